This design comes from an exercise in tuning for a short achievable clock period and few clock cycles on the open sky130 flow, not from production work.
The RTL was checked by simulation tests, not by an equivalence proof against the original design.
Order is by start time. A run may have started before the one above it ended, and the first run may already hold edits.
The series may have gaps, and a smaller design here may also do less where the tests do not look.

==> design/flow/design.v <==
module CPU(clk, rst, memoryData, memoryAddress, dataOut, readSignal, writeSignal, AC);
input clk;
input rst;  
input [15:0] memoryData;
reg [3:0] state;
reg [5:0] PC;
reg [10:0] MAR;
reg signed [15:0] MBR;
reg [3:0] opcode;
reg M;
reg [15:0] IR;
reg zeroFlag, overflowFlag, carryFlag, negativeFlag;
output reg readSignal;
output reg writeSignal;
output reg signed [15:0] AC;
output reg [15:0] dataOut; 
output reg [10:0] memoryAddress;
reg signed [15:0] result;
parameter Load = 4'd1, Store = 4'd2, Add = 4'd3, Sub = 4'd4, Mul = 4'd5, Div = 4'd6 , Branch = 4'd7, BRZ = 4'd8;
always @ (posedge clk) begin
	if (rst) begin
	PC <= 0;
	state = 0;
	AC <= 0;
	dataOut <= 0;
	memoryAddress <= 0;
	zeroFlag = 0;
	overflowFlag = 0;
	carryFlag = 0;
	negativeFlag = 0;
	readSignal = 1;
	writeSignal = 0;
	end
	else
	case (state)
		0: begin  
			MAR <= PC;
			state = 1;
		end
		1: begin  
			writeSignal = 0;
			readSignal = 1;
			memoryAddress <= MAR;
			PC <= PC + 1;
			state = 2;
		end
		2:state = 3;  
		3: begin
			MBR <= memoryData;
			state = 4;
		end
		4: begin
			IR <= MBR;
			state = 5;
		end
		5: begin  
			opcode <= IR[15:12];
			M <= IR[11];
			MAR <= IR[10:0];
			state = 6;
		end
		6: begin
				if (opcode == Branch) begin  
					PC <= MAR; 
					state = 0;
				end
				else if (opcode == BRZ) begin  
					if(zeroFlag == 1 && M == 1) begin
						PC <= MAR;
						state = 0;
					end
					else begin
						state = 0;
					end
				end
				else begin
					state = 7;
				end
		end
		7: begin
			if (opcode == Store) begin
				memoryAddress <= MAR;
			end
			state = 8;
		end
		8: begin
			if (opcode == Store) begin  
				writeSignal = 1;
				readSignal = 0;
				dataOut <= AC;
				state = 0;
			end
			else begin
				state = 9;
			end
		end
		9: begin
			writeSignal = 0;
			readSignal = 1;
			if(M == 1) begin
				memoryAddress <= MAR;
			end
			state = 10;
			end
		10: begin
			state = 11;
		end
		11: begin
			if (M == 1) begin
				MBR <= memoryData;
			end
			else if (M == 0) begin
				MBR <= $signed(IR[10:0]);
			end
			state = 12;
		end
		12: begin  
			if (opcode == Load) begin  
				AC <= MBR;
				state = 0;
			end
			else if (opcode != Add && opcode != Sub && opcode != Mul && opcode != Div) begin  
				state = 0;
			end
			else begin
				case(opcode)
				Add :  
					begin
					{carryFlag, result} = AC + MBR;
					zeroFlag = (result==0)? 1:0;
					if(AC[15]==MBR[15]) begin
					  if(MBR[15]==result[15])begin
					  overflowFlag = 0;
					  end
					  else begin
					  overflowFlag = 1;
					  end
					end
					else begin
					overflowFlag = 0;
					end						
					negativeFlag =(result[15]==1)? 1:0;	
					end
				Sub :  
					begin
					{carryFlag, result} = AC - MBR;
					zeroFlag = (result==0)? 1:0;
					if(AC[15]==MBR[15]) begin
					  if(MBR[15]==result[15])begin
					  overflowFlag = 0;
					  end
					  else begin
					  overflowFlag = 1;
					  end
					end
					else begin
					overflowFlag = 0;
					end
					negativeFlag =(result[15]==1)? 1:0;
					end
				Mul :  
					begin
					result = AC * MBR;
					zeroFlag = (result==0)? 1:0;
					if(result > 16'h0FFF || result < 16'hF000) begin
					overflowFlag = 1;
					end
					else begin
						overflowFlag = 0;
					end
					negativeFlag =(result[15]==1)? 1:0;
					end	
				Div :  
					begin
					if (MBR == 0) result = 0;  
					else result = AC / MBR;
					zeroFlag = (result==0)? 1:0;
					negativeFlag =(result[15]==1)? 1:0;
					end						
			endcase  
			AC <= result;
			state = 0;
			end
		end
	endcase
end
endmodule
==> design/flow/run.sh <==
#!/bin/bash
# synth_recipe.tcl (not shown) runs the flow's synth.tcl, then flattens the netlist and writes it again
# the make line also repeats each setting of config.mk as NAME=value (left out here)
make -C /OpenROAD-flow-scripts/flow DESIGN_CONFIG=/design/flow/config.mk WORK_HOME=/design/flow/orfs CLKGATE_MAP_FILE= SYNTH_SCRIPT=/design/flow/synth_recipe.tcl finish
==> design/flow/config.mk <==
export PLATFORM = sky130hd
export DESIGN_NAME = CPU
export DESIGN_NICKNAME = CPU
export VERILOG_FILES = /design/flow/design.v
export SDC_FILE = /design/flow/constraint.sdc
export NUM_CORES = 4
export LEC_CHECK = 0
export CAP_MARGIN = 20
export CORE_MARGIN = 2
export CORE_UTILIZATION = 40
export PLACE_DENSITY = 0.6
export SLEW_MARGIN = 20
==> design/flow/constraint.sdc <==
create_clock -name core_clock -period 42.0 [get_ports {clk}]
set_input_delay 8.4000 -clock core_clock [delete_from_list [all_inputs] [get_ports {clk}]]
set_output_delay 8.4000 -clock core_clock [all_outputs]
set_load 0.01 [all_outputs]
==> reports/results.ini, run 1 <==
[routing]
viasPerCell = 6.02
wl_per_cell_um = 21.5
wl_um = 65500
dr.pass1.iters = 15
drc = 0
drt_iter0_markers = 1649
ant_nets = 0
num_vias = 18300

[global_route]
track_usage_pct = 25.9
gr-total-overflow = 0
grt_max_degree = 60
grtUsageMet1_pct = 34.3
use_met2_pct = 43.3
grt-busiest-layer = met2
antenna_found_initial = 0
grt_pass1_wl_um = 102000
grt_util_met3_pct = 3.67
grt_pass1_vias = 18000

[floorplanning]
die-area_sq_um = 49900
dieHeight_um = 223
initial_core_util_pct = 40.4
io_pins = 63
num_rows = 80
core_area_sq_um = 47600
die_w_um = 223

[worst_hold_path]
worstHoldStart = IR[13]$_DFFE_PP_
min_to = opcode[1]$_DFFE_PP_
holdPathStages = 0
holdCritPathClass = reg2reg

[sta]
min_period_ns = 37.11
skew_ns = 0.0135
holdWs_ns = 0.418
post-route-period-util_pct = 88.4
worst_slew_pin_slew_ns = 1.03
slew_viol_final = 0
setup_tns_ns = 0
max_slew_margin_pct = 31.2
hold_viol = 0
rsz0062_at_grt = no
setup_viol = 0
fmax_ghz = 0.0269

[synthesis]
ys_ff_latch = 120
synth_cell_type_count = 102
synth.cell_area_sq_um = 19200
synth-seq-area-share_pct = 15.8
synthCells = 2414
ys_async_sr_fraction_pct = 0
synth_edf_count = 64
avgSynthCellArea_sq_um = 7.97
yosys_warnings = 1
synth_fp_nets = 2743
synth_flop_cell = edfxtp_1

[critical_path]
crit_path_start = MBR[1]$_DFFE_PP_
crit-reg2reg-launch = MBR[1]$_DFFE_PP_
critPathKind = reg2reg
reg2reg_slack_ns = 4.89
crit_path_start_kind = register
cp_max_fo = 23
cp.required_ns = 42.32
cp_slowest_cell = o311ai_1
critPathArrivalTime_ns = 37.43
endpoint_kind = register
slowest_delay_ns = 0.79
cpMostUsedCell = ha_1
worstReg2RegEnd = AC[15]$_SDFFE_PP0P_
r2r_cells = 126

[clocking]
ctsResizeCount = 0
postCtsSetupRepairBufs = 0
clockBufferDepth = 2
cts_tree = done
cts.sinks = 120
cts_htree_levels = 4
cts_made_buffers = 17
cts-root-buf = clkbuf_16
postCtsHoldBufs = 0
clkLatencyLatePin_ns = 0.43
clk_pin_slew_ns = 0.06

[run_status]
outcome = finished clean

[cells_and_area]
num_antenna_cells = 0
finalNetCount = 2746
area_delta_synth_final_pct = 9.59
fillers = 4785
drive_gt1_share_pct = 8.02

[placed_design]
io_buffers = 62
gp_congestion = 0.991
dp_hpwl_um = 49400

[job]
cap_violations = 0

[cell usage in the layout, fill, tap and decap left out, types with 26 or more instances in the layout]
cell type,instances
nand2_1,246
ha_1,230
nor2_1,211
inv_1,173
a21oi_1,160
xnor2_1,119
o21ai_0,95
fa_1,81
edfxtp_1,64
clkdlybuf4s50_1,61
and2_1,60
nand3_1,57
xor2_1,57
dfxtp_1,56
buf_4,52
nor3_1,51
a21o_1,45
mux2_2,42
o21a_1,34
a31oi_1,31
or3_1,26
nand2b_1,26
[kinds of logic after synthesis]
group / share of synthesized area (%)
xor gates and xnor gates: 8.10
and+or+nand+nor: 21.6
DFF: 15.8
adders and majority gates: 23.4
AOI/OAI and AO/OA: 21.1
muxes: 3.81
buffers and inverters: 6.16
[worst max-delay path, delay by kind of cell, from the launching register on]
| family | cells | cell delay [ns] |
|---|---|---|
| multiplexers | 4 | 1.43 |
| adder cells (fa/ha/maj) | 16 | 5.07 |
| flip-flops | 1 | 0.35 |
| buffers and inverters | 6 | 1.25 |
| AO/OA/AOI/OAI | 58 | 14.84 |
| AND/OR/NAND/NOR | 41 | 13.56 |
| XOR/XNOR | 1 | 0.40 |
[worst max-delay path by stage]
stage / depth (start not counted) / slack (ns) / end
final: 126 / 4.89 / AC[15]$_SDFFE_PP0P_
after global placement: 126 / 6.31 / AC[15]$_SDFFE_PP0P_
after global routing: 128 / 2.02 / AC[12]$_SDFFE_PP0P_
after detailed placement: 127 / 5.46 / AC[15]$_SDFFE_PP0P_
after floorplan: 137 / 10.54 / AC[14]$_SDFFE_PP0P_
after CTS: 127 / 5.39 / AC[15]$_SDFFE_PP0P_
[synth_stat cells, drive strengths merged (21+ instances only)]
master,n,area (sq um)
nand2,247,930
ha,230,2880
nor2,212,796
inv,174,653
a21oi,160,801
xnor2,121,1060
clkbuf,105,394
o21ai,99,495
fa,81,1620
edfxtp,64,1920
and2,61,384
nand3,57,285
xor2,57,499
dfxtp,56,1120
nor3,56,307
a21o,45,338
mux2,42,473
o21a,34,255
a31oi,32,215
mux2i,26,260
nand2b,26,163
or3,26,163
buf,25,138
nor2b,25,156
nor4,25,178
o211ai,23,173
or2,23,144
a211oi,21,163
[layout make-up]
cell class              count  area, sq um  share of cell area [%]
well taps                 615          769                    3.65
inverters                 174          653                    3.10
clock inverters            15          125                   0.593
multi-input cells        1990        15100                    71.5
clock buffers              17          425                    2.02
flip-flops and latches    120         3040                    14.4
repair buffers            114         1010                    4.77
[registers in the layout, indices dropped and copies added (netlist names)]
signal         flops
result            16
state              4
memoryAddress     11
AC                16
MBR               16
dataOut           16
MAR               11
writeSignal        1
readSignal         1
opcode             4
IR                16
PC                 6
M                  1
zeroFlag           1
[per-stage QoR]
stage               utilization, %  worst slack, ns  std cells  area [sq um]
finish                        44.3             4.89       3045         21100
global route                  44.3             2.02       3045         21100
CTS                           44.3             5.39       3045         21100
detailed placement            43.1             5.46       3013         20500
global placement              43.1             6.31       3013         20500
floorplan                        -            10.54       2414         19200
[layer usage]
metal | up-vias | part of all wire (%) | routed length [um]
li1 | 8654 | - | -
met1 | 8768 | 43 | 27900
met2 | 772 | 46 | 30200
met3 | 141 | 7.8 | 5130
met4 | 0 | 3.5 | 2280
met5 | - | 0 | 0
Testbench counts, summed over its fixed seeds: cycles 115,682.
Power of run 1 is not shown: the default activity estimate is doubtful for this run.
==> run 2, diff against run 1 <==
==> design/flow/design.v (replaced) <==
module CPU(clk, rst, memoryData, memoryAddress, dataOut, readSignal, writeSignal, AC);
input clk;
input rst;  
input [15:0] memoryData;
output reg readSignal;
output reg writeSignal;
output reg signed [15:0] AC;
output reg [15:0] dataOut;
output reg [10:0] memoryAddress;
localparam K_NONE = 2'd0, K_INSTR = 2'd1, K_OPER = 2'd2;
localparam DV_IDLE = 2'd0, DV_ITER = 2'd1, DV_FIX = 2'd2;
reg        ZF;
reg  [5:0] PC;             
reg  [1:0] bt_kind;        
reg  [1:0] bt_idx;         
reg  [5:0] bt_pc;          
reg  [1:0] dt_kind;        
reg  [1:0] dt_idx;
reg  [5:0] dt_pc;
reg [15:0] iq_ir [0:3];
reg  [5:0] iq_pc [0:3];
reg  [2:0] iq_cnt;
reg  [2:0] fk [0:3];       
reg [15:0] fo [0:3];       
reg  [3:0] fv;             
reg  [1:0] hp;             
reg  [2:0] fc;             
reg  [1:0] dv_st;
reg [15:0] dv_r;
reg [18:0] dv_d;
reg [15:0] dv_q;
reg  [1:0] dv_cnt;
reg        dv_neg;
wire        h_ready = (fc != 0) && fv[hp] && (dv_st == DV_IDLE);
wire  [2:0] h_k = fk[hp];
wire [15:0] h_o = fo[hp];
wire        sa = AC[15];
wire        sb = h_o[15];
wire [15:0] ua = sa ? -AC : AC;
wire [15:0] ub = sb ? -h_o : h_o;
wire        dv_zero = (ub == 16'd0) || (ua < ub);
function [3:0] msb16;
  input [15:0] v;
  integer i;
  begin
    msb16 = 4'd0;
    for (i = 0; i < 16; i = i + 1)
      if (v[i]) msb16 = i[3:0];
  end
endfunction
wire [3:0] n_a = msb16(ua);
wire [3:0] n_b = msb16(ub);
wire [3:0] n_diff = n_a - n_b;        
wire [1:0] dv_c = n_diff[3:2];
reg  [18:0] d_init;
always @* begin
  case (dv_c)
    2'd0: d_init = {3'b0, ub} << 3;
    2'd1: d_init = {3'b0, ub} << 7;
    2'd2: d_init = {3'b0, ub} << 11;
    default: d_init = {3'b0, ub} << 15;
  endcase
end
reg [15:0] it_r;
reg [18:0] it_d;
reg [15:0] it_q;
reg [16:0] it_t;
integer j;
always @* begin
  it_r = dv_r; it_d = dv_d; it_q = dv_q;
  for (j = 0; j < 4; j = j + 1) begin
    it_t = {1'b0, it_r} - {1'b0, it_d[15:0]};
    if (it_d[18:16] == 3'd0 && !it_t[16]) begin
      it_r = it_t[15:0];
      it_q = {it_q[14:0], 1'b1};
    end else
      it_q = {it_q[14:0], 1'b0};
    it_d = it_d >> 1;
  end
end
wire [15:0] dv_res = dv_neg ? -dv_q : dv_q;
reg [15:0] alu;
always @* begin
  case (h_k)
    3'd1: alu = h_o;
    3'd3: alu = AC + h_o;
    3'd4: alu = AC - h_o;
    3'd5: alu = AC * h_o;
    default: alu = 16'd0;    
  endcase
end
wire h_exec  = h_ready && (h_k != 3'd6 || dv_zero);    
wire h_dvst  = h_ready && (h_k == 3'd6) && !dv_zero;   
reg [15:0] ac_n;
reg        zf_n;
always @* begin
  ac_n = AC; zf_n = ZF;
  if (dv_st == DV_FIX) begin
    ac_n = dv_res; zf_n = (dv_res == 16'd0);
  end else if (h_exec) begin
    ac_n = alu;
    if (h_k != 3'd1) zf_n = (alu == 16'd0);
  end
end
wire ex_final = (dv_st == DV_IDLE && (fc == 0 || (fc == 1 && fv[hp] && h_k != 3'd6)))
             || (dv_st == DV_FIX && fc == 0);
wire ex_empty = (dv_st == DV_IDLE) && (fc == 0);
wire        md_ins = (dt_kind == K_INSTR);
wire        cur_iq = (iq_cnt != 0);
wire        cur_v  = cur_iq || md_ins;
wire [15:0] cur    = cur_iq ? iq_ir[0] : memoryData;
wire  [5:0] cur_pc = cur_iq ? iq_pc[0] : dt_pc;
wire  [3:0] c_op   = cur[15:12];
wire        c_m    = cur[11];
wire [10:0] c_a    = cur[10:0];
wire c_alu   = (c_op == 4'd1) || (c_op == 4'd3) || (c_op == 4'd4) || (c_op == 4'd5) || (c_op == 4'd6);
wire c_mem   = c_alu && c_m;
wire c_imm   = c_alu && !c_m;
wire c_st    = (c_op == 4'd2);
wire c_br    = (c_op == 4'd7);
wire c_brz   = (c_op == 4'd8);
wire fq_room = (fc != 3'd4);
reg        consume, take, flush, use_bus;
always @* begin
  consume = 1'b0; take = 1'b0; flush = 1'b0; use_bus = 1'b0;
  if (cur_v) begin
    if (c_alu) begin
      consume = fq_room;
      use_bus = fq_room && c_m;
    end else if (c_st) begin
      consume = ex_final;
      use_bus = ex_final;
      flush = ex_final && (c_a[10:6] == 5'd0);
    end else if (c_br) begin
      consume = 1'b1; take = 1'b1; use_bus = 1'b1; flush = 1'b1;
    end else if (c_brz) begin
      consume = ex_empty;
      take = ex_empty && ZF && c_m;
      use_bus = take; flush = take;
    end else
      consume = 1'b1;
  end
end
wire push = consume && c_alu;
wire [1:0] tail = hp + fc[1:0];
reg [2:0] iqn_cnt;
reg [15:0] iqn_ir [0:3];
reg [5:0] iqn_pc [0:3];
integer q;
always @* begin
  for (q = 0; q < 4; q = q + 1) begin
    iqn_ir[q] = iq_ir[q]; iqn_pc[q] = iq_pc[q];
  end
  iqn_cnt = iq_cnt;
  if (consume && cur_iq) begin
    for (q = 0; q < 3; q = q + 1) begin
      iqn_ir[q] = iq_ir[q+1]; iqn_pc[q] = iq_pc[q+1];
    end
    iqn_cnt = iq_cnt - 3'd1;
  end
  if (md_ins && !(consume && !cur_iq)) begin
    iqn_ir[iqn_cnt[1:0]] = memoryData;
    iqn_pc[iqn_cnt[1:0]] = dt_pc;
    iqn_cnt = iqn_cnt + 3'd1;
  end
  if (flush) iqn_cnt = 3'd0;
end
wire bt_fetch_live = (bt_kind == K_INSTR) && !flush;
wire fetch_ok = !use_bus && ({1'b0, iqn_cnt} + {3'b0, bt_fetch_live} < 4'd4);
integer i;
always @(posedge clk) begin
  if (rst) begin
    PC <= 6'd1;
    AC <= 16'd0;
    ZF <= 1'b0;
    dataOut <= 16'd0;
    memoryAddress <= 11'd0;
    readSignal <= 1'b1;
    writeSignal <= 1'b0;
    bt_kind <= K_INSTR;
    bt_pc <= 6'd0;
    bt_idx <= 2'd0;
    dt_kind <= K_NONE;
    dt_pc <= 6'd0;
    dt_idx <= 2'd0;
    iq_cnt <= 3'd0;
    fv <= 4'd0;
    hp <= 2'd0;
    fc <= 3'd0;
    dv_st <= DV_IDLE;
  end else begin
    AC <= ac_n;
    ZF <= zf_n;
    case (dv_st)
      DV_IDLE: if (h_dvst) begin
        dv_st <= DV_ITER;
        dv_r <= ua;
        dv_d <= d_init;
        dv_q <= 16'd0;
        dv_cnt <= dv_c;
        dv_neg <= sa ^ sb;
      end
      DV_ITER: begin
        dv_r <= it_r;
        dv_d <= it_d;
        dv_q <= it_q;
        dv_cnt <= dv_cnt - 2'd1;
        if (dv_cnt == 2'd0) dv_st <= DV_FIX;
      end
      default: dv_st <= DV_IDLE;
    endcase
    if (dt_kind == K_OPER) begin
      fo[dt_idx] <= memoryData;
      fv[dt_idx] <= 1'b1;
    end
    if (push) begin
      fk[tail] <= c_op[2:0];
      if (!c_m) begin
        fo[tail] <= {{5{c_a[10]}}, c_a};
        fv[tail] <= 1'b1;
      end else
        fv[tail] <= 1'b0;
    end
    if (h_ready) hp <= hp + 2'd1;
    fc <= fc + {2'b0, push} - {2'b0, h_ready};
    for (i = 0; i < 4; i = i + 1) begin
      iq_ir[i] <= iqn_ir[i];
      iq_pc[i] <= iqn_pc[i];
    end
    iq_cnt <= iqn_cnt;
    dt_kind <= (bt_kind == K_INSTR && flush) ? K_NONE : bt_kind;
    dt_idx <= bt_idx;
    dt_pc <= bt_pc;
    if (use_bus && c_mem) begin
      memoryAddress <= c_a;
      readSignal <= 1'b1; writeSignal <= 1'b0;
      bt_kind <= K_OPER; bt_idx <= tail;
    end else if (use_bus && c_st) begin
      memoryAddress <= c_a;
      dataOut <= ac_n;
      readSignal <= 1'b0; writeSignal <= 1'b1;
      bt_kind <= K_NONE;
      if (flush) PC <= cur_pc + 6'd1;
    end else if (use_bus) begin    
      memoryAddress <= {5'd0, c_a[5:0]};
      readSignal <= 1'b1; writeSignal <= 1'b0;
      bt_kind <= K_INSTR; bt_pc <= c_a[5:0];
      PC <= c_a[5:0] + 6'd1;
    end else if (fetch_ok) begin
      memoryAddress <= {5'd0, PC};
      readSignal <= 1'b1; writeSignal <= 1'b0;
      bt_kind <= K_INSTR; bt_pc <= PC;
      PC <= PC + 6'd1;
    end else begin
      readSignal <= 1'b0; writeSignal <= 1'b0;
      bt_kind <= K_NONE;
    end
  end
end
endmodule
==> run 2 against run 1 <==
Against the previous run: global-route usage is 3.7 points lower; via count rose by 12%; clock-buffer cell count is 35 higher; register-to-register slack improved by 24 ns; first-iteration DRC count is 7.3% higher; final cell count grew 20%; worst setup slack better by 23 ns; sequential cell count rose by 186; non-clock buffer count fell by 12; hold slack improved by 0.037 ns; clock skew up 0.010 ns; wire length grew 12%; highest routed layer is now met5.
==> reports/results.ini, run 2 <==
[clocking]
cts.sinks = 306  ; was 120
clkLatencyLatePin_ns = 0.57  ; was 0.43 ns
cts-root-buf = clkbuf_16  ; unchanged
cts_htree_levels = 2  ; was 4
postCtsSetupRepairBufs = 0  ; unchanged
cts_made_buffers = 35  ; was 17
cts_tree = done  ; unchanged
clockBufferDepth = 3  ; was 2
postCtsHoldBufs = 0  ; unchanged
ctsResizeCount = 0  ; unchanged
clk_pin_slew_ns = 0.06  ; about the same

[routing]
ant_nets = 0  ; unchanged
wl_um = 73400  ; was 65,500 um
dr.pass1.iters = 6  ; was 15
viasPerCell = 5.66  ; was 6.02
num_vias = 20600  ; was 18,300
drc = 0  ; unchanged
drt_iter0_markers = 1770  ; was 1,649
wl_per_cell_um = 20.2  ; was 21.5 um

[synthesis]
synthCells = 2774  ; was 2,414
avgSynthCellArea_sq_um = 9.11  ; was 7.97 sq um
synth.cell_area_sq_um = 25300  ; was 19,200 sq um
synth_top_area_share_pct = 25.9  ; was 14.9%
synth-seq-area-share_pct = 32.9  ; was 15.8%
ys_async_sr_fraction_pct = 0  ; unchanged
synth_edf_count = 218  ; was 64
ys_top_cells_by_area = edfxtp_1 26%, ha_1 8.0%, dfxtp_1 7.0%, fa_1 6.8%, nand2_1 4.8%  ; was ha_1 15%, edfxtp_1 10%, fa_1 8.4%, dfxtp_1 5.8%, xnor2_1 5.5%
synth_flop_cell = edfxtp_1  ; unchanged
synth_cell_type_count = 90  ; was 102
ys_ff_latch = 306  ; was 120
synth_common_cells = 323 x nand2_1, 275 x nor2_1, 218 x edfxtp_1  ; was 246 x nand2_1, 230 x ha_1, 212 x nor2_1
yosys_warnings = 5  ; was 1
synth_fp_nets = 3040  ; was 2,743
synth_top_cell_by_area = edfxtp_1  ; was ha_1
yosysMostFrequentCell = nand2_1  ; unchanged

[floorplanning]
io_pins = 63  ; unchanged
die-area_sq_um = 65200  ; was 49,900 sq um
core_area_sq_um = 62700  ; was 47,600 sq um
die_w_um = 255  ; was 223 um
num_rows = 92  ; was 80
initial_core_util_pct = 40.3  ; was 40.4%
dieHeight_um = 255  ; was 223 um

[worst_hold_path]
holdCritPathClass = reg2reg  ; unchanged

[global_route]
grt_pass1_vias = 20100  ; was 18,000
grt_max_degree = 75  ; was 60
antenna_found_initial = 1  ; was 0
gr-total-overflow = 0  ; unchanged
track_usage_pct = 22.2  ; was 25.9%
grt_pass1_wl_um = 116000  ; was 102,000 um

[sta]
post-route-period-util_pct = 34.1  ; was 88.4%
setup_viol = 0  ; unchanged
hold_viol = 0  ; unchanged
min_period_ns = 14.33  ; was 37.11 ns
slew_viol_final = 0  ; unchanged
skew_ns = 0.0237  ; was 0.0135 ns
fmax_ghz = 0.0698  ; was 0.0269 GHz
worst_slew_pin_slew_ns = 1.06  ; was 1.03 ns
rsz0062_at_grt = no  ; unchanged
max_slew_margin_pct = 29.4  ; was 31.2%
setup_tns_ns = 0  ; unchanged

[critical_path]
crit-reg2reg-launch = dv_r[0]$_DFFE_PP_  ; was MBR[1]$_DFFE_PP_
critPathKind = in2reg  ; was reg2reg
crit_path_start_kind = input port  ; was register
cp.required_ns = 42.40  ; was 42.32 ns
worstReg2RegEnd = dv_r[13]$_DFFE_PP_  ; was AC[15]$_SDFFE_PP0P_
crit_path_end = PC[4]$_SDFFE_PP0P_  ; was AC[15]$_SDFFE_PP0P_
endpoint_kind = register  ; unchanged
cp_max_fo = 69  ; was 23
crit_path_start = memoryData[14]  ; was MBR[1]$_DFFE_PP_
critPathArrivalTime_ns = 14.73  ; was 37.43 ns
r2r_cells = 49  ; was 126
reg2reg_slack_ns = 28.82  ; was 4.89 ns

[job]
cap_violations = 0  ; unchanged

[cells_and_area]
finalNetCount = 3034  ; was 2,746
drive_gt1_share_pct = 8.38  ; was 8.02%
final_common_cell = nand2_1  ; unchanged
area_delta_synth_final_pct = 10.0  ; was 9.59%
final_cell_mix = 322 x nand2_1, 274 x nor2_1, 218 x edfxtp_1, 198 x inv_1, 162 x ha_1  ; was 246 x nand2_1, 230 x ha_1, 211 x nor2_1, 173 x inv_1, 160 x a21oi_1

[placed_design]
dp_hpwl_um = 53500  ; was 49,400 um
gp_congestion = 0.940  ; was 0.991
io_buffers = 62  ; unchanged

[run_status]
outcome = finished clean  ; unchanged

-- run 2: cell families after synthesis --
logic type / synth area share (%)
AND/OR/NAND/NOR: 17.2
AO/OA/AOI/OAI: 15.5
buffers and inverters: 5.40
flip-flops: 32.9
adder cells (fa/ha/maj): 14.8
multiplexers: 8.66
XOR/XNOR: 5.51
-- run 2: metal layers --
| metal | share of wire (%) | vias to the layer above | global-route usage [%] |
|---|---|---|---|
| met1 | 47 | 10000 | 31.9 |
| li1 | - | 9845 | - |
| met2 | 45 | 614 | 35.5 |
| met3 | 5.6 | 107 | 2.82 |
| met4 | 2.3 | 2 | 5.56 |
| met5 | 0.019 | - | 0 |
-- run 2: final cells by class --
class	count	area (sq um)
Fill cell	6073	34900
Multi-Input combinational cell	2121	15600
Sequential cell	306	8310
Tap cell	846	1060
Clock buffer	52	1010
Timing Repair Buffer	102	916
Inverter	202	761
Clock inverter	11	95.1
Antenna cell	2	5.00
-- run 2: worst min-delay path by stage --
stage                                start                   end  slack (ns)  cells past startpoint
floorplan            bt_pc[0]$_SDFFE_PP0P_   dt_pc[0]$_SDFF_PP0_        0.44                      1
global placement    bt_idx[1]$_SDFFE_PP0P_  dt_idx[1]$_SDFF_PP0_        0.45                      1
detailed placement   bt_pc[3]$_SDFFE_PP0P_   dt_pc[3]$_SDFF_PP0_        0.45                      1
CTS                 bt_idx[0]$_SDFFE_PP0P_  dt_idx[0]$_SDFF_PP0_        0.45                      1
global route        bt_idx[0]$_SDFFE_PP0P_  dt_idx[0]$_SDFF_PP0_        0.46                      1
finish              bt_idx[0]$_SDFFE_PP0P_  dt_idx[0]$_SDFF_PP0_        0.45                      1
-- run 2: stage by stage --
| stage | cells | hold WS [ns] | cell area, sq um | util [%] | setup WS, ns |
|---|---|---|---|---|---|
| 3_3_place_gp | 3577 | 0.448 | 26700 | 42.5 | 27.45 |
| 3_5_place_dp | 3577 | 0.453 | 26700 | 42.5 | 27.05 |
| 2_1_floorplan | 2774 | 0.437 | 25300 | - | 29.54 |
| 6_report | 3642 | 0.455 | 27800 | 44.3 | 27.67 |
| 4_1_cts | 3640 | 0.453 | 27800 | 44.3 | 27.64 |
| 5_1_grt | 3640 | 0.460 | 27800 | 44.3 | 27.18 |
-- run 2: critical path: stages --
cell and delay, ns:
clkdlybuf4s50_1 0.77, nor2_1 0.10, mux2i_1 0.46, a2111oi_0 0.23, nor4_2 0.87, and2_2 0.27, buf_4 0.61, xnor2_1 0.27
ha_1 0.35, a211oi_1 0.04, a2111oi_0 0.74, a41oi_2 0.72, and3_1 0.51, o211ai_1 0.17, or2_1 0.12, a31oi_1 0.07
Testbench counts for the RTL of run 2, summed over its fixed seeds: cycles 17,690.
Power of run 2 is not shown: the default activity estimate is doubtful for this run.
==> run 3, diff against run 2 <==
==> design/flow/design.v (replaced) <==
module CPU(clk, rst, memoryData, memoryAddress, dataOut, readSignal, writeSignal, AC);
input clk;
input rst;  
input [15:0] memoryData;
output reg readSignal;
output reg writeSignal;
output reg signed [15:0] AC;
output reg [15:0] dataOut;
output reg [10:0] memoryAddress;
localparam DV_IDLE = 1'b0, DV_ITER = 1'b1;
localparam ND = 16;        
localparam FD = 8;         
reg        ZF;
reg  [5:0] PC;             
localparam NI = 32, LI = 5, PW = 16;    
reg [15:0]   ic  [0:NI-1];
reg [5-LI:0] ict [0:NI-1];              
reg [NI-1:0] icv;
reg [10:0] dtag [0:ND-1];
reg [15:0] ddat [0:ND-1];
reg [ND-1:0] dval;
reg [ND-1:0] dpnd;         
reg  [2:0] dpix [0:ND-1];  
reg  [3:0] drp;            
reg        fr_v;           
reg [15:0] fr_w;
reg        dp_v;
reg [10:0] dp_a;
reg        bt_rd, bt_op;   
reg [10:0] bt_addr;
reg  [2:0] bt_idx;
reg        dt_rd, dt_op;
reg [10:0] dt_addr;
reg  [2:0] dt_idx;
reg  [2:0] fk [0:FD-1];    
reg [15:0] fo [0:FD-1];    
reg [10:0] fa [0:FD-1];    
reg  [2:0] fw [0:FD-1];    
reg [FD-1:0] fv;           
reg [FD-1:0] fs;           
reg  [2:0] hp;             
reg  [3:0] fc;             
reg        dv_st;
reg [15:0] dv_r;
reg [17:0] dv_d;           
reg [19:0] dv_d3;          
reg [15:0] dv_q;
reg  [1:0] dv_cnt;
reg        dv_neg;
wire        h_ready = (fc != 0) && fv[hp] && (dv_st == DV_IDLE);
wire  [2:0] h_k = fk[hp];
wire [15:0] h_o = fo[hp];
wire [10:0] h_a = fa[hp];
wire        h_st = h_ready && (h_k == 3'd2);    
wire        sa = AC[15];
wire        sb = h_o[15];
wire [15:0] ua = sa ? -AC : AC;
wire [15:0] ub = sb ? -h_o : h_o;
wire        dv_zero = (ub == 16'd0) || (ua < ub);
function [3:0] msb16;
  input [15:0] v;
  integer i;
  begin
    msb16 = 4'd0;
    for (i = 0; i < 16; i = i + 1)
      if (v[i]) msb16 = i[3:0];
  end
endfunction
wire [3:0] n_a = msb16(ua);
wire [3:0] n_b = msb16(ub);
wire [3:0] n_diff = n_a - n_b;        
wire [1:0] dv_c = n_diff[3:2];
wire [17:0] ub3 = {2'b0, ub} + {1'b0, ub, 1'b0};
reg  [17:0] d_init;
reg  [19:0] d3_init;
always @* begin
  case (dv_c)
    2'd0: begin d_init = {2'b0, ub} << 2;  d3_init = {2'b0, ub3} << 2;  end
    2'd1: begin d_init = {2'b0, ub} << 6;  d3_init = {2'b0, ub3} << 6;  end
    2'd2: begin d_init = {2'b0, ub} << 10; d3_init = {2'b0, ub3} << 10; end
    default: begin d_init = {2'b0, ub} << 14; d3_init = {2'b0, ub3} << 14; end
  endcase
end
reg [15:0] it_r;
reg [17:0] it_d;
reg [19:0] it_d3;
reg [15:0] it_q;
reg [16:0] it_t1, it_t2, it_t3;
reg        g1, g2, g3;
integer j;
always @* begin
  it_r = dv_r; it_d = dv_d; it_d3 = dv_d3; it_q = dv_q;
  for (j = 0; j < 2; j = j + 1) begin
    it_t1 = {1'b0, it_r} - {1'b0, it_d[15:0]};
    it_t2 = {1'b0, it_r} - {1'b0, it_d[14:0], 1'b0};
    it_t3 = {1'b0, it_r} - {1'b0, it_d3[15:0]};
    g1 = (it_d[17:16] == 2'd0) && !it_t1[16];
    g2 = (it_d[17:15] == 3'd0) && !it_t2[16];
    g3 = (it_d3[19:16] == 4'd0) && !it_t3[16];
    if (g3) begin
      it_r = it_t3[15:0]; it_q = {it_q[13:0], 2'd3};
    end else if (g2) begin
      it_r = it_t2[15:0]; it_q = {it_q[13:0], 2'd2};
    end else if (g1) begin
      it_r = it_t1[15:0]; it_q = {it_q[13:0], 2'd1};
    end else
      it_q = {it_q[13:0], 2'd0};
    it_d = it_d >> 2;
    it_d3 = it_d3 >> 2;
  end
end
wire [15:0] dv_res = dv_neg ? -it_q : it_q;
wire        dv_last = (dv_st == DV_ITER) && (dv_cnt == 2'd0);
reg [15:0] alu;
always @* begin
  case (h_k)
    3'd1: alu = h_o;
    3'd3: alu = AC + h_o;
    3'd4: alu = AC - h_o;
    3'd5: alu = AC * h_o;
    default: alu = 16'd0;    
  endcase
end
wire h_exec  = h_ready && (h_k != 3'd6 || dv_zero) && (h_k != 3'd2);   
wire h_dvst  = h_ready && (h_k == 3'd6) && !dv_zero;                   
reg [15:0] ac_n;
reg        zf_n;
always @* begin
  ac_n = AC; zf_n = ZF;
  if (dv_last) begin
    ac_n = dv_res; zf_n = (it_q == 16'd0);
  end else if (h_exec) begin
    ac_n = alu;
    if (h_k != 3'd1) zf_n = (alu == 16'd0);
  end
end
reg [FD-1:0] q_in, q_zf;
integer u;
always @* begin
  for (u = 0; u < FD; u = u + 1) begin
    q_in[u] = ((u[2:0] - hp) < fc[2:0]) || (fc == 4'd8);
    q_zf[u] = q_in[u] && (fk[u] == 3'd3 || fk[u] == 3'd4 || fk[u] == 3'd5 || fk[u] == 3'd6);
  end
end
wire [FD-1:0] h_oh = 8'd1 << hp;
wire ex_final = (dv_st == DV_IDLE && (fc == 0 || (fc == 1 && fv[hp] && h_k != 3'd6 && h_k != 3'd2)))
             || (dv_last && fc == 0);
wire zf_now = (dv_st == DV_IDLE) && (q_zf == 0);
wire [15:0] as_res = (h_k == 3'd3) ? AC + h_o : AC - h_o;
wire zf_fwd_ok = (dv_st == DV_IDLE) && fv[hp] && (fc != 0) && (h_k == 3'd3 || h_k == 3'd4)
              && ((q_zf & ~h_oh) == 0);
wire zf_fwd = (as_res == 16'd0);
reg [63:0] pres;
integer pa;
always @* begin
  for (pa = 0; pa < 64; pa = pa + 1)
    pres[pa] = icv[pa % NI] && (ict[pa % NI] == (pa >> LI));
end
wire        cur_v = pres[PC];
wire [15:0] cur   = ic[PC[LI-1:0]];
wire  [3:0] c_op  = cur[15:12];
wire        c_m   = cur[11];
wire [10:0] c_a   = cur[10:0];
wire        c_lo  = (c_a[10:6] == 5'd0);    
wire c_alu   = (c_op == 4'd1) || (c_op == 4'd3) || (c_op == 4'd4) || (c_op == 4'd5) || (c_op == 4'd6);
wire c_mem   = c_alu && c_m;
wire c_st    = (c_op == 4'd2);
wire c_br    = (c_op == 4'd7);
wire c_brz   = (c_op == 4'd8);
reg [ND-1:0] m_c;           
reg [ND-1:0] m_d;           
reg [ND-1:0] m_p;           
reg [15:0]   o_dat;
reg          o_pnd;
reg  [2:0]   o_pix;
integer e;
always @* begin
  o_dat = 16'd0; o_pnd = 1'b0; o_pix = 3'd0;
  for (e = 0; e < ND; e = e + 1) begin
    m_c[e] = dval[e] && (dtag[e] == c_a);
    m_d[e] = dval[e] && (dtag[e] == dt_addr);
    m_p[e] = dval[e] && (dtag[e] == dp_a);
    if (m_c[e]) begin
      o_dat = o_dat | ddat[e];
      o_pnd = o_pnd | dpnd[e];
      o_pix = o_pix | dpix[e];
    end
  end
end
wire o_hit = !c_lo && (m_c != 0);
wire o_now = o_pnd && h_st && (o_pix == hp);
wire fq_room = (fc != 4'd8);
wire st_blk  = dval[drp] && dpnd[drp];       
reg        consume, take;
always @* begin
  consume = 1'b0; take = 1'b0;
  if (cur_v) begin
    if (c_alu)      consume = fq_room && !(c_m && !o_hit && h_st);
    else if (c_st)  consume = c_lo ? ex_final : (fq_room && (m_c != 0 || !st_blk));
    else if (c_br)  begin consume = 1'b1; take = 1'b1; end
    else if (c_brz) begin consume = zf_now || zf_fwd_ok; take = c_m && (zf_now ? ZF : zf_fwd); end
    else            consume = 1'b1;
  end
end
wire q_st    = consume && c_st && !c_lo;           
wire push    = consume && (c_alu || q_st);
wire st_go   = consume && c_st && c_lo;            
wire rd_miss = consume && c_mem && !o_hit;
wire [2:0] tail = hp + fc[2:0];
wire [5:0] pc_n = !consume ? PC : take ? c_a[5:0] : PC + 6'd1;
wire bt_kill = bt_rd && !bt_op && ((st_go && bt_addr == c_a) || (h_st && bt_addr == h_a));
wire [63:0] dt_oh = (dt_rd && dt_addr[10:6] == 5'd0) ? (64'd1 << dt_addr[5:0]) : 64'd0;
wire [63:0] bt_oh = (bt_rd && bt_addr[10:6] == 5'd0 && !bt_kill) ? (64'd1 << bt_addr[5:0]) : 64'd0;
wire [63:0] st_oh = (st_go && c_lo) ? (64'd1 << c_a[5:0]) : 64'd0;
wire [63:0] icv_e = pres | dt_oh | bt_oh | st_oh;
wire need_fetch = !icv_e[pc_n];
wire dp_go = dp_v && (m_p == 0) && !(q_st && c_a == dp_a)
          && !(bt_rd && bt_addr == dp_a) && !(dt_rd && dt_addr == dp_a);
wire [3:0] fr_op = fr_w[15:12];
wire fr_memop = fr_v && fr_w[11] && (fr_w[10:6] != 5'd0) &&
                (fr_op == 4'd1 || fr_op == 4'd3 || fr_op == 4'd4 || fr_op == 4'd5 || fr_op == 4'd6);
wire [127:0] icv_2 = {icv_e, icv_e};
wire [PW-1:0] win  = icv_2[PC + 7'd1 +: PW];
reg  [3:0]   pf_k;
reg          pf_v;
integer w;
always @* begin
  pf_v = 1'b0; pf_k = 4'd0;
  for (w = PW-1; w >= 0; w = w - 1)
    if (!win[w]) begin pf_v = 1'b1; pf_k = w[3:0]; end
end
wire [5:0] pf_a = PC + 6'd1 + {2'b0, pf_k};
wire dc_fill = dt_rd && (dt_addr[10:6] != 5'd0);
wire ic_fill = dt_rd && (dt_addr[10:6] == 5'd0);
wire dc_ins  = dc_fill && (m_d == 0) && !st_blk && !(q_st && (m_c == 0 || m_c[drp]));
integer i;
always @(posedge clk) begin
  if (dv_st == DV_IDLE) begin
    dv_r <= ua;
    dv_d <= d_init;
    dv_d3 <= d3_init;
    dv_q <= 16'd0;
    dv_cnt <= dv_c;
    dv_neg <= sa ^ sb;
  end else begin
    dv_r <= it_r;
    dv_d <= it_d;
    dv_d3 <= it_d3;
    dv_q <= it_q;
    dv_cnt <= dv_cnt - 2'd1;
  end
  if (dt_op) fo[dt_idx] <= memoryData;
  if (h_st)
    for (i = 0; i < FD; i = i + 1)
      if (fs[i] && fw[i] == hp) fo[i] <= AC;
  if (push) begin
    fk[tail] <= c_op[2:0];
    fa[tail] <= c_a;
    fw[tail] <= o_pix;
    fo[tail] <= !c_m ? {{5{c_a[10]}}, c_a} : o_now ? AC : o_dat;
  end
  if (ic_fill) begin
    ic[dt_addr[LI-1:0]] <= memoryData;
    ict[dt_addr[LI-1:0]] <= dt_addr[5:LI];
  end
  if (dc_fill) begin
    if (m_d != 0) begin
      for (i = 0; i < ND; i = i + 1)
        if (m_d[i]) ddat[i] <= memoryData;
    end else if (dc_ins) begin
      dtag[drp] <= dt_addr;
      ddat[drp] <= memoryData;
    end
  end
  if (h_st)
    for (i = 0; i < ND; i = i + 1)
      if (dpnd[i] && dpix[i] == hp) ddat[i] <= AC;
  if (st_go) begin
    ic[c_a[LI-1:0]] <= ac_n;
    ict[c_a[LI-1:0]] <= c_a[5:LI];
  end
  if (q_st) begin
    if (m_c != 0) begin
      for (i = 0; i < ND; i = i + 1)
        if (m_c[i]) dpix[i] <= tail;
    end else begin
      dtag[drp] <= c_a;
      dpix[drp] <= tail;
    end
  end
  fr_w <= memoryData;
  if (fr_memop) dp_a <= fr_w[10:0];
  dt_addr <= bt_addr;
  dt_idx <= bt_idx;
  if (rst)
    bt_addr <= 11'd0;
  else if (h_st)
    bt_addr <= h_a;
  else if (rd_miss) begin
    bt_addr <= c_a; bt_idx <= tail;
  end else if (need_fetch)
    bt_addr <= {5'd0, pc_n};
  else if (dp_go)
    bt_addr <= dp_a;
  else
    bt_addr <= {5'd0, pf_a};
  if (h_st) dataOut <= AC;
  else if (st_go) dataOut <= ac_n;
end
always @(posedge clk) begin
  if (rst) begin
    PC <= 6'd0;
    AC <= 16'd0;
    ZF <= 1'b0;
    memoryAddress <= 11'd0;
    readSignal <= 1'b1;
    writeSignal <= 1'b0;
    bt_rd <= 1'b1;
    bt_op <= 1'b0;
    dt_rd <= 1'b0;
    dt_op <= 1'b0;
    icv <= {NI{1'b0}};
    dval <= {ND{1'b0}};
    dpnd <= {ND{1'b0}};
    drp <= 4'd0;
    dp_v <= 1'b0;
    fr_v <= 1'b0;
    fv <= {FD{1'b0}};
    fs <= {FD{1'b0}};
    hp <= 3'd0;
    fc <= 4'd0;
    dv_st <= DV_IDLE;
  end else begin
    AC <= ac_n;
    ZF <= zf_n;
    case (dv_st)
      DV_IDLE: if (h_dvst) dv_st <= DV_ITER;
      default: if (dv_cnt == 2'd0) dv_st <= DV_IDLE;
    endcase
    if (dt_op) fv[dt_idx] <= 1'b1;
    if (h_st)
      for (i = 0; i < FD; i = i + 1)
        if (fs[i] && fw[i] == hp) begin fv[i] <= 1'b1; fs[i] <= 1'b0; end
    if (push) begin
      fv[tail] <= !c_m || (o_hit && (!o_pnd || o_now)) || q_st;
      fs[tail] <= c_m && o_hit && o_pnd && !o_now;
    end
    if (h_ready && !h_dvst || h_dvst) hp <= hp + 3'd1;
    fc <= fc + {3'b0, push} - {3'b0, h_ready};
    if (ic_fill) icv[dt_addr[LI-1:0]] <= 1'b1;
    if (st_go) icv[c_a[LI-1:0]] <= 1'b1;
    if (dc_ins) dval[drp] <= 1'b1;
    if (h_st)
      for (i = 0; i < ND; i = i + 1)
        if (dpnd[i] && dpix[i] == hp) dpnd[i] <= 1'b0;
    if (q_st) begin
      if (m_c != 0) begin
        for (i = 0; i < ND; i = i + 1)
          if (m_c[i]) dpnd[i] <= 1'b1;
      end else begin
        dval[drp] <= 1'b1;
        dpnd[drp] <= 1'b1;
      end
    end
    if ((dc_fill && m_d == 0) || (q_st && m_c == 0) || (cur_v && c_st && !c_lo && m_c == 0 && st_blk))
      drp <= drp + 4'd1;
    PC <= pc_n;
    fr_v <= ic_fill && !dt_op;
    if (fr_memop)
      dp_v <= 1'b1;
    else if (dp_v && (!dp_go || !(h_st || rd_miss || st_go || need_fetch)))
      dp_v <= 1'b0;
    dt_rd <= bt_rd && !bt_kill;
    dt_op <= bt_op;
    if (h_st) begin
      memoryAddress <= h_a;
      readSignal <= 1'b0; writeSignal <= 1'b1;
      bt_rd <= 1'b0; bt_op <= 1'b0;
    end else if (rd_miss) begin
      memoryAddress <= c_a;
      readSignal <= 1'b1; writeSignal <= 1'b0;
      bt_rd <= 1'b1; bt_op <= 1'b1;
    end else if (st_go) begin
      memoryAddress <= c_a;
      readSignal <= 1'b0; writeSignal <= 1'b1;
      bt_rd <= 1'b0; bt_op <= 1'b0;
    end else if (need_fetch) begin
      memoryAddress <= {5'd0, pc_n};
      readSignal <= 1'b1; writeSignal <= 1'b0;
      bt_rd <= 1'b1; bt_op <= 1'b0;
    end else if (dp_go) begin
      memoryAddress <= dp_a;
      readSignal <= 1'b1; writeSignal <= 1'b0;
      bt_rd <= 1'b1; bt_op <= 1'b0;
    end else if (pf_v) begin
      memoryAddress <= {5'd0, pf_a};
      readSignal <= 1'b1; writeSignal <= 1'b0;
      bt_rd <= 1'b1; bt_op <= 1'b0;
    end else begin
      readSignal <= 1'b0; writeSignal <= 1'b0;
      bt_rd <= 1'b0; bt_op <= 1'b0;
    end
  end
end
endmodule
==> design/flow/flow/run.sh (new file) <==
#!/bin/bash
cp standard.sh standard_sh_copy.txt
export SETUP_SLACK_MARGIN=33
bash standard.sh > standard_flow.log 2>&1
==> design/flow/standard.sh (new file) <==
#!/bin/bash
# synth_recipe.tcl (not shown) runs the flow's synth.tcl, then flattens the netlist and writes it again
# the make line also repeats each setting of config.mk as NAME=value (left out here)
make -C /OpenROAD-flow-scripts/flow DESIGN_CONFIG=/design/flow/config.mk WORK_HOME=/design/flow/orfs CLKGATE_MAP_FILE= SYNTH_SCRIPT=/design/flow/synth_recipe.tcl "${@:-finish}"
--- a/design/flow/config.mk
+++ b/design/flow/config.mk
@@ -7,6 +7,7 @@
 export LEC_CHECK = 0
 export CAP_MARGIN = 20
 export CORE_MARGIN = 2
-export CORE_UTILIZATION = 40
-export PLACE_DENSITY = 0.6
+export CORE_UTILIZATION = 35
+export PLACE_DENSITY = 0.5
 export SLEW_MARGIN = 20
+export TNS_END_PERCENT = 10
removed: design/flow/run.sh
==> run 3 against run 2 <==
Against the previous run: still clean on timing, DRC and antenna; wire length rose to 7.3 times the previous value; non-clock buffer count increased by 509; clock-buffer cell count increased by 194; final cell count grew to 4.1 times the previous value; worst setup slack improved by 4.4 ns; sequential cell count rose by 1258; clock skew increased by 0.070 ns; die area increased to 4.6 times the previous value; critical path depth shrank 14; area after synthesis increased to 4.1 times the previous value.
==> reports/results.ini, run 3 <==
[synthesis]
synthCells = 10700  ; was 2,774
synth_top_cell_by_area = edfxtp_1  ; unchanged
ys_ff_latch = 1564  ; was 306
synth_flop_cell = edfxtp_1  ; unchanged
synth_cell_type_count = 128  ; was 90
synth_edf_count = 1319  ; was 218
synth-seq-area-share_pct = 42.6  ; was 32.9%
ys_async_sr_fraction_pct = 0  ; unchanged
synth_common_cells = 1,347 x nand2_1, 1,319 x edfxtp_1, 945 x o21ai_0  ; was 323 x nand2_1, 275 x nor2_1, 218 x edfxtp_1
yosysMostFrequentCell = nand2_1  ; unchanged
synth_fp_nets = 11100  ; was 3,040
synth.cell_area_sq_um = 104000  ; was 25,300 sq um
yosys_warnings = 1  ; was 5
avgSynthCellArea_sq_um = 9.73  ; was 9.11 sq um
synth_top_area_share_pct = 37.9  ; was 25.9%
ys_top_cells_by_area = edfxtp_1 38%, xnor2_1 5.5%, nand2_1 4.8%, dfxtp_1 4.7%, o21ai_0 4.5%  ; was edfxtp_1 26%, ha_1 8.0%, dfxtp_1 7.0%, fa_1 6.8%, nand2_1 4.8%

[sta]
max_slew_margin_pct = 10.7  ; was 29.4%
skew_ns = 0.0938  ; was 0.0237 ns
setup_tns_ns = 0  ; unchanged
slew_viol_final = 0  ; unchanged
hold_viol = 0  ; unchanged
min_period_ns = 9.92  ; was 14.33 ns
worst_slew_pin_slew_ns = 1.33  ; was 1.06 ns
layout_setup_ws_ns = 32.08  ; was 27.67 ns
setup_viol = 0  ; unchanged
rsz0062_at_grt = yes  ; was no
fmax_ghz = 0.101  ; was 0.0698 GHz
post-route-period-util_pct = 23.6  ; was 34.1%

[global_route]
grt_pass1_wl_um = 723000  ; was 116,000 um
gr-total-overflow = 0  ; unchanged
grt_max_degree = 74  ; was 75
grt_pass1_vias = 88000  ; was 20,100
antenna_found_initial = 39  ; was 1
track_usage_pct = 33.8  ; was 22.2%

[clocking]
clkLatencyLatePin_ns = 0.92  ; was 0.57 ns
cts_made_buffers = 185  ; was 35
cts.sinks = 1564  ; was 306
cts_tree = done  ; unchanged
clk_pin_slew_ns = 0.06  ; about the same
cts-root-buf = clkbuf_16  ; unchanged
clockBufferDepth = 4  ; was 3
cts_htree_levels = 4  ; was 2

[placed_design]
gp_congestion = 1.06  ; was 0.940
dp_hpwl_um = 358000  ; was 53,500 um
pre_cts_ws_ns = 30.04  ; was 27.05 ns
dp.cells = 14200  ; was 3,577
io_buffers = 62  ; unchanged

[floorplanning]
num_rows = 200  ; was 92
initial_core_util_pct = 35.2  ; was 40.3%
dieHeight_um = 550  ; was 255 um
die-area_sq_um = 303000  ; was 65,200 sq um
core_area_sq_um = 297000  ; was 62,700 sq um
die_w_um = 550  ; was 255 um
io_pins = 63  ; unchanged

[job]
cap_violations = 0  ; unchanged

[routing]
wl_per_cell_um = 36.1  ; was 20.2 um
ant_nets = 0  ; unchanged
drt_iter0_markers = 13700  ; was 1,770
viasPerCell = 6.34  ; was 5.66
dr.pass1.iters = 9  ; was 6
wl_um = 533000  ; was 73,400 um
num_vias = 93500  ; was 20,600
drc = 0  ; unchanged

[critical_path]
cp.required_ns = 33.60  ; was 42.40 ns
critPathArrivalTime_ns = 1.52  ; was 14.73 ns
critPathKind = reg2out  ; was in2reg
cp_max_fo = 2  ; was 69
endpoint_kind = output port  ; was register
slowest_delay_ns = 0.35  ; was 0.87 ns
path_cells = buf_12 -> buf_6  ; was clkdlybuf4s50_1 -> nor2_1 -> mux2i_1 -> a2111oi_0 -> nor4_2 -> and2_2 -> buf_4 -> xnor2_1 -> ha_1 -> a211oi_1 -> a2111oi_0 -> a41oi_2 -> and3_1 -> o211ai_1 -> or2_1 -> a31oi_1
crit_path_start_kind = register  ; was input port
cp_slowest_cell = dfxtp_4  ; was nor4_2

[cells_and_area]
largest_reg_flops = 512
area_delta_synth_final_pct = 13.8  ; was 10.0%
final_cells = 14800  ; was 3,642
final_cell_mix = 1,327 x nand2_1, 1,319 x edfxtp_1, 768 x o21ai_0, 673 x nor2_1, 655 x xnor2_1  ; was 322 x nand2_1, 274 x nor2_1, 218 x edfxtp_1, 198 x inv_1, 162 x ha_1
drive_gt1_share_pct = 16.6  ; was 8.38%
final_common_cell = nand2_1  ; unchanged
finalNetCount = 11000  ; was 3,034
fillers = 29200  ; was 6,073

[run_status]
outcome = finished clean  ; unchanged

[worst_hold_path]
holdCritPathClass = reg2reg  ; unchanged

run 3: layout make-up:
class	instances	area [sq um]	area share, %
inverters	399	1550	1.30
flip-flops and latches	1564	44600	37.5
multi-input cells	7897	56300	47.3
clock inverters	95	676	0.568
well taps	3939	4930	4.15
repair buffers	611	5790	4.87
clock buffers	246	5020	4.23
diodes	10	25.0	0.0210
run 3: final timing paths:
kind                            start                       endpoint  slack (ns)  depth (start not counted)
setup / recovery     AC[2]$_SDFF_PP0_                          AC[2]       32.08                          2
hold reg to reg   bt_idx[2]$_DFFE_PP_              dt_idx[2]$_DFF_P_        0.34                          0
hold / removal    bt_idx[2]$_DFFE_PP_              dt_idx[2]$_DFF_P_        0.34                          0
setup reg to reg     PC[0]$_SDFF_PP0_  memoryAddress[5]$_SDFFE_PP0P_       32.58                         35
run 3: metal layers:
metal  global-route usage [%]  up-vias  share of wire (%)
met4                     14.7       20                5.2
met1                     47.2    47300                 42
met5                        0        -              0.024
met3                     8.13     1106                 11
met2                     49.7     5871                 42
li1                         -    39200                  -
run 3: logic make-up after synthesis:
family | count (synthesis) | synth area share [%]
flops | 1564 | 42.6
fa+ha+maj | 367 | 5.06
mux | 769 | 9.45
compound gates | 2748 | 16.7
xor+xnor | 820 | 6.88
simple gates | 3191 | 14.1
buf+inv | 1281 | 5.17
run 3: metrics by stage:
step           cell area (sq um)  hold WS [ns]  utilization [%]
2_1_floorplan             105000         0.323                -
6_report                  119000         0.345             40.1
3_5_place_dp              110000         0.329             37.0
3_3_place_gp              110000         0.329             37.0
4_1_cts                   118000         0.346             39.8
5_1_grt                   119000         0.353             40.0
run 3: timing repair:
action	4_1_cts	5_1_grt
endpoints found under the setup margin	1286	631
resized for setup	396	128
buffers inserted	113	33
gates cloned	15	9
pin swaps	34	60
hold buffers	0	0
run 3: critical path, delay by kind of cell (launching register included):
| family | cells | cell delay [ns] |
|---|---|---|
| buffers and inverters | 2 | 0.26 |
| DFF | 1 | 0.35 |
Testbench counts for the RTL of run 3, summed over its fixed seeds: cycles 12,556.
Power of run 3 is not shown: the default activity estimate is doubtful for this run.
==> run 4, diff against run 3 <==
==> design/flow/design.v: back to that of run 2 <==
--- a/design/flow/config.mk
+++ b/design/flow/config.mk
@@ -7,7 +7,7 @@
 export LEC_CHECK = 0
 export CAP_MARGIN = 20
 export CORE_MARGIN = 2
-export CORE_UTILIZATION = 35
-export PLACE_DENSITY = 0.5
+export CORE_UTILIZATION = 40
+export PLACE_DENSITY = 0.6
 export SLEW_MARGIN = 20
-export TNS_END_PERCENT = 10
+export TNS_END_PERCENT = 20
==> run 4 against run 3 <==
Against the previous run: wire length is 85% lower; die area decreased by 78%; still clean on timing, DRC and antenna; critical path depth rose by 16; clock skew fell by 0.066 ns; register-to-register slack got worse by 0.54 ns; non-clock buffer count shrank 425.
==> reports/results.ini, run 4 <==
[run_status]
outcome = finished clean  ; unchanged

[clocking]
cts_made_buffers = 36  ; was 185
clockBufferDepth = 3  ; was 4
cts-root-buf = clkbuf_16  ; unchanged
clkLatencyLatePin_ns = 0.57  ; was 0.92 ns
cts_tree = done  ; unchanged
cts.sinks = 306  ; was 1,564
cts_htree_levels = 2  ; was 4
clk_pin_slew_ns = 0.06  ; about the same
postCtsHoldBufs = 0  ; unchanged

[floorplanning]
initial_core_util_pct = 40.3  ; was 35.2%
die_w_um = 255  ; was 550 um
dieHeight_um = 255  ; was 550 um
die-area_sq_um = 65200  ; was 303,000 sq um
core_area_sq_um = 62700  ; was 297,000 sq um
io_pins = 63  ; unchanged
num_rows = 92  ; was 200

[synthesis]
synth_flop_cell = edfxtp_1  ; unchanged
synth_fp_nets = 3040  ; was 11,100
synth_common_cells = 323 x nand2_1, 275 x nor2_1, 218 x edfxtp_1  ; was 1,347 x nand2_1, 1,319 x edfxtp_1, 945 x o21ai_0
synthCells = 2774  ; was 10,700
synth-seq-area-share_pct = 32.9  ; was 42.6%
ys_top_cells_by_area = edfxtp_1 26%, ha_1 8.0%, dfxtp_1 7.0%, fa_1 6.8%, nand2_1 4.8%  ; was edfxtp_1 38%, xnor2_1 5.5%, nand2_1 4.8%, dfxtp_1 4.7%, o21ai_0 4.5%
synth_edf_count = 218  ; was 1,319
synth_cell_type_count = 90  ; was 128
synth_top_cell_by_area = edfxtp_1  ; unchanged
synth_top_area_share_pct = 25.9  ; was 37.9%
yosysMostFrequentCell = nand2_1  ; unchanged
ys_ff_latch = 306  ; was 1,564
ys_async_sr_fraction_pct = 0  ; unchanged
avgSynthCellArea_sq_um = 9.11  ; was 9.73 sq um
yosys_warnings = 5  ; was 1
synth.cell_area_sq_um = 25300  ; was 104,000 sq um

[critical_path]
r2r_cells = 54  ; was 35
worstReg2RegEnd = dv_r[3]$_DFFE_PP_  ; was memoryAddress[5]$_SDFFE_PP0P_
crit_path_start_kind = input port  ; was register
slowest_delay_ns = 0.38  ; was 0.35 ns
critPathKind = in2reg  ; was reg2out
crit-reg2reg-launch = dv_r[0]$_DFFE_PP_  ; was PC[0]$_SDFF_PP0_
cp_slowest_cell = nor4_4  ; was dfxtp_4
critPathArrivalTime_ns = 11.64  ; was 1.52 ns
reg2reg_slack_ns = 32.04  ; was 32.58 ns
cp.required_ns = 42.47  ; was 33.60 ns
path_buf_inv = 4  ; was 2
path_cells = buf_12 -> buf_8 -> nor4bb_4 -> a31oi_2 -> a211oi_2 -> nor4_4 -> and2_4 -> buf_12 -> xnor2_4 -> ha_4 -> a211oi_4 -> a2111oi_2 -> buf_4 -> a41oi_4 -> and3_4 -> o211ai_1 -> or2_1 -> a31oi_1  ; was buf_12 -> buf_6
endpoint_kind = register  ; was output port
path_delay_family = simple AND/OR/NAND/NOR gates  ; was flip-flops
cp_max_fo = 6  ; was 2
cpMostUsedCell = buf_12

[global_route]
track_usage_pct = 23.3  ; was 33.8%
grt-busiest-layer = met2  ; unchanged
grt_pass1_vias = 21200  ; was 88,000
grt_pass1_wl_um = 121000  ; was 723,000 um
grt_max_degree = 95  ; was 74
grtUsageMet1_pct = 31.1  ; was 47.2%
gr-total-overflow = 0  ; unchanged
antenna_found_initial = 2  ; was 39
use_met2_pct = 37.7  ; was 49.7%
grt_util_met3_pct = 4.37  ; was 8.13%

[routing]
drt_iter0_markers = 1666  ; was 13,700
dr.pass1.iters = 8  ; was 9
wl_per_cell_um = 20.7  ; was 36.1 um
wl_um = 77300  ; was 533,000 um
ant_nets = 0  ; unchanged
num_vias = 21400  ; was 93,500
viasPerCell = 5.73  ; was 6.34
drc = 0  ; unchanged

[cells_and_area]
final_cell_mix = 316 x nand2_1, 266 x nor2_1, 218 x edfxtp_1, 196 x inv_1, 154 x ha_1  ; was 1,327 x nand2_1, 1,319 x edfxtp_1, 768 x o21ai_0, 673 x nor2_1, 655 x xnor2_1
finalNetCount = 3122  ; was 11,000
drive_gt1_share_pct = 14.9  ; was 16.6%
final_common_cell = nand2_1  ; unchanged
design_area_sq_um = 29600  ; was 119,000 sq um
area_delta_synth_final_pct = 17.0  ; was 13.8%

[sta]
max_slew_margin_pct = 29.1  ; was 10.7%
hold_viol = 0  ; unchanged
setup_tns_ns = 0  ; unchanged
slew_viol_final = 0  ; unchanged
rsz0062_at_grt = yes  ; unchanged
post-route-period-util_pct = 26.6  ; was 23.6%
setup_viol = 0  ; unchanged
skew_ns = 0.0282  ; was 0.0938 ns
min_period_ns = 11.17  ; was 9.92 ns
worst_slew_pin_slew_ns = 1.06  ; was 1.33 ns
fmax_ghz = 0.0895  ; was 0.101 GHz

[worst_hold_path]
min_to = dt_idx[1]$_SDFF_PP0_  ; was dt_idx[2]$_DFF_P_
holdPathStages = 1  ; was 0
holdCritPathClass = reg2reg  ; unchanged
worstHoldStart = bt_idx[1]$_SDFFE_PP0P_  ; was bt_idx[2]$_DFFE_PP_

[job]
cap_violations = 0  ; unchanged

[placed_design]
io_buffers = 62  ; unchanged
placed_cell_area_sq_um = 26700  ; was 110,000 sq um
dp_hpwl_um = 53200  ; was 358,000 um
gp_congestion = 0.930  ; was 1.06

## run 4: changes by cell type after synthesis, moves of 421 or more
| cell | delta |
|---|---|
| nand2_1 | -1024 |
| clkbuf_1 | -543 |
| edfxtp_1 | -1101 |
| a21oi_1 | -424 |
| xnor2_1 | -560 |
| nor2_1 | -421 |
| o21ai_0 | -835 |
## run 4: routing by layer
layer	wire length (um)	up-vias
met3	5600	163
li1	-	10000
met4	2780	2
met5	13	-
met2	35000	724
met1	33900	10400
## run 4: stage by stage
| step | setup WS (ns) | utilization [%] | hold slack [ns] | std cells |
|---|---|---|---|---|
| floorplan | 30.26 | - | 0.437 | 2774 |
| global placement | 27.97 | 42.6 | 0.451 | 3572 |
| detailed placement | 27.77 | 42.6 | 0.454 | 3572 |
| CTS | 30.90 | 46.7 | 0.463 | 3722 |
| global route | 30.71 | 47.1 | 0.488 | 3731 |
| finish | 30.83 | 47.1 | 0.468 | 3732 |
## run 4: logic make-up (layout without fill, tap and decap cells)
family / count (synthesis) / after routing / synth area share [%]
simple gates: 947 / 949 / 17.2
compound gates: 597 / 598 / 15.5
buf+inv: 347 / 454 / 5.40
flops: 306 / 306 / 32.9
fa+ha+maj: 248 / 248 / 14.8
mux: 175 / 175 / 8.66
xor+xnor: 154 / 154 / 5.51
other cells: 0 / 2 / 0
## run 4: layout make-up
type / count / area (sq um)
antenna: 2 / 5.00
clock buffer: 46 / 980
clock inverter: 20 / 280
fill: 5855 / 33200
inverter: 202 / 776
multi-input combinational: 2124 / 16400
sequential: 306 / 8310
tap: 846 / 1060
timing repair buffer: 186 / 1770
## run 4: what timing repair did
| item | 4_1_cts | 5_1_grt |
|---|---|---|
| gates resized for setup | 175 | 35 |
| setup endpoints to repair | 484 | 472 |
| setup buffers | 76 | 8 |
| pin swaps | 76 | 18 |
| cloned | 8 | 0 |
## run 4: how the worst max path moves through the flow
stage | from | end | slack, ns | cells past startpoint
6_report | memoryData[15] | PC[4]$_SDFFE_PP0P_ | 30.83 | 18
5_1_grt | memoryData[15] | bt_pc[5]$_SDFFE_PP0P_ | 30.71 | 18
4_1_cts | memoryData[15] | PC[4]$_SDFFE_PP0P_ | 30.90 | 17
3_5_place_dp | memoryData[13] | PC[4]$_SDFFE_PP0P_ | 27.77 | 16
3_3_place_gp | memoryData[12] | bt_pc[4]$_SDFFE_PP0P_ | 27.97 | 17
2_1_floorplan | memoryData[13] | PC[4]$_SDFFE_PP0P_ | 30.26 | 20
## run 4: worst reg2reg max path: cells and delay by family, from the launching register on
family	cells	cell delay, ns
mux	1	0.33
fa+ha+maj	8	2.21
compound gates	30	4.98
simple gates	6	0.79
buf+inv	9	1.10
flops	1	0.37
Testbench counts for the RTL of run 4, summed over its fixed seeds: cycles 17,690.
Power of run 4 is not shown: the default activity estimate is doubtful for this run.
==> run 5, diff against run 4 <==
==> design/flow/design.v (replaced) <==
module CPU(clk, rst, memoryData, memoryAddress, dataOut, readSignal, writeSignal, AC);
input clk;
input rst;  
input [15:0] memoryData;
output reg readSignal;
output reg writeSignal;
output reg signed [15:0] AC;    
reg [15:0] acc_q;               
wire [15:0] acc = ~acc_q;
output reg [15:0] dataOut;
output reg [10:0] memoryAddress;
localparam DV_IDLE = 1'b0, DV_ITER = 1'b1;
localparam ND = 16;        
localparam FD = 8;         
reg        ZF;
reg  [5:0] PC;             
localparam NI = 32, LI = 5, PW = 16;    
reg [15:0]   ic  [0:NI-1];
reg [5-LI:0] ict [0:NI-1];              
reg [NI-1:0] icv;
reg [10:0] dtag [0:ND-1];
reg [15:0] ddat [0:ND-1];
reg [ND-1:0] dval;
reg [ND-1:0] dpnd;         
reg  [2:0] dpix [0:ND-1];  
reg  [3:0] drp;            
reg        fr_v;           
reg [15:0] fr_w;
reg        dp_v;
reg [10:0] dp_a;
reg        bt_rd, bt_op;   
reg [10:0] bt_addr;
reg  [2:0] bt_idx;
reg        dt_rd, dt_op;
reg [10:0] dt_addr;
reg  [2:0] dt_idx;
reg  [2:0] fk [0:FD-1];    
reg [15:0] fo [0:FD-1];    
reg [10:0] fa [0:FD-1];    
reg  [2:0] fw [0:FD-1];    
reg [FD-1:0] fv;           
reg [FD-1:0] fs;           
reg  [2:0] hp;             
reg  [3:0] fc;             
reg        dv_st;
reg [15:0] dv_r;
reg [17:0] dv_d;           
reg [19:0] dv_d3;          
reg [15:0] dv_q;
reg  [1:0] dv_cnt;
reg        dv_neg;
wire        h_ready = (fc != 0) && fv[hp] && (dv_st == DV_IDLE);
wire  [2:0] h_k = fk[hp];
wire [15:0] h_o = fo[hp];
wire [10:0] h_a = fa[hp];
wire        h_st = h_ready && (h_k == 3'd2);    
wire        sa = acc[15];
wire        sb = h_o[15];
wire [15:0] ua = sa ? -acc : acc;
wire [15:0] ub = sb ? -h_o : h_o;
wire        dv_zero = (ub == 16'd0) || (ua < ub);
function [3:0] msb16;
  input [15:0] v;
  integer i;
  begin
    msb16 = 4'd0;
    for (i = 0; i < 16; i = i + 1)
      if (v[i]) msb16 = i[3:0];
  end
endfunction
wire [3:0] n_a = msb16(ua);
wire [3:0] n_b = msb16(ub);
wire [3:0] n_diff = n_a - n_b;        
wire [1:0] dv_c = n_diff[3:2];
wire [17:0] ub3 = {2'b0, ub} + {1'b0, ub, 1'b0};
reg  [17:0] d_init;
reg  [19:0] d3_init;
always @* begin
  case (dv_c)
    2'd0: begin d_init = {2'b0, ub} << 2;  d3_init = {2'b0, ub3} << 2;  end
    2'd1: begin d_init = {2'b0, ub} << 6;  d3_init = {2'b0, ub3} << 6;  end
    2'd2: begin d_init = {2'b0, ub} << 10; d3_init = {2'b0, ub3} << 10; end
    default: begin d_init = {2'b0, ub} << 14; d3_init = {2'b0, ub3} << 14; end
  endcase
end
reg [15:0] it_r;
reg [17:0] it_d;
reg [19:0] it_d3;
reg [15:0] it_q;
reg [16:0] it_t1, it_t2, it_t3;
reg        g1, g2, g3;
integer j;
always @* begin
  it_r = dv_r; it_d = dv_d; it_d3 = dv_d3; it_q = dv_q;
  for (j = 0; j < 2; j = j + 1) begin
    it_t1 = {1'b0, it_r} - {1'b0, it_d[15:0]};
    it_t2 = {1'b0, it_r} - {1'b0, it_d[14:0], 1'b0};
    it_t3 = {1'b0, it_r} - {1'b0, it_d3[15:0]};
    g1 = (it_d[17:16] == 2'd0) && !it_t1[16];
    g2 = (it_d[17:15] == 3'd0) && !it_t2[16];
    g3 = (it_d3[19:16] == 4'd0) && !it_t3[16];
    if (g3) begin
      it_r = it_t3[15:0]; it_q = {it_q[13:0], 2'd3};
    end else if (g2) begin
      it_r = it_t2[15:0]; it_q = {it_q[13:0], 2'd2};
    end else if (g1) begin
      it_r = it_t1[15:0]; it_q = {it_q[13:0], 2'd1};
    end else
      it_q = {it_q[13:0], 2'd0};
    it_d = it_d >> 2;
    it_d3 = it_d3 >> 2;
  end
end
wire [15:0] dv_res = dv_neg ? -it_q : it_q;
wire        dv_last = (dv_st == DV_ITER) && (dv_cnt == 2'd0);
reg [15:0] alu;
always @* begin
  case (h_k)
    3'd1: alu = h_o;
    3'd3: alu = acc + h_o;
    3'd4: alu = acc - h_o;
    3'd5: alu = acc * h_o;
    default: alu = 16'd0;    
  endcase
end
wire h_exec  = h_ready && (h_k != 3'd6 || dv_zero) && (h_k != 3'd2);   
wire h_dvst  = h_ready && (h_k == 3'd6) && !dv_zero;                   
reg [15:0] ac_n;
reg        zf_n;
always @* begin
  ac_n = acc; zf_n = ZF;
  if (dv_last) begin
    ac_n = dv_res; zf_n = (it_q == 16'd0);
  end else if (h_exec) begin
    ac_n = alu;
    if (h_k != 3'd1) zf_n = (alu == 16'd0);
  end
end
reg [FD-1:0] q_in, q_zf;
integer u;
always @* begin
  for (u = 0; u < FD; u = u + 1) begin
    q_in[u] = ((u[2:0] - hp) < fc[2:0]) || (fc == 4'd8);
    q_zf[u] = q_in[u] && (fk[u] == 3'd3 || fk[u] == 3'd4 || fk[u] == 3'd5 || fk[u] == 3'd6);
  end
end
wire [FD-1:0] h_oh = 8'd1 << hp;
wire ex_final = (dv_st == DV_IDLE && (fc == 0 || (fc == 1 && fv[hp] && h_k != 3'd6 && h_k != 3'd2)))
             || (dv_last && fc == 0);
wire zf_now = (dv_st == DV_IDLE) && (q_zf == 0);
wire [15:0] as_res = (h_k == 3'd3) ? acc + h_o : acc - h_o;
wire zf_fwd_ok = (dv_st == DV_IDLE) && fv[hp] && (fc != 0) && (h_k == 3'd3 || h_k == 3'd4)
              && ((q_zf & ~h_oh) == 0);
wire zf_fwd = (as_res == 16'd0);
reg [63:0] pres;
integer pa;
always @* begin
  for (pa = 0; pa < 64; pa = pa + 1)
    pres[pa] = icv[pa % NI] && (ict[pa % NI] == (pa >> LI));
end
wire        cur_v = pres[PC];
wire [15:0] cur   = ic[PC[LI-1:0]];
wire  [3:0] c_op  = cur[15:12];
wire        c_m   = cur[11];
wire [10:0] c_a   = cur[10:0];
wire        c_lo  = (c_a[10:6] == 5'd0);    
wire c_alu   = (c_op == 4'd1) || (c_op == 4'd3) || (c_op == 4'd4) || (c_op == 4'd5) || (c_op == 4'd6);
wire c_mem   = c_alu && c_m;
wire c_st    = (c_op == 4'd2);
wire c_br    = (c_op == 4'd7);
wire c_brz   = (c_op == 4'd8);
reg [ND-1:0] m_c;           
reg [ND-1:0] m_d;           
reg [ND-1:0] m_p;           
reg [15:0]   o_dat;
reg          o_pnd;
reg  [2:0]   o_pix;
integer e;
always @* begin
  o_dat = 16'd0; o_pnd = 1'b0; o_pix = 3'd0;
  for (e = 0; e < ND; e = e + 1) begin
    m_c[e] = dval[e] && (dtag[e] == c_a);
    m_d[e] = dval[e] && (dtag[e] == dt_addr);
    m_p[e] = dval[e] && (dtag[e] == dp_a);
    if (m_c[e]) begin
      o_dat = o_dat | ddat[e];
      o_pnd = o_pnd | dpnd[e];
      o_pix = o_pix | dpix[e];
    end
  end
end
wire o_hit = !c_lo && (m_c != 0);
wire o_now = o_pnd && h_st && (o_pix == hp);
wire fq_room = (fc != 4'd8);
wire st_blk  = dval[drp] && dpnd[drp];       
reg        consume, take;
always @* begin
  consume = 1'b0; take = 1'b0;
  if (cur_v) begin
    if (c_alu)      consume = fq_room && !(c_m && !o_hit && h_st);
    else if (c_st)  consume = c_lo ? ex_final : (fq_room && (m_c != 0 || !st_blk));
    else if (c_br)  begin consume = 1'b1; take = 1'b1; end
    else if (c_brz) begin consume = zf_now || zf_fwd_ok; take = c_m && (zf_now ? ZF : zf_fwd); end
    else            consume = 1'b1;
  end
end
wire q_st    = consume && c_st && !c_lo;           
wire push    = consume && (c_alu || q_st);
wire st_go   = consume && c_st && c_lo;            
wire rd_miss = consume && c_mem && !o_hit;
wire [2:0] tail = hp + fc[2:0];
wire [5:0] pc_n = !consume ? PC : take ? c_a[5:0] : PC + 6'd1;
wire bt_kill = bt_rd && !bt_op && ((st_go && bt_addr == c_a) || (h_st && bt_addr == h_a));
wire [63:0] dt_oh = (dt_rd && dt_addr[10:6] == 5'd0) ? (64'd1 << dt_addr[5:0]) : 64'd0;
wire [63:0] bt_oh = (bt_rd && bt_addr[10:6] == 5'd0 && !bt_kill) ? (64'd1 << bt_addr[5:0]) : 64'd0;
wire [63:0] st_oh = (st_go && c_lo) ? (64'd1 << c_a[5:0]) : 64'd0;
wire [63:0] icv_e = pres | dt_oh | bt_oh | st_oh;
wire need_fetch = !icv_e[pc_n];
wire dp_go = dp_v && (m_p == 0) && !(q_st && c_a == dp_a)
          && !(bt_rd && bt_addr == dp_a) && !(dt_rd && dt_addr == dp_a);
wire [3:0] fr_op = fr_w[15:12];
wire fr_memop = fr_v && fr_w[11] && (fr_w[10:6] != 5'd0) &&
                (fr_op == 4'd1 || fr_op == 4'd3 || fr_op == 4'd4 || fr_op == 4'd5 || fr_op == 4'd6);
wire [127:0] icv_2 = {icv_e, icv_e};
wire [PW-1:0] win  = icv_2[PC + 7'd1 +: PW];
reg  [3:0]   pf_k;
reg          pf_v;
integer w;
always @* begin
  pf_v = 1'b0; pf_k = 4'd0;
  for (w = PW-1; w >= 0; w = w - 1)
    if (!win[w]) begin pf_v = 1'b1; pf_k = w[3:0]; end
end
wire [5:0] pf_a = PC + 6'd1 + {2'b0, pf_k};
wire dc_fill = dt_rd && (dt_addr[10:6] != 5'd0);
wire ic_fill = dt_rd && (dt_addr[10:6] == 5'd0);
wire dc_ins  = dc_fill && (m_d == 0) && !st_blk && !(q_st && (m_c == 0 || m_c[drp]));
integer i;
always @(posedge clk) begin
  if (dv_st == DV_IDLE) begin
    dv_r <= ua;
    dv_d <= d_init;
    dv_d3 <= d3_init;
    dv_q <= 16'd0;
    dv_cnt <= dv_c;
    dv_neg <= sa ^ sb;
  end else begin
    dv_r <= it_r;
    dv_d <= it_d;
    dv_d3 <= it_d3;
    dv_q <= it_q;
    dv_cnt <= dv_cnt - 2'd1;
  end
  if (dt_op) fo[dt_idx] <= memoryData;
  if (h_st)
    for (i = 0; i < FD; i = i + 1)
      if (fs[i] && fw[i] == hp) fo[i] <= acc;
  if (push) begin
    fk[tail] <= c_op[2:0];
    fa[tail] <= c_a;
    fw[tail] <= o_pix;
    fo[tail] <= !c_m ? {{5{c_a[10]}}, c_a} : o_now ? acc : o_dat;
  end
  if (ic_fill) begin
    ic[dt_addr[LI-1:0]] <= memoryData;
    ict[dt_addr[LI-1:0]] <= dt_addr[5:LI];
  end
  if (dc_fill) begin
    if (m_d != 0) begin
      for (i = 0; i < ND; i = i + 1)
        if (m_d[i]) ddat[i] <= memoryData;
    end else if (dc_ins) begin
      dtag[drp] <= dt_addr;
      ddat[drp] <= memoryData;
    end
  end
  if (h_st)
    for (i = 0; i < ND; i = i + 1)
      if (dpnd[i] && dpix[i] == hp) ddat[i] <= acc;
  if (st_go) begin
    ic[c_a[LI-1:0]] <= ac_n;
    ict[c_a[LI-1:0]] <= c_a[5:LI];
  end
  if (q_st) begin
    if (m_c != 0) begin
      for (i = 0; i < ND; i = i + 1)
        if (m_c[i]) dpix[i] <= tail;
    end else begin
      dtag[drp] <= c_a;
      dpix[drp] <= tail;
    end
  end
  fr_w <= memoryData;
  if (fr_memop) dp_a <= fr_w[10:0];
  dt_addr <= bt_addr;
  dt_idx <= bt_idx;
  if (rst)
    bt_addr <= 11'd0;
  else if (h_st)
    bt_addr <= h_a;
  else if (rd_miss) begin
    bt_addr <= c_a; bt_idx <= tail;
  end else if (need_fetch)
    bt_addr <= {5'd0, pc_n};
  else if (dp_go)
    bt_addr <= dp_a;
  else
    bt_addr <= {5'd0, pf_a};
  if (h_st) dataOut <= acc;
  else if (st_go) dataOut <= ac_n;
end
always @(posedge clk) begin
  if (rst) begin
    PC <= 6'd0;
    AC <= 16'd0;
    acc_q <= 16'hffff;
    ZF <= 1'b0;
    memoryAddress <= 11'd0;
    readSignal <= 1'b1;
    writeSignal <= 1'b0;
    bt_rd <= 1'b1;
    bt_op <= 1'b0;
    dt_rd <= 1'b0;
    dt_op <= 1'b0;
    icv <= {NI{1'b0}};
    dval <= {ND{1'b0}};
    dpnd <= {ND{1'b0}};
    drp <= 4'd0;
    dp_v <= 1'b0;
    fr_v <= 1'b0;
    fv <= {FD{1'b0}};
    fs <= {FD{1'b0}};
    hp <= 3'd0;
    fc <= 4'd0;
    dv_st <= DV_IDLE;
  end else begin
    AC <= ac_n;
    acc_q <= ~ac_n;
    ZF <= zf_n;
    case (dv_st)
      DV_IDLE: if (h_dvst) dv_st <= DV_ITER;
      default: if (dv_cnt == 2'd0) dv_st <= DV_IDLE;
    endcase
    if (dt_op) fv[dt_idx] <= 1'b1;
    if (h_st)
      for (i = 0; i < FD; i = i + 1)
        if (fs[i] && fw[i] == hp) begin fv[i] <= 1'b1; fs[i] <= 1'b0; end
    if (push) begin
      fv[tail] <= !c_m || (o_hit && (!o_pnd || o_now)) || q_st;
      fs[tail] <= c_m && o_hit && o_pnd && !o_now;
    end
    if (h_ready && !h_dvst || h_dvst) hp <= hp + 3'd1;
    fc <= fc + {3'b0, push} - {3'b0, h_ready};
    if (ic_fill) icv[dt_addr[LI-1:0]] <= 1'b1;
    if (st_go) icv[c_a[LI-1:0]] <= 1'b1;
    if (dc_ins) dval[drp] <= 1'b1;
    if (h_st)
      for (i = 0; i < ND; i = i + 1)
        if (dpnd[i] && dpix[i] == hp) dpnd[i] <= 1'b0;
    if (q_st) begin
      if (m_c != 0) begin
        for (i = 0; i < ND; i = i + 1)
          if (m_c[i]) dpnd[i] <= 1'b1;
      end else begin
        dval[drp] <= 1'b1;
        dpnd[drp] <= 1'b1;
      end
    end
    if ((dc_fill && m_d == 0) || (q_st && m_c == 0) || (cur_v && c_st && !c_lo && m_c == 0 && st_blk))
      drp <= drp + 4'd1;
    PC <= pc_n;
    fr_v <= ic_fill && !dt_op;
    if (fr_memop)
      dp_v <= 1'b1;
    else if (dp_v && (!dp_go || !(h_st || rd_miss || st_go || need_fetch)))
      dp_v <= 1'b0;
    dt_rd <= bt_rd && !bt_kill;
    dt_op <= bt_op;
    if (h_st) begin
      memoryAddress <= h_a;
      readSignal <= 1'b0; writeSignal <= 1'b1;
      bt_rd <= 1'b0; bt_op <= 1'b0;
    end else if (rd_miss) begin
      memoryAddress <= c_a;
      readSignal <= 1'b1; writeSignal <= 1'b0;
      bt_rd <= 1'b1; bt_op <= 1'b1;
    end else if (st_go) begin
      memoryAddress <= c_a;
      readSignal <= 1'b0; writeSignal <= 1'b1;
      bt_rd <= 1'b0; bt_op <= 1'b0;
    end else if (need_fetch) begin
      memoryAddress <= {5'd0, pc_n};
      readSignal <= 1'b1; writeSignal <= 1'b0;
      bt_rd <= 1'b1; bt_op <= 1'b0;
    end else if (dp_go) begin
      memoryAddress <= dp_a;
      readSignal <= 1'b1; writeSignal <= 1'b0;
      bt_rd <= 1'b1; bt_op <= 1'b0;
    end else if (pf_v) begin
      memoryAddress <= {5'd0, pf_a};
      readSignal <= 1'b1; writeSignal <= 1'b0;
      bt_rd <= 1'b1; bt_op <= 1'b0;
    end else begin
      readSignal <= 1'b0; writeSignal <= 1'b0;
      bt_rd <= 1'b0; bt_op <= 1'b0;
    end
  end
end
endmodule
--- a/design/flow/config.mk
+++ b/design/flow/config.mk
@@ -6,8 +6,10 @@
 export NUM_CORES = 4
 export LEC_CHECK = 0
 export CAP_MARGIN = 20
+export CELL_PAD_IN_SITES_DETAIL_PLACEMENT = 1
+export CELL_PAD_IN_SITES_GLOBAL_PLACEMENT = 2
 export CORE_MARGIN = 2
-export CORE_UTILIZATION = 40
-export PLACE_DENSITY = 0.6
+export CORE_UTILIZATION = 30
+export PLACE_DENSITY = 0.45
 export SLEW_MARGIN = 20
-export TNS_END_PERCENT = 20
+export TNS_END_PERCENT = 10
==> run 5 against run 4 <==
Against the previous run: fmax is 13% higher; sequential share of layout area is 8.3 points higher; die area grew to 5.5 times the previous value; area after synthesis grew to 4.2 times the previous value; global-route usage is 13 points higher; clock skew is 0.098 ns higher; register-to-register slack better by 0.47 ns; worst setup slack better by 1.3 ns; sequential cell count is 1274 higher; synthesized cell count grew to 4.0 times the previous value.
==> reports/results.ini, run 5 <==
[sta]
hold_viol = 0  ; unchanged
setup_viol = 0  ; unchanged
setup_tns_ns = 0  ; unchanged
worst_slew_pin_slew_ns = 1.19  ; was 1.06 ns
max_slew_margin_pct = 19.7  ; was 29.1%
post-route-period-util_pct = 23.5  ; was 26.6%
skew_ns = 0.126  ; was 0.0282 ns
min_period_ns = 9.87  ; was 11.17 ns
fmax_ghz = 0.101  ; was 0.0895 GHz
slew_viol_final = 0  ; unchanged
rsz0062_at_grt = yes  ; unchanged
layout_setup_ws_ns = 32.13  ; was 30.83 ns

[clocking]
postCtsHoldBufs = 0  ; unchanged
clockBufferDepth = 4  ; was 3
clk_pin_slew_ns = 0.06  ; about the same
cts_tree = done  ; unchanged
cts-root-buf = clkbuf_16  ; unchanged
cts.sinks = 1580  ; was 306
clkLatencyLatePin_ns = 0.97  ; was 0.57 ns
cts_htree_levels = 4  ; was 2
cts_made_buffers = 204  ; was 36

[floorplanning]
dieHeight_um = 598  ; was 255 um
initial_core_util_pct = 30.1  ; was 40.3%
core_area_sq_um = 352000  ; was 62,700 sq um
die-area_sq_um = 358000  ; was 65,200 sq um
io_pins = 63  ; unchanged
die_w_um = 598  ; was 255 um
num_rows = 218  ; was 92

[cells_and_area]
final_common_cell = nand2_1  ; unchanged
largest_reg_flops = 512
area_delta_synth_final_pct = 16.6  ; was 17.0%
final_cells = 16000  ; was 3,732
drive_gt1_share_pct = 15.6  ; was 14.9%
final_cell_mix = 1,453 x nand2_1, 1,319 x edfxtp_1, 1,113 x o21ai_0, 705 x nor2_1, 674 x xnor2_1  ; was 316 x nand2_1, 266 x nor2_1, 218 x edfxtp_1, 196 x inv_1, 154 x ha_1
finalNetCount = 11500  ; was 3,122

[synthesis]
synth_common_cells = 1,479 x nand2_1, 1,319 x edfxtp_1, 1,172 x o21ai_0  ; was 323 x nand2_1, 275 x nor2_1, 218 x edfxtp_1
synthCells = 11200  ; was 2,774
synth.cell_area_sq_um = 106000  ; was 25,300 sq um
synth_fp_nets = 11600  ; was 3,040
synth_top_cell_by_area = edfxtp_1  ; unchanged
ys_async_sr_fraction_pct = 0  ; unchanged
synth-seq-area-share_pct = 42.3  ; was 32.9%
synth_top_area_share_pct = 37.4  ; was 25.9%
synthAdderAreaFrac_pct = 4.98  ; was 14.8%
synth_edf_count = 1319  ; was 218
synth.mux.area_fraction_pct = 7.08  ; was 8.66%
yosys.area_share.simple_pct = 14.8  ; was 17.2%
yosysMostFrequentCell = nand2_1  ; unchanged
avgSynthCellArea_sq_um = 9.45  ; was 9.11 sq um
ys_top_cells_by_area = edfxtp_1 37%, xnor2_1 5.6%, o21ai_0 5.5%, nand2_1 5.2%, dfxtp_1 4.9%  ; was edfxtp_1 26%, ha_1 8.0%, dfxtp_1 7.0%, fa_1 6.8%, nand2_1 4.8%
synth_compound_area_share_pct = 18.9  ; was 15.5%
synth_xor_area_share_pct = 6.65  ; was 5.51%
ys_ff_latch = 1580  ; was 306
synth_top_family_by_area = compound AO/OA/AOI/OAI gates  ; was simple AND/OR/NAND/NOR gates
synth_cell_type_count = 126  ; was 90
yosys_warnings = 1  ; was 5
synth_flop_cell = edfxtp_1  ; unchanged

[routing]
num_vias = 98400  ; was 21,400
wl_per_cell_um = 41.3  ; was 20.7 um
viasPerCell = 6.16  ; was 5.73
drt_iter0_markers = 11000  ; was 1,666
dr.pass1.iters = 6  ; was 8
wl_um = 659000  ; was 77,300 um
ant_nets = 0  ; unchanged
drc = 0  ; unchanged

[job]
cap_violations = 0  ; unchanged

[critical_path]
crit_path_end = memoryAddress[5]  ; was PC[4]$_SDFFE_PP0P_
cp.required_ns = 33.60  ; was 42.47 ns
critPathKind = reg2out  ; was in2reg
endpoint_kind = output port  ; was register
critPathArrivalTime_ns = 1.47  ; was 11.64 ns
crit-reg2reg-launch = PC[3]$_SDFF_PP0_  ; was dv_r[0]$_DFFE_PP_
path_cells = buf_6  ; was buf_12 -> buf_8 -> nor4bb_4 -> a31oi_2 -> a211oi_2 -> nor4_4 -> and2_4 -> buf_12 -> xnor2_4 -> ha_4 -> a211oi_4 -> a2111oi_2 -> buf_4 -> a41oi_4 -> and3_4 -> o211ai_1 -> or2_1 -> a31oi_1
cp_slowest_cell = dfxtp_4  ; was nor4_4
r2r_cells = 23  ; was 54
worstReg2RegEnd = dp_v$_SDFFE_PP0P_  ; was dv_r[3]$_DFFE_PP_
slowest_delay_ns = 0.46  ; was 0.38 ns
crit_path_start_kind = register  ; was input port
crit_path_start = memoryAddress[5]$_SDFFE_PP0P_  ; was memoryData[15]
cp_max_fo = 2  ; was 6
reg2reg_slack_ns = 32.51  ; was 32.04 ns
path_delay_family = flip-flops  ; was simple AND/OR/NAND/NOR gates
cp.depth = 1  ; was 18
path_buf_inv = 1  ; was 4

[global_route]
track_usage_pct = 35.9  ; was 23.3%
grt_max_degree = 66  ; was 95
gr-total-overflow = 0  ; unchanged
antenna_found_initial = 48  ; was 2
grt_pass1_wl_um = 882000  ; was 121,000 um
grt_pass1_vias = 97600  ; was 21,200

[placed_design]
io_buffers = 62  ; unchanged
dp.cells = 15400  ; was 3,572
pre_cts_ws_ns = 29.09  ; was 27.77 ns
gp_congestion = 1.00  ; was 0.930
dp_hpwl_um = 462000  ; was 53,200 um

[worst_hold_path]
holdCritPathClass = reg2reg  ; unchanged
worstHoldStart = bt_idx[0]$_DFFE_PP_  ; was bt_idx[1]$_SDFFE_PP0P_

[run_status]
outcome = finished clean  ; unchanged

run 5: cell type report:
class	instances	area [sq um]
well taps	4620	5780
multi-input cells	8260	57900
clock buffers	262	5660
clock inverters	113	1180
repair buffers	683	6280
inverters	420	1620
flip-flops and latches	1580	44900
fillers	39300	228000
diodes	34	85.1
run 5: through the flow:
stage / util [%] / hold WS [ns] / instance area [sq um]
floorplan: - / 0.323 / 106000
global placement: 32.1 / 0.328 / 113000
detailed placement: 32.2 / 0.328 / 113000
CTS: 35.0 / 0.348 / 123000
global route: 35.1 / 0.349 / 123000
finish: 35.1 / 0.349 / 123000
run 5: logic make-up (layout without fill, tap and decap cells):
logic type      after synthesis  count (layout)
flops                      1580            1580
mux                         571             571
fa+ha+maj                   366             366
simple gates               3432            3433
compound gates             3087            3087
buf+inv                    1365            1478
xor+xnor                    803             803
other cells                   0              34
run 5: how the worst min path moves through the flow:
stage                              endpoint  cells after the start  slack (ns)
after global placement    dt_idx[0]$_DFF_P_                      0        0.33
after global routing      dt_idx[0]$_DFF_P_                      0        0.35
after floorplan           dt_idx[0]$_DFF_P_                      0        0.32
after detailed placement  dt_idx[2]$_DFF_P_                      0        0.33
final                     dt_idx[0]$_DFF_P_                      0        0.35
after CTS                 dt_idx[0]$_DFF_P_                      0        0.35
run 5: per-layer routing:
metal  up-vias  track usage (%)  wire length, um
li1      41100                -                -
met1     51700             47.2           276000
met2      4504             57.7           301000
met3      1115             5.93            46400
met4         8             16.3            35000
met5         -                0               58
run 5: worst register-to-register path: cells and delay by family (launching register included):
family / cells / cell delay (ns)
XOR/XNOR: 1 / 0.16
buffers and inverters: 5 / 1.77
flip-flops: 1 / 0.50
multiplexers: 1 / 0.42
AND/OR/NAND/NOR: 9 / 2.22
AO/OA/AOI/OAI: 7 / 4.35
run 5: timing repair:
| item | in CTS | in global routing |
|---|---|---|
| pin swaps | 73 | 11 |
| endpoints found under the setup margin | 1858 | 717 |
| cloned | 19 | 1 |
| setup buffers | 116 | 10 |
| endpoints found under the hold margin | 0 | 0 |
| resized for setup | 495 | 136 |
Testbench counts for the RTL of run 5, summed over its fixed seeds: cycles 12,556.
Power of run 5 is not shown: the default activity estimate is doubtful for this run.

port drivers added, routing unchanged:
Ports are ideal in the flow. The routed layouts listed here were re-timed in OpenROAD.
Step 1 (the two cells are an assumption about what drives the block):
set clk [get_ports {clk}]
set_driving_cell -lib_cell sky130_fd_sc_hd__clkbuf_16 $clk
set_driving_cell -lib_cell sky130_fd_sc_hd__buf_2 [delete_from_list [all_inputs] $clk]
Step 2, shift: input delay + t, output delay - t, t = (earliest + latest rising clock arrival at the registers) / 2. This alone moves slack from input paths to output paths.
Three values: ideal, step 1, step 2; two values: the first two.
| run | t (ns) | setup WS [ns] | worst setup path after step 2 |
|---|---|---|---|
| run 1 | 0.462 | 4.889 / 4.889 / 4.889 | register to register |
| run 2 | 0.611 | 27.671 / 27.705 / 27.094 | input to register |
| run 3 | 0.971 | 32.077 / 31.981 / 31.916 | input to register |
| run 4 | 0.611 | 30.832 / 30.843 / 30.232 | input to register |
| run 5 | 1.009 | 32.126 / 32.021 / 31.513 | input to register |
After both steps setup and hold are still met in every run listed. The setup slack of run 5, which loses most, moves by -0.105 ns with the drivers and by -0.613 ns with both steps.
